Source: an optimization exercise on an open RTL-to-GDS flow (aim: small area, a short achievable clock period and few clock cycles per item). Production flows keep margins and buffers that such runs may drop.
In this exercise RTL edits were held to simulation tests only and were not proved equivalent to the original.
Order is by start time. A run may have started before the one above it ended, and the first run may already hold edits.
The series may have gaps, and a smaller design here may also do less where the tests do not look.

$ cat flow/config.mk
export PLATFORM = sky130hd
export DESIGN_NAME = VITERBIDECODER
export DESIGN_NICKNAME = VITERBIDECODER
export VERILOG_FILES = /design/flow/design.v
export SDC_FILE = /design/flow/constraint.sdc
export NUM_CORES = 8
export LEC_CHECK = 0
export CAP_MARGIN = 20
export CORE_MARGIN = 2
export CORE_UTILIZATION = 45
export SLEW_MARGIN = 20
export SYNTH_MEMORY_MAX_BITS = 16384
$ cat flow/constraint.sdc
create_clock -name core_clock -period 20.0 [get_ports {CLOCK}]
set_input_delay 4.0000 -clock core_clock [delete_from_list [all_inputs] [get_ports {CLOCK}]]
set_output_delay 4.0000 -clock core_clock [all_outputs]
set_load 0.01 [all_outputs]
$ cat flow/design.v
module VITERBIDECODER (Reset, CLOCK, Active, Code, Ready, DecodeOut, DecodeValid);
input Reset, CLOCK, Active;
input [1:0] Code;
output Ready;
output DecodeOut;
output DecodeValid;
localparam W = 6;
localparam D = 24;
assign Ready = 1'b1;
reg vR;
reg [3:0] d0R, d1R;
wire [3:0] d0N, d1N;
genvar e;
generate
for (e = 0; e < 4; e = e + 1) begin : bm
  wire [1:0] x = Code ^ e[1:0];
  assign d0N[e] = ~x[1] & ~x[0];
  assign d1N[e] = x[1] ^ x[0];
end
endgenerate
reg [5:0] Count;  
wire Compare = |Count[5:3];
always @(posedge CLOCK or negedge Reset)
begin
if (~Reset) begin
  vR <= 0; Count <= 0;
end
else begin
  vR <= Active;
  if (vR & ~Count[5]) Count <= Count + 1;
end
end
always @(posedge CLOCK)
begin
  d0R <= d0N; d1R <= d1N;
end
reg [W*256-1:0] PM;
reg [D*256-1:0] RE;
genvar u;
generate
for (u = 0; u < 128; u = u + 1) begin : bf
  localparam [8:0] R = {1'b0, u[6:0], 1'b0};
  localparam [1:0] E = {^(R & 9'b110101111), ^(R & 9'b100011101)};
  wire z = d0R[E];        
  wire o = d1R[E];        
  wire [1:0] dA = z ? 2'd0 : o ? 2'd1 : 2'd2;  
  wire [1:0] dB = 2'd2 - dA;                   
  wire [W-1:0] pm0 = PM[W*(2*u) +: W];
  wire [W-1:0] pm1 = PM[W*(2*u+1) +: W];
  wire [D-2:0] re0 = RE[D*(2*u) +: D-1];
  wire [D-2:0] re1 = RE[D*(2*u+1) +: D-1];
  wire [W-1:0] df = pm1 - pm0;
  wire [W-1:0] dm2 = df + 2;
  wire [W-1:0] dp2 = df - 2;
  wire le_m2 = dm2[W-1] | (dm2 == 0);
  wire le_0 = df[W-1] | (df == 0);
  wire le_p2 = dp2[W-1] | (dp2 == 0);
  wire s0 = Compare & (z ? le_m2 : o ? le_0 : le_p2);
  wire s1 = Compare & (z ? le_p2 : o ? le_0 : le_m2);
  wire [W-1:0] n0 = (s0 ? pm1 : pm0) + (s0 ? dB : dA);
  wire [W-1:0] n1 = (s1 ? pm1 : pm0) + (s1 ? dA : dB);
  wire [D-1:0] r0 = {(s0 ? re1 : re0), s0};
  wire [D-1:0] r1 = {(s1 ? re1 : re0), s1};
  always @(posedge CLOCK)
  if (vR) begin
    PM[W*u +: W] <= n0; PM[W*(u+128) +: W] <= n1;
    RE[D*u +: D] <= r0; RE[D*(u+128) +: D] <= r1;
  end
end
endgenerate
localparam NW = W + 1;  
localparam SB = 256 >> 4;  
wire [NW*512-1:0] T;
reg [NW*SB-1:0] SPLIT;
genvar n;
generate
for (n = 0; n < 256; n = n + 1) begin : leaf
  assign T[NW*(256+n) +: NW] = {PM[W*n +: W], RE[D*n+D-1]};
end
for (n = 1; n < 256; n = n + 1) begin : nd
  wire [NW-1:0] a, b;
  if (n >= SB/2 && n < SB) begin : fromreg
    assign a = SPLIT[NW*(2*n-SB) +: NW];
    assign b = SPLIT[NW*(2*n+1-SB) +: NW];
  end else begin : fromwire
    assign a = T[NW*(2*n) +: NW];
    assign b = T[NW*(2*n+1) +: NW];
  end
  wire [W-1:0] df = b[NW-1:1] - a[NW-1:1];  
  wire ble = df[W-1] | (df == 0);            
  wire blt = df[W-1];                        
  wire takeb = (n >= 64) ? ble : blt;        
  assign T[NW*n +: NW] = takeb ? b : a;
end
endgenerate
always @(posedge CLOCK) SPLIT <= T[NW*SB +: NW*SB];
reg DecodeOut, DecodeValid, V1;
always @(posedge CLOCK) DecodeOut <= T[NW];
always @(posedge CLOCK or negedge Reset)
begin
if (~Reset) begin
  V1 <= 0; DecodeValid <= 0;
end
else begin
  V1 <= vR & Count[5];
  DecodeValid <= V1;
end
end
endmodule
$ cat flow/run.sh
#!/bin/bash
# synth_recipe.tcl (not shown) runs the flow's synth.tcl, then flattens the netlist and writes it again
# the make line also repeats each setting of config.mk as NAME=value (left out here)
make -C /OpenROAD-flow-scripts/flow DESIGN_CONFIG=/design/flow/config.mk WORK_HOME=/design/flow/orfs CLKGATE_MAP_FILE= SYNTH_SCRIPT=/design/flow/synth_recipe.tcl finish
==> results.json, run 1 <==
{
  "timing.hold.ws_ns": 0.357,
  "root_buffer": "clkbuf_16",
  "drv_slew": 0,
  "hp-start": "V1",
  "tritoncts": "done",
  "clock_latency_ns": 1.23,
  "final_common_cell": "edfxtp_1",
  "cp-start-kind": "flop",
  "clock_tree.buffer_depth": 5,
  "dieArea_sq_um": 1020000,
  "startpoint": "PM[258]",
  "yosysSeqAreaShare": 0.510,
  "final_nets": 43262,
  "ys.warnings.count": 1,
  "grt_max_degree": 185,
  "postRouteAntennaNets": 0,
  "status": "timing/DRC/antenna clean",
  "crit_type": "reg2reg",
  "final.min_clock_period_ns": 10.49,
  "path_delay_family": "compound AO/OA/AOI/OAI gates",
  "cts.repair.resized": 0,
  "required_ns": 21.02,
  "period_share": 0.525,
  "maxCapViolCount": 0,
  "clock_sinks": 7808,
  "crit_top_cell": "inv_1",
  "rsz0062_at_grt": "no",
  "end_kind": "flop",
  "core_area_sq_um": 1010000,
  "grt_pass1_wl_um": 2900000,
  "area_delta_synth_final_pct": 11.0,
  "start_util": 0.451,
  "drive_gt1_frac": 0.172,
  "io_pins": 8,
  "num_rows": 370,
  "ys.flop_type": "edfxtp_1",
  "grt_pass1_vias": 317913,
  "finalSetupTns_ns": 0,
  "tightest_slew_ns": 1.40,
  "most-common-layout-cells": "edfxtp_1 (7680), nand2_1 (7107), mux2_2 (4519), inv_1 (2741), nor2_1 (2330)",
  "async_flop_share": 0.00115,
  "drt-wirelength-per-cell_um": 39.9,
  "drc": 0,
  "hpwl_um": 1760000,
  "worst-path-buf-inv": 5,
  "htree_num_levels": 6,
  "die_w_um": 1010,
  "timing.final.hold_violations": 0,
  "fmax_mhz": 95.3,
  "cts_buffers": 856,
  "cpPeakStageDelay_ns": 0.96,
  "ys_ff_latch": 7808,
  "grt_remaining_overflow": 0,
  "synth_edf_count": 7680,
  "synth_top_area_frac": 0.504,
  "cts_setup_buffers": 0,
  "hold_class": "reg2reg",
  "routed_via_density": 6.21,
  "syn-cell-area_sq_um": 457000,
  "synth.area.top_cells": "edfxtp_1 (50%), mux2_2 (11%), nand2_1 (5.8%)",
  "gp_congestion": 1.04,
  "relSlewSlack": 0.0643,
  "firstDrtPassIters": 9,
  "ys_types": 120,
  "io_buffers": 6,
  "die_h_um": 1010,
  "cp.arrival_ns": 11.52,
  "setup_viol": 0,
  "r2r_start": "PM[258]",
  "drt_iter0_markers": 54046,
  "dr_total_vias": 345648,
  "synthCells": 40607,
  "crit_path_top_delay_cell": "xor2_1",
  "syn_nets": 42964,
  "cts_hold_buffers": 0,
  "antenna_found_initial": 496,
  "synth_largest_area_cell": "edfxtp_1",
  "grt.total_usage": 0.423,
  "fin_skew_ns": 0.115,
  "clk_pin_slew_worst_paths_ns": 0.07,
  "crit_fanout": 9,
  "drt-total-wl_um": 2220000,
  "avgSynthCellArea_sq_um": 11.3
}
==> cells in the mapped netlist, types with 98 or more instances <==
library cell	number
a211oi_1	301
nand2b_1	260
and2_1	243
or3_1	151
xnor2_1	1117
clkbuf_1	1164
nor2b_1	207
ha_1	1920
nor3_1	379
dfxtp_1	119
o211a_1	98
a21o_1	212
nor4_1	119
o31ai_1	166
nand2_1	7121
a22o_1	104
a21oi_1	1909
buf_1	164
o211ai_1	183
xor2_1	887
and3_1	182
fa_1	432
inv_1	2753
o21ai_0	1152
a22oi_1	181
edfxtp_1	7680
nor2_1	2450
mux2_2	4519
nand3_1	701
nor3b_1	134
o21a_1	244
mux2i_1	1753
a31oi_1	231
==> registers in the layout, indices dropped and copies added, names as in the netlist <==
register	count
d0R	4
Count	6
V1	1
RE	6144
d1R	2
DecodeValid	1
DecodeOut	1
SPLIT	112
vR	1
PM	1536
==> cells by family after synthesis <==
logic type                 count (synthesis)  share of synthesized area
and+or+nand+nor                        12255                      0.114
DFF                                     7808                      0.510
muxes                                   6281                      0.150
AOI/OAI and AO/OA                       5641                     0.0793
buffers and inverters                   4146                     0.0341
adders and majority gates               2441                     0.0734
xor gates and xnor gates                2034                     0.0396
other                                      1                 0.00000820
==> worst paths after layout <==
| path | slack (ns) | cells past startpoint | endpoint |
|---|---|---|---|
| setup / recovery | 9.51 | 34 | SPLIT[16] |
| hold / removal | 0.36 | 0 | DecodeValid |
| setup reg to reg | 9.51 | 34 | SPLIT[16] |
| hold reg to reg | 0.36 | 0 | DecodeValid |
| max in group asynchronous | 16.40 | 1 | vR |
| min in group asynchronous | 3.15 | 1 | vR |
==> metal layers <==
| metal | track usage | routed length (um) | vias up |
|---|---|---|---|
| met5 | 0 | 700 | - |
| met4 | 0.379 | 238000 | 98 |
| met3 | 0.0976 | 212000 | 4927 |
| met2 | 0.618 | 948000 | 21588 |
| met1 | 0.523 | 822000 | 171950 |
| li1 | - | - | 147085 |
==> through the flow <==
step | cells | cell area, sq um | util | setup WS (ns)
after floorplan | 40607 | 457000 | - | -34.86
after global placement | 53411 | 477000 | 0.471 | 9.65
after detailed placement | 53420 | 478000 | 0.471 | 9.74
after CTS | 55003 | 506000 | 0.499 | 9.66
after global routing | 55307 | 507000 | 0.500 | 9.15
final | 55627 | 508000 | 0.501 | 9.51
==> cell type report <==
cell class | instances | area, sq um
diodes | 605 | 1510
clock buffers | 1033 | 22300
clock inverters | 550 | 5850
fillers | 89351 | 506000
inverters | 2782 | 10500
multi-input cells | 28653 | 211000
flip-flops and latches | 7808 | 233000
well taps | 13392 | 16800
repair buffers | 804 | 6710
Testbench counts, summed over its fixed seeds: cycles 5,144, items 4,864.
Power of run 1 is left out: the tool's default activity adds up to more than one toggle a clock period on the data nets, which glitch-free logic cannot reach.
==> inputs of run 2 (changes only) <==
==> flow/design.v (replaced) <==
module VITERBIDECODER (Reset, CLOCK, Active, Code, Ready, DecodeOut, DecodeValid);
input Reset, CLOCK, Active;
input [1:0] Code;
output Ready;
output DecodeOut;
output DecodeValid;
localparam W = 4;
localparam D = 24;
assign Ready = 1'b1;
reg vR, OutR, First;
reg [5:0] Count;
reg [3:0] Z, O, T, ZC, OC, TC;
reg [7:0] RM;
wire Cmp = |Count[5:3];
always @(posedge CLOCK or negedge Reset)
begin
if (~Reset) begin
  vR <= 0; OutR <= 0; Count <= 0;
end
else begin
  vR <= Active;
  OutR <= Active & Count[5];   
  if (Active & ~Count[5]) Count <= Count + 1;
end
end
genvar e;
generate
for (e = 0; e < 4; e = e + 1) begin : bm
  wire [1:0] x = Code ^ e[1:0];
  always @(posedge CLOCK)
  begin
    Z[e] <= ~x[1] & ~x[0];
    O[e] <= x[1] ^ x[0];
    T[e] <= x[1] & x[0];
    ZC[e] <= Active & Cmp & ~x[1] & ~x[0];
    OC[e] <= Active & Cmp & (x[1] ^ x[0]);
    TC[e] <= Active & Cmp & x[1] & x[0];
  end
  always @(posedge CLOCK)
  begin
    RM[2*e] <= Count >= 8 - 2*e;
    RM[2*e+1] <= Count >= 7 - 2*e;
  end
end
endgenerate
always @(posedge CLOCK) First <= Count == 0;
reg [W*256-1:0] PM;
reg [D*256-1:0] RE;
reg Inv;
wire Hold = ~vR;
always @(posedge CLOCK) if (Hold) Inv <= ~Inv;
wire [255:0] ZF, OF;
wire AnyZ = |ZF;
wire AnyO = |OF;
wire [1:0] Mu = AnyZ ? 2'd0 : AnyO ? 2'd1 : 2'd2;
reg [1:0] MR, DR;
reg vR1;
wire [1:0] Dn = First ? 2'd0 : vR1 ? MR - DR : MR;
always @(posedge CLOCK)
begin
  MR <= Mu; DR <= Dn; vR1 <= vR;
end
genvar t;
generate
for (t = 0; t < 256; t = t + 1) begin : zf
  localparam integer TZ = (t == 0) ? 8 : (t % 2) ? 0 : (t % 4) ? 1 : (t % 8) ? 2 :
                          (t % 16) ? 3 : (t % 32) ? 4 : (t % 64) ? 5 : (t % 128) ? 6 : 7;
  wire reach;
  if (TZ == 8) begin : s0
    assign reach = 1'b1;
  end else begin : sn
    assign reach = RM[TZ];
  end
  wire [W-1:0] v = PM[W*t +: W];
  if (t == 0) begin : first
    assign ZF[t] = First | (v == 0);
    assign OF[t] = ~First & (v == 1);
  end else begin : other
    assign ZF[t] = reach & (v == 0);
    assign OF[t] = reach & (v == 1);
  end
end
endgenerate
wire [3:0] FLIP, E1A, E1B, SA, SB, G0, G1;
generate
for (e = 0; e < 4; e = e + 1) begin : bmd
  wire [2:0] dA = {1'b0, T[e], O[e]};
  wire [2:0] dB = {1'b0, Z[e], O[e]};
  wire [2:0] eA = dA - {1'b0, Dn};
  wire [2:0] eB = dB - {1'b0, Dn};
  assign FLIP[e] = eA[0];
  assign E1A[e] = eA[1];
  assign E1B[e] = eB[1];
  assign SA[e] = eA[2];
  assign SB[e] = eB[2];
  assign G0[e] = OC[e] | TC[e];
  assign G1[e] = ZC[e] | OC[e];
end
endgenerate
genvar u, j;
generate
for (u = 0; u < 128; u = u + 1) begin : bf
  localparam [8:0] R = {1'b0, u[6:0], 1'b0};
  localparam [1:0] E = {^(R & 9'b110101111), ^(R & 9'b100011101)};
  wire [W-1:0] p, q;
  if (u == 0) begin : u0
    assign p = First ? {W{1'b0}} : PM[0 +: W];
  end else begin : un
    assign p = PM[W*(2*u) +: W];
  end
  assign q = PM[W*(2*u+1) +: W];
  wire s0, s1, b0, b1;
  wire [W-1:0] n0, n1;
  BFLY acs (.p(p), .q(q), .Kz(ZC[E]), .Kt(TC[E]), .G0(G0[E]), .G1(G1[E]), .FLIP(FLIP[E]),
            .E1A(E1A[E]), .E1B(E1B[E]), .SA(SA[E]), .SB(SB[E]), .Hold(Hold),
            .s0(s0), .s1(s1), .b0(b0), .b1(b1), .n0(n0), .n1(n1));
  always @(posedge CLOCK)
  if (vR) begin
    PM[W*u +: W] <= n0; PM[W*(u+128) +: W] <= n1;
  end
  for (j = 0; j < D; j = j + 1) begin : rb
    wire r0, r1;
    if (j == 0) begin : newbit
      SEL3N x0 (.c1(s0), .a(Inv), .c0(b0), .b(~Inv), .h(Hold), .q(RE[D*u]), .y(r0));
      SEL3N x1 (.c1(s1), .a(Inv), .c0(b1), .b(~Inv), .h(Hold), .q(RE[D*(u+128)]), .y(r1));
    end else begin : older
      SEL3N x0 (.c1(s0), .a(RE[D*(2*u+1)+j-1]), .c0(b0), .b(RE[D*(2*u)+j-1]), .h(Hold), .q(RE[D*u+j]), .y(r0));
      SEL3N x1 (.c1(s1), .a(RE[D*(2*u+1)+j-1]), .c0(b1), .b(RE[D*(2*u)+j-1]), .h(Hold), .q(RE[D*(u+128)+j]), .y(r1));
    end
    always @(posedge CLOCK)
    begin
      RE[D*u+j] <= r0; RE[D*(u+128)+j] <= r1;
    end
  end
end
endgenerate
wire [2*512-1:0] TR;
reg [2*32-1:0] P1;
genvar n;
generate
for (n = 0; n < 256; n = n + 1) begin : leaf
  assign TR[2*(256+n) +: 2] = {PM[W*n +: W] == {{(W-2){1'b0}}, Mu}, RE[D*n+D-1]};
end
for (n = 1; n < 256; n = n + 1) begin : nd
  wire [1:0] a, b;
  if (n >= 16 && n < 32) begin : fromp1
    assign a = P1[2*(2*n-32) +: 2];
    assign b = P1[2*(2*n+1-32) +: 2];
  end else begin : fromwire
    assign a = TR[2*(2*n) +: 2];
    assign b = TR[2*(2*n+1) +: 2];
  end
  wire takeb = (n >= 64) ? b[1] : ~a[1];
  assign TR[2*n +: 2] = {a[1] | b[1], takeb ? b[0] : a[0]};
end
endgenerate
always @(posedge CLOCK) P1 <= TR[2*32 +: 2*32];
reg DecodeOut, DecodeValid, V1, InvP1;
always @(posedge CLOCK) InvP1 <= Inv;
always @(posedge CLOCK) DecodeOut <= TR[2] ^ ~InvP1;   
always @(posedge CLOCK or negedge Reset)
begin
if (~Reset) V1 <= 0;
else V1 <= OutR;
end
always @(posedge CLOCK) DecodeValid <= V1;
endmodule
module BFLY (p, q, Kz, Kt, G0, G1, FLIP, E1A, E1B, SA, SB, Hold, s0, s1, b0, b1, n0, n1);
input [3:0] p, q;
input Kz, Kt, G0, G1, FLIP, E1A, E1B, SA, SB, Hold;
output s0, s1, b0, b1;
output [3:0] n0, n1;
wire c1 = p[0] | ~q[0];
wire c2 = p[1] & ~q[1] | (p[1] | ~q[1]) & c1;
wire c3 = p[2] & ~q[2] | (p[2] | ~q[2]) & c2;
wire c4 = p[3] & ~q[3] | (p[3] | ~q[3]) & c3;
wire [3:1] x = (p[3:1] ^ ~q[3:1]) ^ {c3, c2, c1};
wire t = c4 & (|x);    
wire a3 = &x;          
assign s0 = Kz & t | G0 & c4 | Kt & a3;
assign s1 = G1 & c4 | Kz & a3 | Kt & t;
assign b0 = ~(s0 | Hold);
assign b1 = ~(s1 | Hold);
wire [3:0] m0 = s0 ? q : p;
wire [3:0] m1 = s1 ? q : p;
wire e0 = s0 ? E1B : E1A, g0 = s0 ? SB : SA;
wire e1 = s1 ? E1A : E1B, g1 = s1 ? SA : SB;
assign n0 = m0 + {g0, g0, e0, FLIP};
assign n1 = m1 + {g1, g1, e1, FLIP};
endmodule
module SEL3N (c1, a, c0, b, h, q, y);
input c1, a, c0, b, h, q;
output y;
assign y = ~((c1 & a) | (c0 & b) | (h & q));
endmodule
==> flow/flow/run.sh (new file) <==
#!/bin/bash
# Own layout flow: the standard flow (standard.sh: its floorplan, power
# grid and steps) with
#  - synthesis by synth_hand.tcl: the standard synthesis with the
#    add-compare-select module BFLY mapped by hand (bfly_cells.v),
#  - the resizer's setup repair aimed at a 14.4 ns margin on the 20 ns clock,
#    so that it keeps shortening paths that already meet the clock,
#  - the ports buffered with buf_4,
#  - clock tree synthesis with larger sink clusters and no dummy loads.
# Floorplan runs first without the margin (its pre-placement repair cannot
# use it). Each make run's whole output goes to its own log in the work
# folder; ORFS keeps each step's log under orfs/logs/.
set -euo pipefail
W=$(pwd)
sed "s#@FLOW@#$W/flow#g" flow/synth_hand.tcl > synth_hand.tcl
bash standard.sh "SYNTH_SCRIPT=$W/synth_hand.tcl" floorplan > flow_make_floorplan.log 2>&1
bash standard.sh "SYNTH_SCRIPT=$W/synth_hand.tcl" \
  SETUP_SLACK_MARGIN=14.4 \
  "BUFFER_PORTS_ARGS=-buffer_cell sky130_fd_sc_hd__buf_4" \
  "CTS_ARGS=-sink_clustering_enable -repair_clock_nets -dont_use_dummy_load -sink_clustering_size 25 -sink_clustering_max_diameter 80" \
  finish > flow_make_finish.log 2>&1
==> flow/flow/bfly_cells.v (new file) <==
// BFLY mapped by hand to sky130_fd_sc_hd cells (same function as BFLY in
// rtl/decoder.v); the own flow's synthesis puts it in place of Yosys's mapping.
module BFLY (p, q, Kz, Kt, G0, G1, FLIP, E1A, E1B, SA, SB, Hold, s0, s1, b0, b1, n0, n1);
input [3:0] p, q;
input Kz, Kt, G0, G1, FLIP, E1A, E1B, SA, SB, Hold;
output s0, s1, b0, b1;
output [3:0] n0, n1;
wire nq1, nq2, nq3, c1, c2, c3, c4, x1, x2, x3, z3, a3, t, sn0, sn1;
// x = p - q: carries of p + ~q + 1
sky130_fd_sc_hd__inv_1 iq1 (.A(q[1]), .Y(nq1));
sky130_fd_sc_hd__inv_1 iq2 (.A(q[2]), .Y(nq2));
sky130_fd_sc_hd__inv_1 iq3 (.A(q[3]), .Y(nq3));
sky130_fd_sc_hd__nand2b_1 cc1 (.A_N(p[0]), .B(q[0]), .Y(c1));
sky130_fd_sc_hd__fa_1 cx1 (.A(p[1]), .B(nq1), .CIN(c1), .COUT(c2), .SUM(x1));
sky130_fd_sc_hd__fa_1 cx2 (.A(p[2]), .B(nq2), .CIN(c2), .COUT(c3), .SUM(x2));
sky130_fd_sc_hd__fa_1 cx3 (.A(p[3]), .B(nq3), .CIN(c3), .COUT(c4), .SUM(x3));
sky130_fd_sc_hd__nor3_1 fz (.A(x1), .B(x2), .C(x3), .Y(z3));
sky130_fd_sc_hd__and3_1 fa3 (.A(x1), .B(x2), .C(x3), .X(a3));
sky130_fd_sc_hd__nor2b_1 ft (.A(z3), .B_N(c4), .Y(t));
sky130_fd_sc_hd__a222oi_1 ss0 (.A1(Kz), .A2(t), .B1(G0), .B2(c4), .C1(Kt), .C2(a3), .Y(sn0));
sky130_fd_sc_hd__a222oi_1 ss1 (.A1(G1), .A2(c4), .B1(Kz), .B2(a3), .C1(Kt), .C2(t), .Y(sn1));
// state {0,u}
wire [3:0] m0; wire e0, g0, k01, k02, k03, h0;
sky130_fd_sc_hd__inv_1 is0 (.A(sn0), .Y(s0));
sky130_fd_sc_hd__nor2b_1 ib0 (.A(Hold), .B_N(sn0), .Y(b0));
sky130_fd_sc_hd__a22o_1 mm00 (.A1(sn0), .A2(p[0]), .B1(s0), .B2(q[0]), .X(m0[0]));
sky130_fd_sc_hd__a22o_1 mm01 (.A1(sn0), .A2(p[1]), .B1(s0), .B2(q[1]), .X(m0[1]));
sky130_fd_sc_hd__a22o_1 mm02 (.A1(sn0), .A2(p[2]), .B1(s0), .B2(q[2]), .X(m0[2]));
sky130_fd_sc_hd__a22o_1 mm03 (.A1(sn0), .A2(p[3]), .B1(s0), .B2(q[3]), .X(m0[3]));
sky130_fd_sc_hd__a22o_1 me0 (.A1(sn0), .A2(E1A), .B1(s0), .B2(E1B), .X(e0));
sky130_fd_sc_hd__a22o_1 mg0 (.A1(sn0), .A2(SA), .B1(s0), .B2(SB), .X(g0));
sky130_fd_sc_hd__ha_1 ad00 (.A(m0[0]), .B(FLIP), .COUT(k01), .SUM(n0[0]));
sky130_fd_sc_hd__fa_1 ad01 (.A(m0[1]), .B(e0), .CIN(k01), .COUT(k02), .SUM(n0[1]));
sky130_fd_sc_hd__fa_1 ad02 (.A(m0[2]), .B(g0), .CIN(k02), .COUT(k03), .SUM(n0[2]));
sky130_fd_sc_hd__xor2_1 ad03a (.A(m0[3]), .B(g0), .X(h0));
sky130_fd_sc_hd__xor2_1 ad03b (.A(h0), .B(k03), .X(n0[3]));
// state {1,u}
wire [3:0] m1; wire e1, g1, k11, k12, k13, h1;
sky130_fd_sc_hd__inv_1 is1 (.A(sn1), .Y(s1));
sky130_fd_sc_hd__nor2b_1 ib1 (.A(Hold), .B_N(sn1), .Y(b1));
sky130_fd_sc_hd__a22o_1 mm10 (.A1(sn1), .A2(p[0]), .B1(s1), .B2(q[0]), .X(m1[0]));
sky130_fd_sc_hd__a22o_1 mm11 (.A1(sn1), .A2(p[1]), .B1(s1), .B2(q[1]), .X(m1[1]));
sky130_fd_sc_hd__a22o_1 mm12 (.A1(sn1), .A2(p[2]), .B1(s1), .B2(q[2]), .X(m1[2]));
sky130_fd_sc_hd__a22o_1 mm13 (.A1(sn1), .A2(p[3]), .B1(s1), .B2(q[3]), .X(m1[3]));
sky130_fd_sc_hd__a22o_1 me1 (.A1(sn1), .A2(E1B), .B1(s1), .B2(E1A), .X(e1));
sky130_fd_sc_hd__a22o_1 mg1 (.A1(sn1), .A2(SB), .B1(s1), .B2(SA), .X(g1));
sky130_fd_sc_hd__ha_1 ad10 (.A(m1[0]), .B(FLIP), .COUT(k11), .SUM(n1[0]));
sky130_fd_sc_hd__fa_1 ad11 (.A(m1[1]), .B(e1), .CIN(k11), .COUT(k12), .SUM(n1[1]));
sky130_fd_sc_hd__fa_1 ad12 (.A(m1[2]), .B(g1), .CIN(k12), .COUT(k13), .SUM(n1[2]));
sky130_fd_sc_hd__xor2_1 ad13a (.A(m1[3]), .B(g1), .X(h1));
sky130_fd_sc_hd__xor2_1 ad13b (.A(h1), .B(k13), .X(n1[3]));
endmodule
==> flow/flow/synth_hand.tcl (new file) <==
# The standard synthesis (synth_recipe.tcl), with one change: the cells Yosys
# mapped module BFLY to are replaced by the hand mapping in bfly_cells.v
# (the same function, checked equal with a SAT proof). BFLY holds no
# register, so the registers are the standard synthesis's.
proc synth {args} { yosys synth -nofsm -noshare {*}$args }
source $::env(SCRIPTS_DIR)/synth.tcl
yosys delete BFLY
yosys read_verilog @FLOW@/bfly_cells.v
yosys hierarchy -check -top $::env(DESIGN_NAME)
# left out here: clear keep_hierarchy, flatten, clean up, hide names made inside functions, write 1_2_yosys.v
==> flow/standard.sh (new file) <==
#!/bin/bash
# synth_recipe.tcl (not shown) runs the flow's synth.tcl, then flattens the netlist and writes it again
# the make line also repeats each setting of config.mk as NAME=value (left out here)
make -C /OpenROAD-flow-scripts/flow DESIGN_CONFIG=/design/flow/config.mk WORK_HOME=/design/flow/orfs CLKGATE_MAP_FILE= SYNTH_SCRIPT=/design/flow/synth_recipe.tcl "${@:-finish}"
--- a/flow/config.mk
+++ b/flow/config.mk
@@ -6,7 +6,10 @@
 export NUM_CORES = 8
 export LEC_CHECK = 0
 export CAP_MARGIN = 20
+export CELL_PAD_IN_SITES_DETAIL_PLACEMENT = 1
+export CELL_PAD_IN_SITES_GLOBAL_PLACEMENT = 1
 export CORE_MARGIN = 2
-export CORE_UTILIZATION = 45
+export CORE_UTILIZATION = 40
+export PLACE_DENSITY = 0.5
 export SLEW_MARGIN = 20
-export SYNTH_MEMORY_MAX_BITS = 16384
+export SYNTH_HIERARCHICAL = 1
removed: flow/run.sh
==> run 2 against run 1 <==
Hold slack lost 0.0039 ns. Final cell count down 42%. Critical path depth shrank 21. Setup slack improved by 4.3 ns. Die area decreased by 30%. Synthesized cell count shrank 48%. Area after synthesis fell by 38%. Global-route usage increased by 10 points. Register-to-register slack gained 4.3 ns. Utilization is 4.9 points lower. Routed wire length decreased by 12%. Largest cell class unchanged.
==> results.json, run 2 <==
{
  "r2r_start": "P1[59]",
  "final_common_cell": "a222oi_1",
  "num_rows": 309,
  "io_buffers": 6,
  "clock_sinks": 7270,
  "drv_slew": 0,
  "crit_type": "reg2reg",
  "largest_reg_flops": 6144,
  "largestRegisters": "RE x6144, PM x1024, P1 x63",
  "hold_class": "reg2reg",
  "final_nets": 23876,
  "setup_viol": 0,
  "num-fill-cells": 71756,
  "tightest_slew_ns": 1.46,
  "die_w_um": 847,
  "postRouteAntennaNets": 0,
  "grt_remaining_overflow": 0,
  "drt-total-wl_um": 1970000,
  "ys.warnings.count": 7,
  "antenna_found_initial": 256,
  "multi_input_area_sq_um": 128000,
  "cts_hold_buffers": 0,
  "synthCells": 21161,
  "clock_tree.buffer_depth": 4,
  "htree_num_levels": 5,
  "cts_buffers": 440,
  "routed_via_density": 8.41,
  "seq_area_sq_um": 156000,
  "final.min_clock_period_ns": 6.20,
  "start_util": 0.402,
  "tritoncts": "done",
  "grt.total_usage": 0.523,
  "root_buffer": "clkbuf_16",
  "relSlewSlack": 0.0278,
  "area_delta_synth_final_pct": 12.5,
  "end_kind": "flop",
  "clock_latency_ns": 1.23,
  "drive_gt1_frac": 0.106,
  "grt_pass1_wl_um": 2510000,
  "rsz0062_at_grt": "yes",
  "required_ns": 21.14,
  "firstDrtPassIters": 17,
  "io_pins": 8,
  "drt_iter0_markers": 86163,
  "syn-cell-area_sq_um": 284000,
  "gp_congestion": 1.10,
  "core_area_sq_um": 708000,
  "avgSynthCellArea_sq_um": 13.4,
  "hp-start": "V1",
  "largest_register": "RE",
  "cp-start-kind": "flop",
  "fin_util": 0.452,
  "fmax_mhz": 161,
  "hpwl_um": 1500000,
  "fin_skew_ns": 0.203,
  "grt_max_degree": 241,
  "drt-wirelength-per-cell_um": 60.7,
  "startpoint": "P1[59]",
  "most-common-layout-cells": "a222oi_1 (6400), dfxtp_1 (6212), a22o_1 (1562), buf_4 (1138), edfxtp_1 (1025)",
  "status": "timing/DRC/antenna clean",
  "maxCapViolCount": 0,
  "syn_nets": 22332,
  "timing.final.hold_violations": 0,
  "grt_pass1_vias": 244511,
  "dieArea_sq_um": 718000,
  "cp.arrival_ns": 7.34,
  "clk_pin_slew_worst_paths_ns": 0.09,
  "finalSetupTns_ns": 0,
  "dr_total_vias": 272545,
  "crit_fanout": 2,
  "die_h_um": 847,
  "drc": 0,
  "period_share": 0.310
}
[run 2: changes by cell type in the layout (fill, tap and decap cells not counted), sizes merged, moves of 1135 or more]
cell    change
mux2i    -1719
o21ai    -1135
a21oi    -1831
inv      -1979
edfxtp   -6655
dfxtp    +6117
nor2     -2163
a222oi   +6400
a22o     +1458
mux2     -4520
xnor2    -1135
ha       -1654
nand2    -6911
[run 2: metal layers]
| layer | vias to the layer above | wire, um | share of wire | GRT usage |
|---|---|---|---|---|
| met5 | - | 647 | 0.00033 | 0.000463 |
| met4 | 68 | 265000 | 0.13 | 0.553 |
| met3 | 5576 | 267000 | 0.14 | 0.152 |
| met2 | 24971 | 784000 | 0.40 | 0.730 |
| met1 | 141137 | 649000 | 0.33 | 0.619 |
| li1 | 100793 | - | - | - |
[run 2: worst max-delay path: stages (launching register included)]
cell and delay, ns:
dfxtp_1 0.47, nor2b_1 0.45, a211oi_1 0.20, a211oi_1 0.83, o311ai_1 0.15, buf_4 0.20, a22oi_1 0.55, o21ai_0 0.39
a221o_1 0.55, mux2i_1 1.02, a31oi_1 0.37, o41ai_4 0.39, buf_4 0.42, xor2_1 0.17
[run 2: final cells by class]
| type | instances | area share |
|---|---|---|
| multi-input combinational | 12926 | 0.399 |
| tap | 9485 | 0.0371 |
| timing repair buffer | 1248 | 0.0315 |
| clock buffer | 440 | 0.0344 |
| sequential | 7270 | 0.487 |
| inverter | 819 | 0.00991 |
| antenna | 205 | 0.00160 |
[run 2: worst paths after layout]
check | endpoint | slack [ns] | cells after the start
max in group asynchronous | vR | 17.18 | 1
worst max register to register | DecodeOut | 13.80 | 13
worst min register to register | DecodeValid | 0.35 | 0
worst min-delay path | DecodeValid | 0.35 | 0
worst max-delay path | DecodeOut | 13.80 | 13
min in group asynchronous | Count[0] | 2.67 | 1
[run 2: timing repair]
item                                    in CTS  in global routing
endpoints found under the setup margin     936               1018
buffers inserted                            45                 59
pin swaps                                   26                 31
cloned                                       4                  0
resized for setup                          138                 59
[run 2: stage by stage]
stage	instance area, sq um	cells	worst slack, ns	hold slack (ns)
after floorplan	284000	21161	-171.52	0.324
after global placement	306000	31605	12.36	0.338
after detailed placement	307000	31623	12.30	0.335
after CTS	319000	32112	14.27	0.358
after global routing	320000	32245	14.31	0.373
final	320000	32393	13.80	0.353
Testbench counts for the RTL of run 2, summed over its fixed seeds: cycles 5,144, items 4,864.
Power of run 2 is not shown: the default activity estimate is doubtful for this run.
==> inputs of run 3 (changes only) <==
--- a/flow/design.v
+++ b/flow/design.v
@@ -49,17 +49,8 @@
 reg Inv;
 wire Hold = ~vR;
 always @(posedge CLOCK) if (Hold) Inv <= ~Inv;
-wire [255:0] ZF, OF;
-wire AnyZ = |ZF;
-wire AnyO = |OF;
-wire [1:0] Mu = AnyZ ? 2'd0 : AnyO ? 2'd1 : 2'd2;
-reg [1:0] MR, DR;
-reg vR1;
-wire [1:0] Dn = First ? 2'd0 : vR1 ? MR - DR : MR;
-always @(posedge CLOCK)
-begin
-  MR <= Mu; DR <= Dn; vR1 <= vR;
-end
+wire [255:0] ZF;
+wire Dl = ~(|ZF) & ~First;
 genvar t;
 generate
 for (t = 0; t < 256; t = t + 1) begin : zf
@@ -71,30 +62,15 @@
   end else begin : sn
     assign reach = RM[TZ];
   end
-  wire [W-1:0] v = PM[W*t +: W];
-  if (t == 0) begin : first
-    assign ZF[t] = First | (v == 0);
-    assign OF[t] = ~First & (v == 1);
-  end else begin : other
-    assign ZF[t] = reach & (v == 0);
-    assign OF[t] = reach & (v == 1);
-  end
+  assign ZF[t] = reach & (PM[W*t +: W] == 0);
 end
 endgenerate
-wire [3:0] FLIP, E1A, E1B, SA, SB, G0, G1;
+wire [3:0] AA [0:3];
+wire [3:0] AB [0:3];
 generate
 for (e = 0; e < 4; e = e + 1) begin : bmd
-  wire [2:0] dA = {1'b0, T[e], O[e]};
-  wire [2:0] dB = {1'b0, Z[e], O[e]};
-  wire [2:0] eA = dA - {1'b0, Dn};
-  wire [2:0] eB = dB - {1'b0, Dn};
-  assign FLIP[e] = eA[0];
-  assign E1A[e] = eA[1];
-  assign E1B[e] = eB[1];
-  assign SA[e] = eA[2];
-  assign SB[e] = eB[2];
-  assign G0[e] = OC[e] | TC[e];
-  assign G1[e] = ZC[e] | OC[e];
+  assign AA[e] = {2'b00, T[e], O[e]} - {3'b000, Dl};
+  assign AB[e] = {2'b00, Z[e], O[e]} - {3'b000, Dl};
 end
 endgenerate
 genvar u, j;
@@ -109,15 +85,23 @@
     assign p = PM[W*(2*u) +: W];
   end
   assign q = PM[W*(2*u+1) +: W];
-  wire s0, s1, b0, b1;
-  wire [W-1:0] n0, n1;
-  BFLY acs (.p(p), .q(q), .Kz(ZC[E]), .Kt(TC[E]), .G0(G0[E]), .G1(G1[E]), .FLIP(FLIP[E]),
-            .E1A(E1A[E]), .E1B(E1B[E]), .SA(SA[E]), .SB(SB[E]), .Hold(Hold),
-            .s0(s0), .s1(s1), .b0(b0), .b1(b1), .n0(n0), .n1(n1));
+  wire c1 = p[0] | ~q[0];
+  wire c2 = p[1] & ~q[1] | (p[1] | ~q[1]) & c1;
+  wire c3 = p[2] & ~q[2] | (p[2] | ~q[2]) & c2;
+  wire c4 = p[3] & ~q[3] | (p[3] | ~q[3]) & c3;
+  wire [4:1] x = {~c4, (p[3:1] ^ ~q[3:1]) ^ {c3, c2, c1}};
+  wire ge_0 = ~x[4];                      
+  wire ge_p2 = ~(x[4] ^ (x[3:1] == 0));   
+  wire ge_m2 = ~(x[4] ^ (&x[3:1]));       
+  wire s0 = ZC[E] & ge_p2 | OC[E] & ge_0 | TC[E] & ge_m2;
+  wire s1 = ZC[E] & ge_m2 | OC[E] & ge_0 | TC[E] & ge_p2;
+  wire [W-1:0] n0 = (s0 ? q : p) + (s0 ? AB[E] : AA[E]);
+  wire [W-1:0] n1 = (s1 ? q : p) + (s1 ? AA[E] : AB[E]);
   always @(posedge CLOCK)
   if (vR) begin
     PM[W*u +: W] <= n0; PM[W*(u+128) +: W] <= n1;
   end
+  wire b0 = ~(s0 | Hold), b1 = ~(s1 | Hold);
   for (j = 0; j < D; j = j + 1) begin : rb
     wire r0, r1;
     if (j == 0) begin : newbit
@@ -139,7 +123,7 @@
 genvar n;
 generate
 for (n = 0; n < 256; n = n + 1) begin : leaf
-  assign TR[2*(256+n) +: 2] = {PM[W*n +: W] == {{(W-2){1'b0}}, Mu}, RE[D*n+D-1]};
+  assign TR[2*(256+n) +: 2] = {PM[W*n +: W] == {{(W-1){1'b0}}, Dl}, RE[D*n+D-1]};
 end
 for (n = 1; n < 256; n = n + 1) begin : nd
   wire [1:0] a, b;
@@ -160,33 +144,14 @@
 always @(posedge CLOCK) DecodeOut <= TR[2] ^ ~InvP1;   
 always @(posedge CLOCK or negedge Reset)
 begin
-if (~Reset) V1 <= 0;
-else V1 <= OutR;
+if (~Reset) begin
+  V1 <= 0; DecodeValid <= 0;
 end
-always @(posedge CLOCK) DecodeValid <= V1;
-endmodule
-module BFLY (p, q, Kz, Kt, G0, G1, FLIP, E1A, E1B, SA, SB, Hold, s0, s1, b0, b1, n0, n1);
-input [3:0] p, q;
-input Kz, Kt, G0, G1, FLIP, E1A, E1B, SA, SB, Hold;
-output s0, s1, b0, b1;
-output [3:0] n0, n1;
-wire c1 = p[0] | ~q[0];
-wire c2 = p[1] & ~q[1] | (p[1] | ~q[1]) & c1;
-wire c3 = p[2] & ~q[2] | (p[2] | ~q[2]) & c2;
-wire c4 = p[3] & ~q[3] | (p[3] | ~q[3]) & c3;
-wire [3:1] x = (p[3:1] ^ ~q[3:1]) ^ {c3, c2, c1};
-wire t = c4 & (|x);    
-wire a3 = &x;          
-assign s0 = Kz & t | G0 & c4 | Kt & a3;
-assign s1 = G1 & c4 | Kz & a3 | Kt & t;
-assign b0 = ~(s0 | Hold);
-assign b1 = ~(s1 | Hold);
-wire [3:0] m0 = s0 ? q : p;
-wire [3:0] m1 = s1 ? q : p;
-wire e0 = s0 ? E1B : E1A, g0 = s0 ? SB : SA;
-wire e1 = s1 ? E1A : E1B, g1 = s1 ? SA : SB;
-assign n0 = m0 + {g0, g0, e0, FLIP};
-assign n1 = m1 + {g1, g1, e1, FLIP};
+else begin
+  V1 <= OutR;
+  DecodeValid <= V1;
+end
+end
 endmodule
 module SEL3N (c1, a, c0, b, h, q, y);
 input c1, a, c0, b, h, q;
==> flow/flow/run.sh (replaced) <==
#!/bin/bash
# Own layout flow: the standard flow (standard.sh: unchanged synthesis,
# floorplan, power grid and steps), with
#  - the resizer's setup repair aimed at a 14.3 ns margin on the 20 ns clock,
#    so that it keeps shortening paths that already meet the clock,
#  - the ports buffered with buf_4,
#  - clock tree synthesis with larger sink clusters and no dummy loads.
# Floorplan runs first without the margin (its pre-placement repair cannot
# use it). Each make run's whole output goes to its own log in the work
# folder; ORFS keeps each step's log under orfs/logs/.
set -euo pipefail
bash standard.sh floorplan > flow_make_floorplan.log 2>&1
bash standard.sh \
  SETUP_SLACK_MARGIN=14.3 \
  "BUFFER_PORTS_ARGS=-buffer_cell sky130_fd_sc_hd__buf_4" \
  "CTS_ARGS=-sink_clustering_enable -repair_clock_nets -dont_use_dummy_load -sink_clustering_size 25 -sink_clustering_max_diameter 80" \
  finish > flow_make_finish.log 2>&1
--- a/flow/config.mk
+++ b/flow/config.mk
@@ -6,8 +6,6 @@
 export NUM_CORES = 8
 export LEC_CHECK = 0
 export CAP_MARGIN = 20
-export CELL_PAD_IN_SITES_DETAIL_PLACEMENT = 1
-export CELL_PAD_IN_SITES_GLOBAL_PLACEMENT = 1
 export CORE_MARGIN = 2
 export CORE_UTILIZATION = 40
 export PLACE_DENSITY = 0.5
removed: flow/flow/bfly_cells.v
removed: flow/flow/synth_hand.tcl
==> run 3 against run 2 <==
Global-route usage is 2.9 points lower. Utilization is 0.25 points lower. Routed wire length is 2.4% lower. Synthesized cell count is 8.4% higher. Clock-buffer cell count is 12 higher. Maximum frequency is 2.6% higher. Critical path type unchanged. Critical endpoint is now P1[39]. Highest routed layer unchanged.
==> results.json, run 3 <==
{
  "crit_type": "reg2reg",
  "synth_edf_count": 1025,
  "postRouteAntennaNets": 0,
  "io_pins": 8,
  "synth_top_area_frac": 0.425,
  "dp_slack_ns": 10.73,
  "grt_remaining_overflow": 0,
  "die_h_um": 860,
  "dieArea_sq_um": 740000,
  "final_common_cell": "a222oi_1",
  "fmax_mhz": 166,
  "maxCapViolCount": 0,
  "timing.final.hold_violations": 0,
  "cp-start-kind": "flop",
  "cts_buffers": 452,
  "antenna_found_initial": 231,
  "period_share": 0.302,
  "hpwl_um": 1460000,
  "htree_num_levels": 5,
  "clock_sinks": 7265,
  "grt_max_degree": 183,
  "syn-cell-area_sq_um": 293000,
  "final_nets": 25391,
  "fin_skew_ns": 0.183,
  "grt.total_usage": 0.494,
  "drt-total-wl_um": 1920000,
  "layout_setup_ws_ns": 13.96,
  "core_area_sq_um": 731000,
  "post-synth-top-count-cell": "a222oi_1",
  "tritoncts": "done",
  "synthCells": 22938,
  "start_util": 0.401,
  "place_inst": 33026,
  "required_ns": 20.94,
  "crit_fanout": 76,
  "ys.flop_type": "dfxtp_1",
  "drt_iter0_markers": 89199,
  "largest_reg_flops": 6144,
  "tightest_slew_ns": 1.43,
  "cp.arrival_ns": 6.98,
  "status": "timing/DRC/antenna clean",
  "clock_tree.buffer_depth": 4,
  "gp_congestion": 1.08,
  "largest_register": "RE",
  "die_w_um": 860,
  "synth.area.top_cells": "dfxtp_1 (43%), a222oi_1 (22%), edfxtp_1 (10%)",
  "placed_area_sq_um": 314000,
  "routed_via_density": 7.89,
  "clock_latency_ns": 1.24,
  "synthTopCellsByCount": "a222oi_1 (6400), dfxtp_1 (6230), inv_1 (1401)",
  "rsz0062_at_grt": "yes",
  "hp-start": "V1",
  "grt_pass1_wl_um": 2440000,
  "grt_pass1_vias": 235941,
  "setup_viol": 0,
  "async_flop_share": 0.00138,
  "synth_largest_area_cell": "dfxtp_1",
  "final_area_sq_um": 328000,
  "drive_gt1_frac": 0.121,
  "firstDrtPassIters": 22,
  "drv_slew": 0,
  "startpoint": "PM[129]",
  "final.min_clock_period_ns": 6.04,
  "ys_types": 85,
  "yosysSeqAreaShare": 0.531,
  "finalNonFillerCells": 33762,
  "drt-wirelength-per-cell_um": 56.8,
  "avgSynthCellArea_sq_um": 12.8,
  "ys.warnings.count": 7,
  "drc": 0,
  "r2r_start": "PM[129]",
  "ys_ff_latch": 7265,
  "io_buffers": 6,
  "most-common-layout-cells": "a222oi_1 (6400), dfxtp_1 (6218), inv_1 (1391), edfxtp_1 (1025), buf_4 (988)",
  "clk_pin_slew_worst_paths_ns": 0.08,
  "root_buffer": "clkbuf_16",
  "hold_class": "reg2reg",
  "area_delta_synth_final_pct": 12.0,
  "largestRegisters": "RE x6144, PM x1024, P1 x63",
  "dr_total_vias": 266484,
  "relSlewSlack": 0.0446,
  "num_rows": 314,
  "finalSetupTns_ns": 0,
  "end_kind": "flop",
  "cts_hold_buffers": 0,
  "syn_nets": 24368
}
## run 3: worst max-delay path, cell delays in order, from the launching register on
cell and delay (ns):
edfxtp_1 0.51, nor3_2 0.38, nand3b_1 0.80, nand4_1 0.50
nor4_4 0.14, buf_8 0.20, nand3_4 0.08, buf_4 0.25
buf_4 0.33, buf_16 0.42, o21ai_0 0.44, a21oi_1 0.51
nand3b_1 0.45, a2111o_1 0.53
## run 3: through the flow
| step | hold slack, ns | utilization |
|---|---|---|
| after floorplan | 0.331 | - |
| after global placement | 0.343 | 0.428 |
| after detailed placement | 0.349 | 0.429 |
| after CTS | 0.373 | 0.448 |
| after global routing | 0.389 | 0.449 |
| final | 0.370 | 0.449 |
## run 3: final cells by class
type                            instances  area [sq um]
Timing Repair inverter                  1          8.76
Multi-Input combinational cell      13696        133000
Clock buffer                          452         11300
Timing Repair Buffer                 1142         10100
Tap cell                             9638         12100
Sequential cell                      7265        156000
Antenna cell                          165           413
Inverter                             1403          5350
Fill cell                           67217        402000
## run 3: per-module statistics from Yosys (local to each module, per instance)
| module | flops+latches | copies in the design |
|---|---|---|
| SEL3N | 0 | 6144 |
| VITERBIDECODER | 7265 | 1 |
## run 3: final timing paths
path | end | slack, ns | cells after the start
min in group asynchronous | OutR | 2.82 | 1
worst max register to register | P1[39] | 13.96 | 13
worst min register to register | DecodeValid | 0.37 | 0
worst min-delay path | DecodeValid | 0.37 | 0
worst max-delay path | P1[39] | 13.96 | 13
max in group asynchronous | vR | 16.82 | 1
## run 3: layer usage
metal  vias to the layer above  GRT usage  wire, um
met1                    136367      0.594    661000
met2                     23146      0.674    748000
met3                      4730      0.190    283000
met4                        60      0.455    226000
li1                     102181          -         -
met5                         -  0.0000640       468
## run 3: cell families after synthesis
logic type               synth area share
multiplexers                       0.0455
AND/OR/NAND/NOR                    0.0337
other                           0.0000128
adder cells (fa/ha/maj)            0.0772
XOR/XNOR                           0.0336
flip-flops                          0.531
buffers and inverters              0.0259
AO/OA/AOI/OAI                       0.253
## run 3: timing repair
action / in CTS / in global routing
pin swaps: 31 / 11
buffers inserted: 65 / 27
endpoints found under the hold margin: 0 / 0
endpoints found under the setup margin: 2309 / 1087
gates resized for setup: 226 / 44
gates cloned: 15 / 1
Testbench counts for the RTL of run 3, summed over its fixed seeds: cycles 5,144, items 4,864.
Power of run 3 is not shown: the default activity estimate is doubtful for this run.
==> inputs of run 4 (changes only) <==
--- a/flow/design.v
+++ b/flow/design.v
@@ -49,8 +49,17 @@
 reg Inv;
 wire Hold = ~vR;
 always @(posedge CLOCK) if (Hold) Inv <= ~Inv;
-wire [255:0] ZF;
-wire Dl = ~(|ZF) & ~First;
+wire [255:0] ZF, OF;
+wire AnyZ = |ZF;
+wire AnyO = |OF;
+wire [1:0] Mu = AnyZ ? 2'd0 : AnyO ? 2'd1 : 2'd2;
+reg [1:0] MR, DR;
+reg vR1;
+wire [1:0] Dn = First ? 2'd0 : vR1 ? MR - DR : MR;
+always @(posedge CLOCK)
+begin
+  MR <= Mu; DR <= Dn; vR1 <= vR;
+end
 genvar t;
 generate
 for (t = 0; t < 256; t = t + 1) begin : zf
@@ -62,15 +71,30 @@
   end else begin : sn
     assign reach = RM[TZ];
   end
-  assign ZF[t] = reach & (PM[W*t +: W] == 0);
-end
-endgenerate
-wire [3:0] AA [0:3];
-wire [3:0] AB [0:3];
+  wire [W-1:0] v = PM[W*t +: W];
+  if (t == 0) begin : first
+    assign ZF[t] = First | (v == 0);
+    assign OF[t] = ~First & (v == 1);
+  end else begin : other
+    assign ZF[t] = reach & (v == 0);
+    assign OF[t] = reach & (v == 1);
+  end
+end
+endgenerate
+wire [3:0] FLIP, E1A, E1B, SA, SB, G0, G1;
 generate
 for (e = 0; e < 4; e = e + 1) begin : bmd
-  assign AA[e] = {2'b00, T[e], O[e]} - {3'b000, Dl};
-  assign AB[e] = {2'b00, Z[e], O[e]} - {3'b000, Dl};
+  wire [2:0] dA = {1'b0, T[e], O[e]};
+  wire [2:0] dB = {1'b0, Z[e], O[e]};
+  wire [2:0] eA = dA - {1'b0, Dn};
+  wire [2:0] eB = dB - {1'b0, Dn};
+  assign FLIP[e] = eA[0];
+  assign E1A[e] = eA[1];
+  assign E1B[e] = eB[1];
+  assign SA[e] = eA[2];
+  assign SB[e] = eB[2];
+  assign G0[e] = OC[e] | TC[e];
+  assign G1[e] = ZC[e] | OC[e];
 end
 endgenerate
 genvar u, j;
@@ -85,23 +109,15 @@
     assign p = PM[W*(2*u) +: W];
   end
   assign q = PM[W*(2*u+1) +: W];
-  wire c1 = p[0] | ~q[0];
-  wire c2 = p[1] & ~q[1] | (p[1] | ~q[1]) & c1;
-  wire c3 = p[2] & ~q[2] | (p[2] | ~q[2]) & c2;
-  wire c4 = p[3] & ~q[3] | (p[3] | ~q[3]) & c3;
-  wire [4:1] x = {~c4, (p[3:1] ^ ~q[3:1]) ^ {c3, c2, c1}};
-  wire ge_0 = ~x[4];                      
-  wire ge_p2 = ~(x[4] ^ (x[3:1] == 0));   
-  wire ge_m2 = ~(x[4] ^ (&x[3:1]));       
-  wire s0 = ZC[E] & ge_p2 | OC[E] & ge_0 | TC[E] & ge_m2;
-  wire s1 = ZC[E] & ge_m2 | OC[E] & ge_0 | TC[E] & ge_p2;
-  wire [W-1:0] n0 = (s0 ? q : p) + (s0 ? AB[E] : AA[E]);
-  wire [W-1:0] n1 = (s1 ? q : p) + (s1 ? AA[E] : AB[E]);
+  wire s0, s1, b0, b1;
+  wire [W-1:0] n0, n1;
+  BFLY acs (.p(p), .q(q), .Kz(ZC[E]), .Kt(TC[E]), .G0(G0[E]), .G1(G1[E]), .FLIP(FLIP[E]),
+            .E1A(E1A[E]), .E1B(E1B[E]), .SA(SA[E]), .SB(SB[E]), .Hold(Hold),
+            .s0(s0), .s1(s1), .b0(b0), .b1(b1), .n0(n0), .n1(n1));
   always @(posedge CLOCK)
   if (vR) begin
     PM[W*u +: W] <= n0; PM[W*(u+128) +: W] <= n1;
   end
-  wire b0 = ~(s0 | Hold), b1 = ~(s1 | Hold);
   for (j = 0; j < D; j = j + 1) begin : rb
     wire r0, r1;
     if (j == 0) begin : newbit
@@ -119,17 +135,21 @@
 end
 endgenerate
 wire [2*512-1:0] TR;
-reg [2*32-1:0] P1;
+reg [2*64-1:0] P1;
+reg [2*8-1:0] P2;
 genvar n;
 generate
 for (n = 0; n < 256; n = n + 1) begin : leaf
-  assign TR[2*(256+n) +: 2] = {PM[W*n +: W] == {{(W-1){1'b0}}, Dl}, RE[D*n+D-1]};
+  assign TR[2*(256+n) +: 2] = {PM[W*n +: W] == {{(W-2){1'b0}}, Mu}, RE[D*n+D-1]};
 end
 for (n = 1; n < 256; n = n + 1) begin : nd
   wire [1:0] a, b;
-  if (n >= 16 && n < 32) begin : fromp1
-    assign a = P1[2*(2*n-32) +: 2];
-    assign b = P1[2*(2*n+1-32) +: 2];
+  if (n >= 32 && n < 64) begin : fromp1
+    assign a = P1[2*(2*n-64) +: 2];
+    assign b = P1[2*(2*n+1-64) +: 2];
+  end else if (n >= 4 && n < 8) begin : fromp2
+    assign a = P2[2*(2*n-8) +: 2];
+    assign b = P2[2*(2*n+1-8) +: 2];
   end else begin : fromwire
     assign a = TR[2*(2*n) +: 2];
     assign b = TR[2*(2*n+1) +: 2];
@@ -138,20 +158,50 @@
   assign TR[2*n +: 2] = {a[1] | b[1], takeb ? b[0] : a[0]};
 end
 endgenerate
-always @(posedge CLOCK) P1 <= TR[2*32 +: 2*32];
-reg DecodeOut, DecodeValid, V1, InvP1;
-always @(posedge CLOCK) InvP1 <= Inv;
-always @(posedge CLOCK) DecodeOut <= TR[2] ^ ~InvP1;   
+always @(posedge CLOCK)
+begin
+  P1 <= TR[2*64 +: 2*64];
+  P2 <= TR[2*8 +: 2*8];
+end
+reg DecodeOut, DecodeValid, V1, V2, InvP1, InvP2;
+always @(posedge CLOCK)
+begin
+  InvP1 <= Inv; InvP2 <= InvP1;
+end
+always @(posedge CLOCK) DecodeOut <= TR[2] ^ ~InvP2;   
 always @(posedge CLOCK or negedge Reset)
 begin
 if (~Reset) begin
-  V1 <= 0; DecodeValid <= 0;
+  V1 <= 0; V2 <= 0;
 end
 else begin
-  V1 <= OutR;
-  DecodeValid <= V1;
-end
-end
+  V1 <= OutR; V2 <= V1;
+end
+end
+always @(posedge CLOCK) DecodeValid <= V2;
+endmodule
+module BFLY (p, q, Kz, Kt, G0, G1, FLIP, E1A, E1B, SA, SB, Hold, s0, s1, b0, b1, n0, n1);
+input [3:0] p, q;
+input Kz, Kt, G0, G1, FLIP, E1A, E1B, SA, SB, Hold;
+output s0, s1, b0, b1;
+output [3:0] n0, n1;
+wire c1 = p[0] | ~q[0];
+wire c2 = p[1] & ~q[1] | (p[1] | ~q[1]) & c1;
+wire c3 = p[2] & ~q[2] | (p[2] | ~q[2]) & c2;
+wire c4 = p[3] & ~q[3] | (p[3] | ~q[3]) & c3;
+wire [3:1] x = (p[3:1] ^ ~q[3:1]) ^ {c3, c2, c1};
+wire t = c4 & (|x);    
+wire a3 = &x;          
+assign s0 = Kz & t | G0 & c4 | Kt & a3;
+assign s1 = G1 & c4 | Kz & a3 | Kt & t;
+assign b0 = ~(s0 | Hold);
+assign b1 = ~(s1 | Hold);
+wire [3:0] m0 = s0 ? q : p;
+wire [3:0] m1 = s1 ? q : p;
+wire e0 = s0 ? E1B : E1A, g0 = s0 ? SB : SA;
+wire e1 = s1 ? E1A : E1B, g1 = s1 ? SA : SB;
+assign n0 = m0 + {g0, g0, e0, FLIP};
+assign n1 = m1 + {g1, g1, e1, FLIP};
 endmodule
 module SEL3N (c1, a, c0, b, h, q, y);
 input c1, a, c0, b, h, q;
==> flow/flow/run.sh (replaced) <==
#!/bin/bash
# Own layout flow: the standard flow (standard.sh: its floorplan, power
# grid and steps) with
#  - synthesis by synth_hand.tcl: the standard synthesis with the
#    add-compare-select module BFLY mapped by hand (bfly_cells.v),
#  - the resizer's setup repair aimed at a 14.5 ns margin on the 20 ns clock,
#    so that it keeps shortening paths that already meet the clock,
#  - the ports buffered with buf_4,
#  - clock tree synthesis with larger sink clusters and no dummy loads.
# Floorplan runs first without the margin (its pre-placement repair cannot
# use it). Each make run's whole output goes to its own log in the work
# folder; ORFS keeps each step's log under orfs/logs/.
set -euo pipefail
W=$(pwd)
sed "s#@FLOW@#$W/flow#g" flow/synth_hand.tcl > synth_hand.tcl
bash standard.sh "SYNTH_SCRIPT=$W/synth_hand.tcl" floorplan > flow_make_floorplan.log 2>&1
bash standard.sh "SYNTH_SCRIPT=$W/synth_hand.tcl" \
  SETUP_SLACK_MARGIN=14.5 \
  "BUFFER_PORTS_ARGS=-buffer_cell sky130_fd_sc_hd__buf_4" \
  "CTS_ARGS=-sink_clustering_enable -repair_clock_nets -dont_use_dummy_load -sink_clustering_size 25 -sink_clustering_max_diameter 80" \
  finish > flow_make_finish.log 2>&1
==> flow/flow/bfly_cells.v: back to that of run 2 <==
==> flow/flow/synth_hand.tcl (new file) <==
# The standard synthesis (synth_recipe.tcl), with one change: the cells Yosys
# mapped module BFLY to are replaced by the hand mapping in bfly_cells.v
# (the same function, checked equal with a SAT proof). BFLY holds no
# register, so the registers are the standard synthesis's.
proc synth {args} { yosys synth -nofsm -noshare {*}$args }
source $::env(SCRIPTS_DIR)/synth.tcl
yosys delete BFLY
yosys read_verilog @FLOW@/bfly_cells.v
yosys hierarchy -check -top $::env(DESIGN_NAME)
# left out here: clear keep_hierarchy, flatten, clean up, hide names made inside functions, write 1_2_yosys.v
--- a/flow/config.mk
+++ b/flow/config.mk
@@ -6,6 +6,8 @@
 export NUM_CORES = 8
 export LEC_CHECK = 0
 export CAP_MARGIN = 20
+export CELL_PAD_IN_SITES_DETAIL_PLACEMENT = 1
+export CELL_PAD_IN_SITES_GLOBAL_PLACEMENT = 1
 export CORE_MARGIN = 2
 export CORE_UTILIZATION = 40
 export PLACE_DENSITY = 0.5
==> run 4 against run 3 <==
Still clean on timing, DRC and antenna. Clock-buffer cell count unchanged. Sequential cell count up 86. Die area is 2.9% lower. Sequential share of layout area is 1.8 points higher. Area after synthesis is 2.9% lower. Routed wire length fell by 0.27%. First-iteration DRC count is 6.2% lower. Register-to-register slack better by 0.24 ns. Via count up 0.38%. Clock skew shrank 0.0078 ns.
==> results.json, run 4 <==
{
  "status": "timing/DRC/antenna clean",
  "r2r_cells": 12,
  "area_delta_synth_final_pct": 12.5,
  "num-fill-cells": 71503,
  "drt_iter0_markers": 83650,
  "drv_slew": 0,
  "grt_pass1_wl_um": 2450000,
  "rsz0062_at_grt": "yes",
  "core_area_sq_um": 709000,
  "io_buffers": 6,
  "grt_pass1_vias": 240555,
  "tightest_slew_ns": 1.42,
  "antenna_found_initial": 241,
  "die_h_um": 847,
  "setup_viol": 0,
  "num_rows": 309,
  "fmax_mhz": 173,
  "routed_via_density": 8.32,
  "required_ns": 20.97,
  "start_util": 0.402,
  "wl_met1_um": 649000,
  "grt.total_usage": 0.509,
  "grt_max_degree": 231,
  "fin_util": 0.452,
  "worst-path-buf-inv": 2,
  "fin_skew_ns": 0.175,
  "dr_total_vias": 267495,
  "end_kind": "flop",
  "die_w_um": 847,
  "crit_type": "reg2reg",
  "hold_class": "reg2reg",
  "timing.hold.ws_ns": 0.354,
  "seq_area_sq_um": 158000,
  "path_depth": 12,
  "gp_congestion": 1.06,
  "drt-total-wl_um": 1910000,
  "cpPeakStageDelay_ns": 0.80,
  "cts_hold_buffers": 0,
  "final.min_clock_period_ns": 5.80,
  "grt_remaining_overflow": 0,
  "wl_met2_um": 767000,
  "hpwl_um": 1480000,
  "clock_tree.buffer_depth": 4,
  "crit_top_cell": "buf_4",
  "clock_latency_ns": 1.23,
  "finalSetupTns_ns": 0,
  "path_cells": "nor4_2, nor4_1, nand4_1, or3_1, o41ai_4, buf_4, nand3_4, buf_4, nand2_1, o211ai_1, mux2i_2, a221oi_1",
  "holdPathStages": 0,
  "period_share": 0.290,
  "final_common_cell": "a222oi_1",
  "cts_buffers": 452,
  "relSlewSlack": 0.0531,
  "syn_nets": 22110,
  "clock_sinks": 7351,
  "multi_input_area_sq_um": 126000,
  "crit_fanout": 50,
  "timing.final.hold_violations": 0,
  "final_nets": 23659,
  "postRouteAntennaNets": 0,
  "largest_reg_flops": 6144,
  "synthCells": 20939,
  "syn-cell-area_sq_um": 285000,
  "dr.max_layer_used": "met5",
  "htree_num_levels": 5,
  "path_delay_family": "simple AND/OR/NAND/NOR gates",
  "avgSynthCellArea_sq_um": 13.6,
  "root_buffer": "clkbuf_16",
  "drive_gt1_frac": 0.106,
  "drc": 0,
  "largest_register": "RE",
  "maxCapViolCount": 0,
  "cp.arrival_ns": 6.77,
  "largestRegisters": "RE x6144, PM x1024, P1 x127",
  "io_pins": 8,
  "cp-start-kind": "flop",
  "crit_path_top_delay_cell": "edfxtp_1",
  "most-common-layout-cells": "a222oi_1 (6401), dfxtp_1 (6294), a22o_1 (1539), buf_4 (1107), edfxtp_1 (1025)",
  "ys.warnings.count": 7,
  "dieArea_sq_um": 718000,
  "firstDrtPassIters": 17,
  "drt-wirelength-per-cell_um": 59.5,
  "clk_pin_slew_worst_paths_ns": 0.07,
  "wl_met3_um": 243000,
  "tritoncts": "done"
}
-- run 4: area by class of cell --
type                    instances  area share
flip-flops and latches       7351       0.492
multi-input cells           12735       0.395
well taps                    9485      0.0371
clock buffers                 452      0.0353
repair buffers               1210      0.0305
inverters                     738     0.00888
diodes                        174     0.00136
-- run 4: metal layers --
metal | global-route usage | up-vias
met5 | 0.000727 | -
met4 | 0.540 | 38
met3 | 0.122 | 4940
met2 | 0.710 | 23544
met1 | 0.618 | 139020
li1 | - | 99953
-- run 4: stage by stage --
stage | instances | area [sq um] | setup slack, ns
after CTS | 31896 | 319000 | 14.40
after floorplan | 20939 | 285000 | -171.52
after global routing | 32021 | 320000 | 14.43
after global placement | 31375 | 306000 | 10.57
after detailed placement | 31388 | 307000 | 12.58
final | 32145 | 320000 | 14.20
-- run 4: timing repair --
item,CTS,global route
pin swaps,37,25
endpoints found under the hold margin,0,0
buffers inserted,50,59
setup endpoints to repair,964,1148
gates cloned,6,0
gates resized for setup,114,29
-- run 4: path summary, 6_finish.rpt --
| path | startpoint | endpoint | slack [ns] |
|---|---|---|---|
| min in group asynchronous | Reset | Count[3] | 2.71 |
| max in group asynchronous | Reset | vR | 17.12 |
| setup reg to reg | PM[876] | P1[80] | 14.20 |
| setup / recovery | PM[876] | P1[80] | 14.20 |
| hold / removal | V2 | DecodeValid | 0.35 |
| hold reg to reg | V2 | DecodeValid | 0.35 |
Testbench counts for the RTL of run 4, summed over its fixed seeds: cycles 5,152, items 4,864.
Power of run 4 is not shown: the default activity estimate is doubtful for this run.
==> inputs of run 5 (changes only) <==
--- a/flow/design.v
+++ b/flow/design.v
@@ -111,9 +111,23 @@
   assign q = PM[W*(2*u+1) +: W];
   wire s0, s1, b0, b1;
   wire [W-1:0] n0, n1;
-  BFLY acs (.p(p), .q(q), .Kz(ZC[E]), .Kt(TC[E]), .G0(G0[E]), .G1(G1[E]), .FLIP(FLIP[E]),
-            .E1A(E1A[E]), .E1B(E1B[E]), .SA(SA[E]), .SB(SB[E]), .Hold(Hold),
-            .s0(s0), .s1(s1), .b0(b0), .b1(b1), .n0(n0), .n1(n1));
+  wire c1 = p[0] | ~q[0];
+  wire c2 = p[1] & ~q[1] | (p[1] | ~q[1]) & c1;
+  wire c3 = p[2] & ~q[2] | (p[2] | ~q[2]) & c2;
+  wire c4 = p[3] & ~q[3] | (p[3] | ~q[3]) & c3;
+  wire [3:1] x = (p[3:1] ^ ~q[3:1]) ^ {c3, c2, c1};
+  wire tt = c4 & (|x);
+  wire a3 = &x;
+  assign s0 = ZC[E] & tt | G0[E] & c4 | TC[E] & a3;
+  assign s1 = G1[E] & c4 | ZC[E] & a3 | TC[E] & tt;
+  assign b0 = ~(s0 | Hold);
+  assign b1 = ~(s1 | Hold);
+  wire [3:0] m0 = s0 ? q : p;
+  wire [3:0] m1 = s1 ? q : p;
+  wire e0 = s0 ? E1B[E] : E1A[E], g0 = s0 ? SB[E] : SA[E];
+  wire e1 = s1 ? E1A[E] : E1B[E], g1 = s1 ? SA[E] : SB[E];
+  assign n0 = m0 + {g0, g0, e0, FLIP[E]};
+  assign n1 = m1 + {g1, g1, e1, FLIP[E]};
   always @(posedge CLOCK)
   if (vR) begin
     PM[W*u +: W] <= n0; PM[W*(u+128) +: W] <= n1;
@@ -180,29 +194,6 @@
 end
 always @(posedge CLOCK) DecodeValid <= V2;
 endmodule
-module BFLY (p, q, Kz, Kt, G0, G1, FLIP, E1A, E1B, SA, SB, Hold, s0, s1, b0, b1, n0, n1);
-input [3:0] p, q;
-input Kz, Kt, G0, G1, FLIP, E1A, E1B, SA, SB, Hold;
-output s0, s1, b0, b1;
-output [3:0] n0, n1;
-wire c1 = p[0] | ~q[0];
-wire c2 = p[1] & ~q[1] | (p[1] | ~q[1]) & c1;
-wire c3 = p[2] & ~q[2] | (p[2] | ~q[2]) & c2;
-wire c4 = p[3] & ~q[3] | (p[3] | ~q[3]) & c3;
-wire [3:1] x = (p[3:1] ^ ~q[3:1]) ^ {c3, c2, c1};
-wire t = c4 & (|x);    
-wire a3 = &x;          
-assign s0 = Kz & t | G0 & c4 | Kt & a3;
-assign s1 = G1 & c4 | Kz & a3 | Kt & t;
-assign b0 = ~(s0 | Hold);
-assign b1 = ~(s1 | Hold);
-wire [3:0] m0 = s0 ? q : p;
-wire [3:0] m1 = s1 ? q : p;
-wire e0 = s0 ? E1B : E1A, g0 = s0 ? SB : SA;
-wire e1 = s1 ? E1A : E1B, g1 = s1 ? SA : SB;
-assign n0 = m0 + {g0, g0, e0, FLIP};
-assign n1 = m1 + {g1, g1, e1, FLIP};
-endmodule
 module SEL3N (c1, a, c0, b, h, q, y);
 input c1, a, c0, b, h, q;
 output y;
==> flow/flow/run.sh (replaced) <==
#!/bin/bash
# Own layout flow: the standard flow (standard.sh: its synthesis,
# floorplan, power grid and steps, all unchanged) with
#  - the resizer's setup repair aimed at a 14.5 ns margin on the 20 ns clock,
#    so that it keeps shortening paths that already meet the clock,
#  - the ports buffered with buf_4,
#  - clock tree synthesis with larger sink clusters and no dummy loads.
# Floorplan runs first without the margin (its pre-placement repair cannot
# use it). Each make run's whole output goes to its own log in the work
# folder; ORFS keeps each step's log under orfs/logs/.
set -euo pipefail
bash standard.sh floorplan > flow_make_floorplan.log 2>&1
bash standard.sh \
  SETUP_SLACK_MARGIN=14.5 \
  "BUFFER_PORTS_ARGS=-buffer_cell sky130_fd_sc_hd__buf_4" \
  "CTS_ARGS=-sink_clustering_enable -repair_clock_nets -dont_use_dummy_load -sink_clustering_size 25 -sink_clustering_max_diameter 80" \
  finish > flow_make_finish.log 2>&1
--- a/flow/config.mk
+++ b/flow/config.mk
@@ -5,11 +5,11 @@
 export SDC_FILE = /design/flow/constraint.sdc
 export NUM_CORES = 8
 export LEC_CHECK = 0
-export CAP_MARGIN = 20
+export CAP_MARGIN = 35
 export CELL_PAD_IN_SITES_DETAIL_PLACEMENT = 1
 export CELL_PAD_IN_SITES_GLOBAL_PLACEMENT = 1
 export CORE_MARGIN = 2
 export CORE_UTILIZATION = 40
 export PLACE_DENSITY = 0.5
-export SLEW_MARGIN = 20
+export SLEW_MARGIN = 35
 export SYNTH_HIERARCHICAL = 1
removed: flow/flow/bfly_cells.v
removed: flow/flow/synth_hand.tcl
==> run 5 against run 4 <==
Setup slack got worse by 0.18 ns. Global-route usage rose by 1.4 points. Final cell count rose by 15%. Clock-buffer cell count down 2. Design area rose by 6.0%. Register-to-register slack worse by 0.18 ns. Synthesized cell count is 21% higher. Still clean on timing, DRC and antenna. Routed wire length is 10% higher.
==> results.json, run 5 <==
{
  "period_share": 0.299,
  "synthCells": 25360,
  "required_ns": 21.04,
  "synth.area.top_cells": "dfxtp_1 (42%), a222oi_1 (20%), edfxtp_1 (10%)",
  "placed_area_sq_um": 326000,
  "clock_tree.buffer_depth": 4,
  "end_kind": "flop",
  "htree_num_levels": 5,
  "num-fill-cells": 78636,
  "largest_reg_flops": 6144,
  "grt.total_usage": 0.523,
  "postRouteAntennaNets": 0,
  "drc": 0,
  "io_buffers": 6,
  "ys_ff_latch": 7351,
  "syn_nets": 26791,
  "start_util": 0.401,
  "ys_types": 92,
  "drt-wirelength-per-cell_um": 57.2,
  "dieArea_sq_um": 763000,
  "syn-cell-area_sq_um": 302000,
  "ys.warnings.count": 7,
  "grt_pass1_wl_um": 2670000,
  "die_h_um": 873,
  "final_nets": 27996,
  "post-synth-top-count-cell": "dfxtp_1",
  "clock_latency_ns": 1.20,
  "area_delta_synth_final_pct": 12.3,
  "rsz0062_at_grt": "yes",
  "drive_gt1_frac": 0.107,
  "antenna_found_initial": 433,
  "timing.final.hold_violations": 0,
  "firstDrtPassIters": 17,
  "synth_edf_count": 1025,
  "io_pins": 8,
  "final.min_clock_period_ns": 5.97,
  "root_buffer": "clkbuf_16",
  "final_common_cell": "dfxtp_1",
  "grt_remaining_overflow": 0,
  "cts_hold_buffers": 0,
  "crit_type": "reg2reg",
  "gp_congestion": 1.09,
  "hold_class": "reg2reg",
  "final_area_sq_um": 340000,
  "synth_largest_area_cell": "dfxtp_1",
  "largest_register": "RE",
  "die_w_um": 873,
  "setup_viol": 0,
  "grt_pass1_vias": 261979,
  "yosysSeqAreaShare": 0.521,
  "async_flop_share": 0.00136,
  "core_area_sq_um": 754000,
  "largestRegisters": "RE x6144, PM x1024, P1 x127",
  "status": "timing/DRC/antenna clean",
  "clock_sinks": 7351,
  "drt_iter0_markers": 90886,
  "finalSetupTns_ns": 0,
  "dr_total_vias": 298738,
  "most-common-layout-cells": "dfxtp_1 (6227), a222oi_1 (6144), inv_1 (1792), nand2_1 (1123), edfxtp_1 (1025)",
  "synth_top_area_frac": 0.418,
  "fmax_mhz": 167,
  "maxCapViolCount": 0,
  "drt-total-wl_um": 2110000,
  "relSlewSlack": 0.200,
  "cts_buffers": 450,
  "fin_skew_ns": 0.157,
  "drv_slew": 0,
  "grt_max_degree": 205,
  "fin_util": 0.450,
  "ys.flop_type": "dfxtp_1",
  "clk_pin_slew_worst_paths_ns": 0.08,
  "tightest_slew_ns": 1.19,
  "avgSynthCellArea_sq_um": 11.9,
  "crit_fanout": 27,
  "hpwl_um": 1640000,
  "routed_via_density": 8.11,
  "num_rows": 319,
  "tritoncts": "done",
  "cp-start-kind": "flop",
  "cp.arrival_ns": 7.01,
  "synthTopCellsByCount": "dfxtp_1 (6316), a222oi_1 (6144), inv_1 (1852)"
}
## run 5: cell count changes in the layout (fill, tap and decap cells not counted), sizes merged, moves of 445 or more
cell and change:
a21oi +617, a22o -1535, ha +513, inv +1087, nand2 +955, nor2 +734, o21ai +970, xnor2 +702
xor2 -445
## run 5: kinds of logic after synthesis
kind of cell,synth area share
buffers and inverters,0.0289
flip-flops,0.521
XOR/XNOR,0.0225
multiplexers,0.0308
AND/OR/NAND/NOR,0.0621
other,0.0000124
AO/OA/AOI/OAI,0.260
adder cells (fa/ha/maj),0.0751
## run 5: worst paths after layout
kind,depth (start not counted),slack [ns],startpoint,to
worst max-delay path,14,14.03,PM[268],P1[91]
worst min-delay path,0,0.33,OutR,V1
worst max register to register,14,14.03,PM[268],P1[91]
worst min register to register,0,0.33,OutR,V1
max in group asynchronous,1,17.16,Reset,OutR
min in group asynchronous,1,2.68,Reset,vR
## run 5: metrics by stage
step / hold slack (ns) / std cells / worst slack (ns)
after global placement: 0.312 / 35934 / 10.63
final: 0.330 / 36854 / 14.03
after global routing: 0.347 / 36552 / 14.32
after detailed placement: 0.319 / 36002 / 12.86
after CTS: 0.334 / 36480 / 14.29
after floorplan: 0.310 / 25360 / 0.622
## run 5: repair_timing
item / in CTS / in global routing
cloned: 6 / 3
setup buffers: 22 / 18
endpoints found under the setup margin: 940 / 773
gates resized for setup: 117 / 74
pin swaps: 12 / 10
## run 5: critical path: stages (launching register included)
cell and delay, ns:
edfxtp_1 0.47, nor4b_2 0.20, buf_4 0.24, nor4_1 0.87, nand4_1 0.20, nor3_1 0.48, a41oi_1 0.44, nor4_4 0.46
buf_6 0.48, nand2_8 0.32, inv_1 0.37, buf_4 0.33, nand3_1 0.12, a211oi_1 0.57, or3_1 0.19
## run 5: final cells by class
cell class	count	area (sq um)	area share
flip-flops and latches	7351	158000	0.464
clock buffers	450	11300	0.0332
inverters	1856	7050	0.0207
diodes	340	851	0.00251
repair buffers	1190	10500	0.0309
multi-input cells	15716	140000	0.412
well taps	9951	12500	0.0367
## run 5: per-layer routing
| metal | GRT usage | part of all wire | vias to the layer above |
|---|---|---|---|
| li1 | - | - | 110755 |
| met2 | 0.687 | 0.37 | 27367 |
| met1 | 0.662 | 0.37 | 155352 |
| met4 | 0.267 | 0.070 | 234 |
| met3 | 0.310 | 0.18 | 5030 |
| met5 | 0.0490 | 0.0033 | - |
## run 5: Yosys stat by module (local to each module, per instance)
module	cells	cell area, sq um	copies in the design	flip-flops and latches
SEL3N	1	10.0	6144	0
VITERBIDECODER	19216	241000	1	7351
Testbench counts for the RTL of run 5, summed over its fixed seeds: cycles 5,152, items 4,864.
Power of run 5 is left out: the tool's default activity adds up to more than one toggle a clock period on the data nets, which glitch-free logic cannot reach.

static timing again, ports no longer ideal:
The results above use ideal ports. As a check the final layouts listed here were re-extracted and re-timed, cells and wires unchanged. Step 1 sets driving cells, clkbuf_16 on the clock port and buf_2 on the other inputs (assumed; they add their load-dependent delay and slew). Step 2 moves the port delays by t, midway between the first and last clock arrival at a register: inputs arrive t later, outputs are due t later. That takes back most of the time a late clock gives input paths. Three values: ideal ports, drivers, drivers and shift; two values: the first two.
| run | t, ns | setup slack, ns | cell pins on the clock port's net |
|---|---|---|---|
| run 1 | 1.357 | 9.510 / 9.510 / 9.510 | 1 |
| run 2 | 1.305 | 13.802 / 13.802 / 13.802 | 1 |
| run 3 | 1.307 | 13.960 / 13.960 / 13.960 | 1 |
| run 4 | 1.304 | 14.205 / 14.205 / 14.205 | 1 |
| run 5 | 1.292 | 14.028 / 14.028 / 14.028 | 1 |
After both steps setup and hold are still met in every run listed.
